From an optimization exercise on the open Yosys and OpenROAD flow, aimed at small area; shortcuts taken in it are not production practice. In this exercise RTL edits were held to simulation tests only and were not proved equivalent to the original. Runs are listed by start time; runs that overlapped did not see each other's results, and the first one shown may already differ from the original design. Not every run is shown, and edits may drop behaviour that the tests do not exercise. Power figures rest on the tool's default switching activity, not on a simulated workload.

### design/flow/design.v
module MIPS(
	input clk,
	input rst_n,
	input cpu_en,
	input [7:0] data_read,
	input ram_send,
	input ram_receive,
	output reg cpu_send,
	output reg cpu_receive,
	output reg cpu_ready,
	output reg [15:0] data_addr,
	output reg [7:0] data_store,
	output reg [1:0] mem_ctrl, 
	output reg done
	);
	reg [15:0] R [7:0]; 
	reg [15:0] PC,IR;
	reg [3:0] OP;
	reg [2:0] funct; 
	reg [2:0] state,next_state;
	parameter IDLE = 3'b000,
				 IF = 3'b001,
				 ID = 3'b010,
				 EX = 3'b011,
				 MEM = 3'b100,
				 WB = 3'b101;
	always@(posedge clk)
	begin
		if(~(rst_n&cpu_en))
		begin
			state <= IDLE;
		end
		else
		begin
			case(next_state)
				IDLE:state <= IDLE;
				IF:state <= IF;
				ID:state <= ID;
				EX:state <= EX;
				MEM:state <= MEM;
				WB:state <= WB;
				default:state <= state;
			endcase
		end
	end
	reg [15:0] rs,rt;
	reg [5:0] im;
	reg [11:0] addr;
	reg [15:0] temp;
	reg [1:0] read_cnt;
	reg [1:0] write_cnt;
	reg delay_cnt;
	reg delay_en;
	always@(posedge clk) 
	begin
		if(~(rst_n&cpu_en))
		begin
			cpu_ready <= 1'b0;
			delay_cnt <= 1'b0;
		end
		else if(delay_en)
		begin
			if(delay_cnt)
				cpu_ready <= 1'b0; 
			else
			begin
				cpu_ready <= 1'b1;
				delay_cnt <= 1'b1;
			end
		end
		else
		begin
			cpu_ready <= 1'b0;
			delay_cnt <= 1'b0;
		end
	end
	wire [15:0]PC_1;
	assign PC_1 = PC + 16'd2;
	always@(posedge clk)
	begin
		if(~(rst_n&cpu_en))
		begin
			{R[0],R[1],R[2],R[3],R[4],R[5],R[6],R[7]} <= 128'd0;
			{PC,IR} <= 32'd0;
			{rs,rt} <= 32'd0;
			im <= 6'd0;
			addr <= 12'd0;
			temp <= 16'd0;
			{cpu_receive,cpu_send} <= 2'b00;
			next_state <= IDLE;
			data_addr <= 16'd0;
			data_store <= 8'd0;
			OP <= 4'd0;
			IR <= 16'd0;
			funct <= 3'd0;
			delay_en <= 1'b0;
			done <= 1'b0;
			mem_ctrl <= 2'd0; 
			read_cnt <= 2'd0;
			write_cnt <= 2'd0;
		end
		else
		begin
			case(state)
				IDLE:
				begin
					done <= 1'b0;
					next_state <= IF;
					read_cnt <= 2'd0;
					write_cnt <= 2'd0;
					{cpu_receive,cpu_send} <= 2'b00;
					mem_ctrl <= 2'b00; 
				end
				IF:
				begin
					mem_ctrl <= 2'b10; 
					{cpu_receive,cpu_send} <= 2'b00; 
					if(read_cnt == 2'd0)
					begin
						data_addr <= PC;
						delay_en <= 1'b1;
						if(cpu_receive && ram_send) 
						begin
							cpu_receive <= 1'b0;
							delay_en <= 1'b0;
							read_cnt <= 2'd1;
						end
						else if(ram_send) 
						begin
							IR[15:8] <= data_read;
							if(IR[15:8] == data_read)
								cpu_receive <= 1'b1;
							else
								cpu_receive <= 1'b0;
						end
						else
						begin
							IR[15:8] <= IR[15:8];
							read_cnt <= 2'd0;
						end
					end
					else if(read_cnt == 2'd1)
					begin
						data_addr <= PC + 16'd1;
						delay_en <= 1'b1;
						if(cpu_receive && ram_send) 
						begin
							cpu_receive <= 1'b0;
							delay_en <= 1'b0;
							read_cnt <= 2'd2;
						end
						else if(ram_send) 
						begin
							IR[7:0] <= data_read;
							if(IR[7:0] == data_read)
								cpu_receive <= 1'b1;
							else
								cpu_receive <= 1'b0;
						end
						else
						begin
							IR[7:0] <= IR[7:0];
							read_cnt <= 2'd1;
						end
					end
					else if(read_cnt == 2'd2)
					begin
						next_state <= ID;
						PC <= PC + 16'd2;
						read_cnt <= 2'd0;
						mem_ctrl <= 2'b00; 
						{cpu_receive,cpu_send} <= 2'b00;
					end
					else
					begin
						next_state <= IF;
						PC <= PC;
					end
				end
				ID:
				begin
					OP <= IR[15:12];
					case(IR[11:9])
						3'd0:rs <= R[0];
						3'd1:rs <= R[1];
						3'd2:rs <= R[2];
						3'd3:rs <= R[3];
						3'd4:rs <= R[4];
						3'd5:rs <= R[5];
						3'd6:rs <= R[6];
						3'd7:rs <= R[7];
						default:rs <= 16'd0;
					endcase
					case(IR[8:6])
						3'd0:rt <= R[0];
						3'd1:rt <= R[1];
						3'd2:rt <= R[2];
						3'd3:rt <= R[3];
						3'd4:rt <= R[4];
						3'd5:rt <= R[5];
						3'd6:rt <= R[6];
						3'd7:rt <= R[7];
						default:rt <= 16'd0;
					endcase
					funct <= IR[2:0];
					im <= IR[5:0];
					addr <= IR[11:0];
					next_state <= EX;
				end
				EX:
				begin
					if(OP == 4'b0000) 
					begin
						case(funct)
							3'b000,3'b001:temp <= rs + rt; 
							3'b010,3'b011:temp <= rs - rt; 
							3'b100:temp <= (rs < rt) ? 16'd1:16'd0; 
							3'b101:temp <= rs & rt; 
							3'b110:temp <= rs | rt; 
							3'b111:PC <= rs; 
							default:temp <= 16'd0;
						endcase
					end
					else if(OP[3]) 
					begin
						case(OP)
							4'b1000:temp <= rs + {10'd0,im}; 
							4'b1001:temp <= rs - {10'd0,im}; 
							4'b1010:temp <= rs & {10'd0,im}; 
							4'b1011:temp <= rs | {10'd0,im}; 
							4'b1110:PC <= (rs==rt) ? (PC+16'd2+im<<1):PC; 
							4'b1111:PC <= (rs!=rt) ? (PC+16'd2+im<<1):PC; 
							default:temp <= 16'd0;
						endcase
					end
					else if(OP[2]) 
					begin
						if(OP == 4'b0100) 
							PC <= {PC_1[15:12],addr};
						else if(OP == 4'b0101) 
						begin
							R[7] <= PC;
							PC <= {PC_1[15:12],addr};
						end
					end
					else
						next_state <= IDLE;
					next_state <= MEM;
					read_cnt <= 2'd0;
					write_cnt <= 2'd0;
					data_addr <= 16'd0;
				end
				MEM:
				begin
					case(OP)
						4'b1100: 
							begin
								mem_ctrl <= 2'b10; 
								{cpu_receive,cpu_send} <= 2'b00; 
								if(read_cnt == 2'd0)
								begin
									data_addr <= rs + {10'd0,im};
									delay_en <= 1'b1;
									if(cpu_receive && ram_send) 
									begin
										cpu_receive <= 1'b0;
										delay_en <= 1'b0;
										read_cnt <= 2'd1;
									end
									else if(ram_send) 
									begin
										temp[15:8] <= data_read;
										if(temp[15:8] == data_read)
											cpu_receive <= 1'b1;
										else
											cpu_receive <= 1'b0;
									end
									else
									begin
										temp[15:8] <= temp[15:8];
										read_cnt <= 2'd0;
									end
								end
								else if(read_cnt == 2'd1)
								begin
									data_addr <= rs + {10'd0,im} + 16'd1;
									delay_en <= 1'b1;
									if(cpu_receive && ram_send) 
									begin
										cpu_receive <= 1'b0;
										delay_en <= 1'b0;
										read_cnt <= 2'd2;
									end
									else if(ram_send) 
									begin
										temp[7:0] <= data_read;
										if(temp[7:0] == data_read)
											cpu_receive <= 1'b1;
										else
											cpu_receive <= 1'b0;
									end
									else
									begin
										temp[7:0] <= temp[7:0];
										read_cnt <= 2'd1;
									end
								end
								else if(read_cnt == 2'd2)
								begin
									next_state <= WB;
									read_cnt <= 2'd0;
									mem_ctrl <= 2'b00; 
									{cpu_receive,cpu_send} <= 2'b00;
								end
								else
								begin
									next_state <= MEM;
									temp <= temp;
								end
							end
						4'b1101: 
							begin
								mem_ctrl <= 2'b01; 
								{cpu_receive,cpu_send} <= 2'b00; 
								if(write_cnt == 2'd0)
								begin
									data_addr <= rs + {10'd0,im};
									data_store <= rt[15:8];
									if(cpu_send && ram_receive)
									begin
										cpu_send <= 1'b0;
										write_cnt <= 2'd1;
									end
									else if(data_store == rt[15:8])
										cpu_send <= 1'b1;
									else
									begin
										cpu_send <= 1'b0;
										write_cnt <= 2'd0;
									end
								end
								else if(write_cnt == 2'd1)
								begin
									data_addr <= rs + {10'd0,im} + 16'd1;
									data_store <= rt[7:0];
									if(cpu_send && ram_receive)
									begin
										cpu_send <= 1'b0;
										write_cnt <= 2'd2;
									end
									else if(data_store == rt[7:0])
										cpu_send <= 1'b1;
									else
									begin
										cpu_send <= 1'b0;
										write_cnt <= 2'd1;
									end
								end
								else if(write_cnt == 2'd2)
								begin
									next_state <= WB;
									write_cnt <= 2'd0;
									mem_ctrl <= 2'b00; 
									{cpu_receive,cpu_send} <= 2'b00;
								end
								else
								begin
									next_state <= MEM;
									write_cnt <= write_cnt;
								end
							end
						default:
							begin
								mem_ctrl <= 2'b00; 
								temp <= temp;
								data_store <= 8'd0;
								data_addr <= 8'd0;
								next_state <= WB;
							end
					endcase
				end
				WB:
				begin
					if(OP == 4'b0000) 
					begin
						case(IR[5:3])
							3'd0:R[0] <= temp;
							3'd1:R[1] <= temp;
							3'd2:R[2] <= temp;
							3'd3:R[3] <= temp;
							3'd4:R[4] <= temp;
							3'd5:R[5] <= temp;
							3'd6:R[6] <= temp;
							3'd7:R[7] <= temp;
						endcase
					end
					else if(OP[3]) 
					begin
						if((OP[3:2] == 2'b10) | (OP == 4'b1100)) 
						begin
							case(IR[8:6])
								3'd0:R[0] <= temp;
								3'd1:R[1] <= temp;
								3'd2:R[2] <= temp;
								3'd3:R[3] <= temp;
								3'd4:R[4] <= temp;
								3'd5:R[5] <= temp;
								3'd6:R[6] <= temp;
								3'd7:R[7] <= temp;
							endcase
						end
					end
					else 
						{R[0],R[1],R[2],R[3],R[4],R[5],R[6],R[7]} <= {R[0],R[1],R[2],R[3],R[4],R[5],R[6],R[7]};
					done <= 1'b1;
					next_state <= IDLE;
				end
			endcase
		end
	end
endmodule
### design/flow/run.sh
#!/bin/bash
# synth_recipe.tcl (not shown) runs the flow's synth.tcl, then flattens the netlist and writes it again
# the make line also repeats each setting of config.mk as NAME=value (left out here)
make -C /OpenROAD-flow-scripts/flow DESIGN_CONFIG=/design/flow/config.mk WORK_HOME=/design/flow/orfs CLKGATE_MAP_FILE= SYNTH_SCRIPT=/design/flow/synth_recipe.tcl finish
### design/flow/config.mk
export PLATFORM = sky130hd
export DESIGN_NAME = MIPS
export DESIGN_NICKNAME = MIPS
export VERILOG_FILES = /design/flow/design.v
export SDC_FILE = /design/flow/constraint.sdc
export NUM_CORES = 4
export LEC_CHECK = 0
export CAP_MARGIN = 20
export CORE_MARGIN = 2
export CORE_UTILIZATION = 40
export SLEW_MARGIN = 20
### design/flow/constraint.sdc
create_clock -name core_clock -period 10.0 [get_ports {clk}]
set_input_delay 2.0000 -clock core_clock [delete_from_list [all_inputs] [get_ports {clk}]]
set_output_delay 2.0000 -clock core_clock [all_outputs]
set_load 0.01 [all_outputs]
==> results by group, run 1 <==
Timing
  – Slew @ Worst Pin: about 1.1 ns
  – Unrepaired setup endpoints after global routing: no
  – Hold slack: 0.382 ns
  – Hold Vio Cnt, Final: 0
  – Period utilization: a little over two fifths
  – Final worst path period need: around 4.2 ns
  – Final number of setup-violating endpoints: 0
  – Final setup TNS: 0 ns
  – Fmax: about 0.24 GHz
  – Rel. slew slack: between 20% and 30%
  – Setup Skew: 0.0205 ns
  – Final Slew Violations: 0

Setup path
  – Worst Path Arrival: ~4.6 ns
  – Crit path max fanout: 27
  – CP Cell Sequence: clkinv_1 -> ha_1 -> nor4_1 -> nand4b_1 -> or4_1 -> a31oi_1 -> a21oi_1 -> a21oi_4 -> a21boi_0 -> o22ai_1
  – CP max-delay cell: a21oi_4
  – Crit path capture type: register
  – Critical path class: register to register
  – Reg-to-reg startpoint: rs[9]
  – Register-to-Register Path Depth: 10
  – Worst endpoint required time: around 10 ns
  – Startpoint types: register
  – Reg-to-reg endpoint: PC[6]
  – FF-to-FF setup slack: 5.81 ns
  – CP max stage delay: roughly 0.66 ns

Synthesis
  – Sequential fraction of the synthesis area: 28.6%
  – Post-synthesis simple-gate area fraction: 19.2%
  – Mux cell area share after synthesis: roughly an eighth
  – Ys flop type: dfxtp_1
  – Combinational family with the most area after synthesis: compound AO/OA/AOI/OAI gates
  – Post-Synthesis Cells: approximately 2400
  – Netlist Area Pre-Place: ~19000 µm²
  – Synth Area in Adders: under 10%
  – Async SR Flop Fraction: 0%
  – Synth Area in Compound Gates: 23.4%
  – Synth Register Bits: 266
  – Synth area leader: dfxtp_1
  – Syn_area_per_cell: roughly 7.8 µm²
  – Synth Area in XOR/XNOR: roughly 5.6%
  – Unique masters post-synth: 90
  – YS warnings: 2
  – Count leader, synth: nor2_1
  – Post-synth EDFFs: 0
  – Ranking of synthesized cells by area: dfxtp_1, mux2i_1, nor2_1
  – Syn nets: between 2000 and 2500
  – Top cells by count, synth: nor2_1, dfxtp_1, a21oi_1
  – Area share of the largest cell type after synthesis: 28.6%

CTS
  – CTS H-tree depth: 1
  – Clk slew on worst S/H paths: about 0.060 ns
  – Inserted Clock Buffers: 31
  – Clock Tree Buf Depth: 3
  – Root Driver: clkbuf_16
  – Clock latency on the worst-skew pair: 0.60 ns
  – Sink Count: approximately 270
  – CTS tree: done
  – Post-CTS Resized: 0
  – Setup Buffers After CTS: 0
  – Cts-stage hold buffer count: 0

Final layout
  – Storage element area: 5330 µm²
  – # diodes: 0
  – Layout area overhead: 9.57%
  – Fin nets: ~2400
  – Area of the multi-input gates: roughly 12000 µm²
  – Fillers: around 4700
  – Fraction of layout instances using a drive strength above 1: under 10%

Floorplanning
  – Core Footprint: around 46000 µm²
  – Initial Utilization: 40.2%
  – Die Area: roughly 48000 µm²
  – Die Height: roughly 220 µm
  – Die X: 220 µm
  – # IOs: 43
  – Core Rows: 79

Route
  – Per-cell routed wire length: 24.4 µm
  – Residual DRC: 0
  – Total wire length: 71700 µm
  – DR vias/cell: 6.28
  – Antenna-violating nets left: 0
  – Via count: around 18000
  – 1st-pass router iterations: 6
  – DR iter-0 viols: ~2300

Placed design
  – IO Port Bufs: 42
  – Routability Congestion: about 1.0
  – Post-DP HPWL: 50900 µm

Global route
  – Initial antenna violation count: 1
  – Number of global-route vias before repair: ~17000
  – First-pass GRT wire length: 107000 µm
  – Remaining global-route overflow: 0
  – Largest net degree at the start of global routing: 84
  – Total global-route track usage: just under 30%

Worst hold path
  – Worst hold path class: register to register
  – WHS Endpoint: cpu_ready
  – Worst Hold Path Cells: 1
  – Worst Hold Launch: delay_cnt

Outcome
  – Outcome: timing/DRC/antenna clean

Flow run
  – Max cap viols: 0
placed cells by master (no fill, tap or decap), types with 31 or more instances in the layout:
master,count
nand3_1,72
o21ai_0,119
nor2_1,298
clkbuf_16,31
ha_1,75
xor2_1,41
buf_4,42
nand2_1,197
a21oi_1,205
clkdlybuf4s50_1,42
nor3_1,65
mux2i_1,175
xnor2_1,77
inv_1,73
dfxtp_1,263
area by class of cell:
| cell class | count | share of cell area [%] |
|---|---|---|
| Sequential cell | 266 | 26.1 |
| Inverter | 79 | 1.45 |
| Clock buffer | 50 | 4.74 |
| Multi-Input combinational cell | 1847 | 59.9 |
| Timing Repair Buffer | 84 | 3.61 |
| Tap cell | 607 | 3.73 |
| Clock inverter | 7 | 0.460 |
per-layer routing:
layer	GRT usage, %	up-vias	routed length (µm)
met1	39.1	8898	30200
li1	-	8441	-
met2	46.5	946	32500
met3	4.51	173	6210
met4	11.7	0	2820
met5	0	-	0
per-stage QoR:
stage | instance area, µm² | util [%] | cells | setup slack [ns]
3_5_place_dp | 19300 | 41.8 | 2883 | 5.36
4_1_cts | 20400 | 44.1 | 2940 | 5.89
3_3_place_gp | 19300 | 41.8 | 2882 | 5.39
2_1_floorplan | 18600 | - | 2392 | 6.55
6_report | 20400 | 44.1 | 2940 | 5.81
5_1_grt | 20400 | 44.1 | 2940 | 5.53
worst max path at each step:
stage                      start     endpoint  slack, ns  cells after the start
global placement           rst_n     temp[14]       5.39                      5
CTS                        rs[9]        PC[6]       5.89                     10
finish                     rs[9]        PC[6]       5.81                     10
detailed placement         rst_n     temp[14]       5.36                      5
floorplan           data_read[5]  cpu_receive       6.55                      8
global route               rs[9]        PC[6]       5.53                     10
sequential cells by signal (all words and copies together), names as in the netlist, 2 cells and up:
register and flops:
IR 16, OP 4, PC 16, R 128, addr 7, data_addr 16
data_store 8, funct 2, im 3, mem_ctrl 2, next_state 3, read_cnt 2
rs 16, rt 16, state 3, temp 16, write_cnt 2
critical path: cells and delay by family, from the launching register on:
family	cells	cell delay, ns
AO/OA/AOI/OAI	5	1.40
adder cells (fa/ha/maj)	1	0.48
buffers and inverters	1	0.33
flip-flops	1	0.57
AND/OR/NAND/NOR	3	1.25
cell families after synthesis:
family	after synthesis
AO/OA/AOI/OAI	667
XOR/XNOR	118
buffers and inverters	279
AND/OR/NAND/NOR	783
adder cells (fa/ha/maj)	80
flip-flops	266
multiplexers	199
Power of run 1 is not shown: the default activity estimate is doubtful for this run.
==> inputs of run 2 (changes only) <==
==> design/flow/design.v (replaced) <==
module MIPS(
	input clk,
	input rst_n,
	input cpu_en,
	input [7:0] data_read,
	input ram_send,
	input ram_receive,
	output reg cpu_send,
	output reg cpu_receive,
	output reg cpu_ready,
	output reg [15:0] data_addr,
	output reg [7:0] data_store,
	output reg [1:0] mem_ctrl,
	output reg done
	);
	localparam IDLE = 3'b000, IF = 3'b001, ID = 3'b011, EX = 3'b111, MEM = 3'b110, WB = 3'b100;
	wire rst = ~(rst_n & cpu_en);
	reg [15:0] R [7:0];
	reg [15:0] PC, IR, temp;
	reg [2:0] state;
	reg lv;
	reg [1:0] cnt;
	reg delay_cnt, delay_en;
	wire [3:0] OP = IR[15:12];
	wire [2:0] funct = IR[2:0];
	wire [5:0] im = IR[5:0];
	reg [15:0] rt;
	wire [15:0] rs = R[(state == ID) ? IR[8:6] : IR[11:9]];
	wire s_idle = state == IDLE;
	wire s_if   = state == IF;
	wire s_id   = state == ID;
	wire s_ex   = state == EX;
	wire s_mem  = state == MEM;
	wire s_wb   = state == WB;
	wire is_lw = OP == 4'b1100;
	wire is_sw = OP == 4'b1101;
	wire is_br = OP[3:1] == 3'b111;
	wire is_j  = OP[3:1] == 3'b010;
	wire [6:0] pc_b = s_ex ? ({1'b0, is_br ? im : 6'd0} + 7'd2) : {5'd0, cnt == 2'd2, cnt == 2'd1};
	wire [15:0] pc_sum = PC + {9'd0, pc_b};
	wire rtype = OP == 4'b0000;
	wire sub = s_ex & (rtype ? (funct[2:1] == 2'b01 || funct == 3'b100) : (OP[1:0] == 2'b01 || OP[2:1] == 2'b11));
	wire [15:0] alu_b0 = (s_ex & (rtype | is_br)) ? rt : {10'd0, im};
	wire eq = alu_sum[15:0] == 16'd0;
	wire [15:0] alu_b = sub ? ~alu_b0 : alu_b0;
	wire [16:0] alu_sum = {1'b0, rs} + {1'b0, alu_b} + {16'd0, sub | (cnt == 2'd1)};
	wire [15:0] logic_and = rs & alu_b0;
	wire [15:0] logic_or = rs | alu_b0;
	wire [7:0] cap_byte = s_if ? (cnt[0] ? IR[7:0] : IR[15:8]) : (cnt[0] ? temp[7:0] : temp[15:8]);
	wire cap_eq = cap_byte == data_read;
	wire [7:0] st_byte = cnt[0] ? rt[7:0] : rt[15:8];
	always @(posedge clk) begin
		if (rst) begin
			cpu_ready <= 1'b0;
			delay_cnt <= 1'b0;
		end else begin
			cpu_ready <= delay_en & ~delay_cnt;
			delay_cnt <= delay_en;
		end
	end
	always @(posedge clk)
		if (s_id) rt <= rs;
	wire wb_we = s_wb & (rtype | OP[3:2] == 2'b10 | is_lw);
	wire [2:0] wb_a = rtype ? IR[5:3] : IR[8:6];
	wire jal_we = s_ex & OP == 4'b0101;
	wire [15:0] wd = (jal_we ? PC : temp) & {16{~rst}};
	integer i;
	always @(posedge clk)
		for (i = 0; i < 8; i = i + 1)
			if (rst | (wb_we & wb_a == i) | (jal_we & i == 7))
				R[i] <= wd;
	always @(posedge clk) begin
		if (rst) begin
			PC <= 16'd0;
			IR <= 16'd0;
			temp <= 16'd0;
			{cpu_receive, cpu_send} <= 2'b00;
			lv <= 1'b0;
			state <= IDLE;
			data_addr <= 16'd0;
			data_store <= 8'd0;
			delay_en <= 1'b0;
			done <= 1'b0;
			mem_ctrl <= 2'd0;
			cnt <= 2'd0;
		end else begin
			if (lv) state <= {state[1:0], ~state[2]};
			lv <= ~lv & (cnt == 2'd2 | ~(s_if | (s_mem & (is_lw | is_sw))));
			case (state)
			IDLE: begin
				done <= 1'b0;
				cnt <= 2'd0;
				{cpu_receive, cpu_send} <= 2'b00;
				mem_ctrl <= 2'b00;
			end
			IF, MEM: begin
				if (s_if | is_lw) begin
					mem_ctrl <= 2'b10;
					{cpu_receive, cpu_send} <= 2'b00;
					if (cnt != 2'd2) begin
						data_addr <= s_if ? pc_sum : alu_sum[15:0];
						delay_en <= 1'b1;
						if (cpu_receive && ram_send) begin
							delay_en <= 1'b0;
							cnt <= cnt + 2'd1;
						end else if (ram_send) begin
							case ({s_if, cnt[0]})
							2'b11: IR[7:0] <= data_read;
							2'b10: IR[15:8] <= data_read;
							2'b01: temp[7:0] <= data_read;
							2'b00: temp[15:8] <= data_read;
							endcase
							cpu_receive <= cap_eq;
						end
					end else begin
						if (s_if) PC <= pc_sum;
						cnt <= 2'd0;
						mem_ctrl <= 2'b00;
					end
				end else if (is_sw) begin
					mem_ctrl <= 2'b01;
					{cpu_receive, cpu_send} <= 2'b00;
					if (cnt != 2'd2) begin
						data_addr <= alu_sum[15:0];
						data_store <= st_byte;
						if (cpu_send && ram_receive)
							cnt <= cnt + 2'd1;
						else if (data_store == st_byte)
							cpu_send <= 1'b1;
					end else begin
						cnt <= 2'd0;
						mem_ctrl <= 2'b00;
					end
				end else begin
					mem_ctrl <= 2'b00;
					data_store <= 8'd0;
					data_addr <= 16'd0;
				end
			end
			ID: begin
			end
			EX: begin
				if (rtype) begin
					case (funct)
					3'b000, 3'b001, 3'b010, 3'b011: temp <= alu_sum[15:0];
					3'b100: temp <= {15'd0, ~alu_sum[16]};
					3'b101: temp <= logic_and;
					3'b110: temp <= logic_or;
					3'b111: PC <= rs;
					endcase
				end else if (OP[3]) begin
					case (OP[2:0])
					3'b000, 3'b001: temp <= alu_sum[15:0];
					3'b010: temp <= logic_and;
					3'b011: temp <= logic_or;
					3'b110: if (eq) PC <= {pc_sum[14:0], 1'b0};
					3'b111: if (!eq) PC <= {pc_sum[14:0], 1'b0};
					default: temp <= 16'd0;
					endcase
				end else if (is_j) begin
					PC <= {pc_sum[15:12], IR[11:0]};
				end
				cnt <= 2'd0;
				data_addr <= 16'd0;
			end
			WB: begin
				done <= 1'b1;
			end
			default: ;
			endcase
		end
	end
endmodule
==> run 2 against run 1 <==
  * First-iteration DRC count down 41%
  * Highest routed layer unchanged
  * Worst setup slack worse by 3.2 ns
  * Via count down 36%
  * Maximum frequency down 44%
  * Register-to-register slack worse by 3.2 ns
  * Non-clock buffer count down 6
  * Synthesized cell count down 40%
  * Worst hold slack worse by 0.0024 ns
==> results by group, run 2 <==
Synthesis
  – Count leader, synth: nor2_1
  – Synth Area in Compound Gates: roughly 20%
  – Synth area leader: edfxtp_1
  – Post-synth EDFFs: 144
  – Ranking of synthesized cells by area: edfxtp_1, dfxtp_1, nor2_1
  – Async SR Flop Fraction: 0%
  – Synth Area in Adders: 2.52%
  – Netlist Area Pre-Place: between 10000 and 15000 µm²
  – Sequential fraction of the synthesis area: a little under half
  – Synth Area in XOR/XNOR: roughly 3.7%
  – Syn nets: 1475
  – Post-Synthesis Cells: 1438
  – Area share of the largest cell type after synthesis: roughly a third
  – Synth Register Bits: 230
  – Syn_area_per_cell: 9.29 µm²
  – Mux cell area share after synthesis: approximately 7%
  – Post-synthesis simple-gate area fraction: 17.2%
  – Combinational family with the most area after synthesis: compound AO/OA/AOI/OAI gates
  – Top cells by count, synth: nor2_1, edfxtp_1, nand2_1
  – Unique masters post-synth: between 80 and 90
  – Ys flop type: edfxtp_1
  – YS warnings: 2

Final layout
  – Fin nets: between 1000 and 1500
  – Layout area overhead: 13.4%
  – Most frequent cells in the layout: nor2_1, edfxtp_1, nand2_1, a21oi_1, dfxtp_1
  – Most common cell after layout, fill and taps aside: nor2_1
  – # diodes: 0
  – Fillers: ~3200
  – Max reg flops: between 100 and 150
  – Most flops, register: R
  – Fraction of layout instances using a drive strength above 1: 8.82%

Power and ir drop
  – Pwr Density: approximately 140 nW/µm²
  – Peak supply drop: approximately 0.18 mV
  – P_leak: ~5.6 nW

Flow run
  – Max cap viols: 0

CTS
  – Clock Tree Buf Depth: 3
  – Clk slew on worst S/H paths: about 0.060 ns
  – Clock latency on the worst-skew pair: 0.56 ns
  – Sink Count: 230
  – Cts-stage hold buffer count: 0
  – CTS tree: done
  – CTS H-tree depth: 1
  – Inserted Clock Buffers: 27
  – Root Driver: clkbuf_16
  – Post-CTS Resized: 0
  – Setup Buffers After CTS: 0

Placed design
  – Post-DP HPWL: 32800 µm
  – Routability Congestion: about 0.96
  – IO Port Bufs: 42
  – Post-Place Setup Slack: ~2.7 ns

Setup path
  – Crit path max fanout: 29
  – CP max stage delay: between 0.6 and 0.7 ns
  – Register-to-Register Path Depth: 23
  – End of the critical path: PC[1]
  – Worst Path Arrival: approximately 7.9 ns
  – Critical path class: register to register
  – Startpoint types: register
  – Crit path capture type: register
  – Reg-to-reg startpoint: state[0]
  – FF-to-FF setup slack: around 2.6 ns
  – Reg-to-reg endpoint: PC[1]
  – Worst setup startpoint: state[0]
  – CP max-delay cell: inv_2
  – CP Cell Sequence: nand3b_4 -> inv_2 -> mux2i_2 -> buf_4 -> nor2_1 -> nand2_1 -> a21oi_1 -> o22ai_1 -> inv_1 -> ha_1 -> a21o_1 -> a21o_1 -> a21o_1 -> a21oi_1 -> o31ai_1 -> o31a_1 -> a311o_1 -> a21oi_1 -> nand3_1 -> or4_4 -> nand3_2 -> nor2_1 -> a211oi_2
  – Worst endpoint required time: 10.47 ns

Floorplanning
  – Die X: 187 µm
  – Die Area: about 35000 µm²
  – Core Rows: 66
  – Core Footprint: about 33000 µm²
  – # IOs: 43
  – Die Height: approximately 190 µm
  – Initial Utilization: around two fifths

Timing
  – Final setup TNS: 0 ns
  – Slew @ Worst Pin: roughly 1.1 ns
  – Final Slew Violations: 0
  – Fmax: about 0.13 GHz
  – Setup WS post-layout: 2.56 ns
  – Final number of setup-violating endpoints: 0
  – Unrepaired setup endpoints after global routing: no
  – Period utilization: 74.4%
  – Setup Skew: 0.0141 ns
  – Final worst path period need: roughly 7.4 ns
  – Hold Vio Cnt, Final: 0
  – Rel. slew slack: a little over a quarter

Route
  – Total wire length: approximately 47000 µm
  – Antenna-violating nets left: 0
  – Residual DRC: 0
  – Via count: ~12000
  – 1st-pass router iterations: 6
  – Per-cell routed wire length: 24.6 µm
  – DR vias/cell: just over 6
  – DR iter-0 viols: approximately 1400

Outcome
  – Outcome: timing/DRC/antenna clean

Global route
  – Initial antenna violation count: 0
  – First-pass GRT wire length: between 70000 and 80000 µm
  – Total global-route track usage: a little over a quarter
  – Remaining global-route overflow: 0
  – Largest net degree at the start of global routing: 52
  – Number of global-route vias before repair: 11000

Worst hold path
  – Worst hold path class: register to register
-- run 2: cell count changes after synthesis, sizes merged, moves of 71 or more --
| cell | before | now |
|---|---|---|
| clkbuf | 155 | 84 |
| edfxtp | 0 | 144 |
| mux2i | 175 | 61 |
| dfxtp | 266 | 86 |
| a21oi | 210 | 119 |
| nor2 | 299 | 178 |
-- run 2: routing by layer --
metal | vias to the layer above | global-route usage [%] | wire length [µm]
met1 | 5760 | 36.5 | 19600
li1 | 5333 | - | -
met5 | - | 0 | 0
met4 | 0 | 10.9 | 2170
met3 | 128 | 4.89 | 4370
met2 | 627 | 40.4 | 20800
-- run 2: worst min-delay path by stage --
stage                          from        end  slack, ns  depth (start not counted)
final                     delay_cnt  cpu_ready       0.38                          1
after global routing      delay_cnt  cpu_ready       0.39                          1
after CTS                 delay_cnt  cpu_ready       0.38                          1
after detailed placement  delay_cnt  cpu_ready       0.37                          1
after global placement    delay_cnt  cpu_ready       0.37                          1
after floorplan           delay_cnt  cpu_ready       0.37                          1
-- run 2: per-stage QoR --
stage	util, %	instances	total power (W)	instance area [µm²]	hold WS [ns]
floorplan	-	1438	0.00112	13400	0.367
global placement	43.5	1855	0.00118	14200	0.375
detailed placement	43.5	1856	0.00118	14200	0.375
CTS	46.3	1904	0.00217	15100	0.382
global route	46.3	1904	0.00223	15200	0.389
finish	46.3	1904	0.00216	15200	0.379
-- run 2: worst max-delay path: cells and delay by family, from the launching register on --
kind            cells  cell delay (ns)
buf+inv             3             1.18
fa+ha+maj           1             0.37
compound gates     11             2.73
mux                 1             0.44
flops               1             0.59
simple gates        7             2.00
-- run 2: kinds of logic after synthesis --
family | after synthesis
XOR/XNOR | 57
multiplexers | 84
flip-flops | 230
buffers and inverters | 128
AO/OA/AOI/OAI | 419
AND/OR/NAND/NOR | 494
adder cells (fa/ha/maj) | 26
-- run 2: layout make-up --
| cell class | count | area [µm²] | share of cell area [%] |
|---|---|---|---|
| inverters | 26 | 100 | 0.661 |
| repair buffers | 78 | 691 | 4.56 |
| well taps | 442 | 553 | 3.65 |
| multi-input cells | 1080 | 6870 | 45.3 |
| clock inverters | 15 | 174 | 1.15 |
| flip-flops and latches | 230 | 6050 | 39.9 |
| clock buffers | 33 | 719 | 4.75 |
-- run 2: power by group --
group / internal (W) / switching, W / leakage (nW)
clock: 0.000592 / 0.000413 / 0.428
sequential: 0.00103 / 0.00000817 / 2.26
combinational: 0.0000370 / 0.0000871 / 2.87
total: 0.00166 / 0.000508 / 5.56
==> inputs of run 3 (changes only) <==
==> design/flow/design.v (replaced) <==
module MIPS(
	input clk,
	input rst_n,
	input cpu_en,
	input [7:0] data_read,
	input ram_send,
	input ram_receive,
	output reg cpu_send,
	output reg cpu_receive,
	output reg cpu_ready,
	output reg [15:0] data_addr,
	output reg [7:0] data_store,
	output reg [1:0] mem_ctrl,
	output reg done
	);
	localparam IDLE = 3'b000, IF = 3'b001, ID = 3'b011, EX = 3'b111, MEM = 3'b110, WB = 3'b100;
	wire rst = ~(rst_n & cpu_en);
	reg [15:0] R [7:0];
	reg [15:0] PC, IR, temp, rt;
	reg [2:0] state;
	reg lv;
	reg [1:0] cnt;
	reg delay_cnt, delay_en;
	wire s_idle = state == IDLE;
	wire s_if   = state == IF;
	wire s_id   = state == ID;
	wire s_ex   = state == EX;
	wire s_mem  = state == MEM;
	wire s_wb   = state == WB;
	wire [3:0] OP = IR[15:12];
	wire [2:0] funct = IR[2:0];
	wire [5:0] im = IR[5:0];
	wire rtype = OP == 4'b0000;
	wire is_lw = OP == 4'b1100;
	wire is_sw = OP == 4'b1101;
	wire is_br = OP[3:1] == 3'b111;
	wire is_j  = OP[3:1] == 3'b010;
	wire c0 = cnt == 2'd0;
	wire c1 = cnt == 2'd1;
	wire c2 = cnt == 2'd2;
	wire bus_rd = s_if | (s_mem & is_lw);
	wire bus_wr = s_mem & is_sw;
	wire rd_hs = cpu_receive & ram_send;
	wire rd_cap = bus_rd & ~c2 & ram_send & ~cpu_receive;
	wire wr_hs = cpu_send & ram_receive;
	wire [15:0] rs = R[s_id ? IR[8:6] : IR[11:9]];
	wire is_jr = rtype & funct == 3'b111;
	wire ex1 = s_ex & ~lv;
	reg taken;
	wire br_step = is_br & taken & ((s_ex & lv) | s_mem | (s_wb & ~lv));
	wire a_pc = s_if | (s_ex & is_j) | br_step;
	wire b_rt = ex1 & ((rtype & ~is_jr) | is_br);
	wire b_im = (ex1 & OP[3:2] == 2'b10) | (s_mem & (is_lw | is_sw)) | (br_step & lv);
	wire b_two = (s_if & c2) | (s_ex & is_j);
	wire sub = ex1 & (rtype ? (funct[2:1] == 2'b01 || funct == 3'b100) : (OP[3] & (OP[1:0] == 2'b01 || OP[2:1] == 2'b11)));
	wire [15:0] alu_b0 = b_rt ? rt : {10'd0, im & {6{b_im}}};
	wire [15:0] alu_b = (sub ? ~alu_b0 : alu_b0) | {14'd0, b_two, 1'b0};
	wire [15:0] alu_a = a_pc ? PC : rs;
	wire [16:0] alu_sum = {1'b0, alu_a} + {1'b0, alu_b} + {16'd0, sub | (c1 & (s_if | s_mem)) | br_step};
	wire eq = alu_sum[15:0] == 16'd0;
	wire op_and = rtype ? funct == 3'b101 : OP[2:0] == 3'b010;
	wire op_or  = rtype ? funct == 3'b110 : OP[2:0] == 3'b011;
	wire op_slt = rtype & funct == 3'b100;
	wire op_zero = ~rtype & OP[2];
	wire [15:0] alu_res = op_zero ? 16'd0 :
	                      op_and ? (rs & alu_b0) :
	                      op_or  ? (rs | alu_b0) :
	                      op_slt ? {15'd0, ~alu_sum[16]} : alu_sum[15:0];
	wire ex_temp = ex1 & (rtype ? ~is_jr : (OP[3] & ~is_br));
	wire [7:0] cap_byte = s_if ? (cnt[0] ? IR[7:0] : IR[15:8]) : (cnt[0] ? temp[7:0] : temp[15:8]);
	wire cap_eq = cap_byte == data_read;
	wire [7:0] st_byte = cnt[0] ? rt[7:0] : rt[15:8];
	wire [7:0] dr = data_read & {8{~rst}};
	always @(posedge clk) begin
		cpu_ready <= ~rst & delay_en & ~delay_cnt;
		delay_cnt <= ~rst & delay_en;
	end
	always @(posedge clk)
		if (s_id) rt <= rs;
	wire wb_we = s_wb & (rtype | OP[3:2] == 2'b10 | is_lw);
	wire [2:0] wb_a = rtype ? IR[5:3] : IR[8:6];
	wire jal_we = s_ex & OP == 4'b0101;
	wire [15:0] wd = (jal_we ? PC : temp) & {16{~rst}};
	integer i;
	always @(posedge clk)
		for (i = 0; i < 8; i = i + 1)
			if (rst | (wb_we & wb_a == i) | (jal_we & i == 7))
				R[i] <= wd;
	always @(posedge clk) begin
		if (rst | (rd_cap & s_if & ~cnt[0])) IR[15:8] <= dr;
		if (rst | (rd_cap & s_if & cnt[0])) IR[7:0] <= dr;
		if (rst | ex_temp | (rd_cap & ~s_if & ~cnt[0])) temp[15:8] <= ex_temp ? alu_res[15:8] & {8{~rst}} : dr;
		if (rst | ex_temp | (rd_cap & ~s_if & cnt[0])) temp[7:0] <= ex_temp ? alu_res[7:0] & {8{~rst}} : dr;
	end
	always @(posedge clk)
		if (ex1) taken <= eq ^ OP[0];
	wire pc_j = s_ex & is_j;
	wire pc_sh = br_step & ~lv;
	wire pc_en = (s_if & c2) | (s_ex & is_jr) | pc_j | br_step;
	wire [15:0] pc_d = pc_j ? {alu_sum[15:12], IR[11:0]} : pc_sh ? {alu_sum[14:0], 1'b0} : alu_sum[15:0];
	always @(posedge clk)
		if (rst | pc_en) PC <= pc_d & {16{~rst}};
	wire da_zero = rst | s_ex | (s_mem & ~is_lw & ~is_sw);
	always @(posedge clk)
		if (da_zero | ((bus_rd | bus_wr) & ~c2)) data_addr <= alu_sum[15:0] & {16{~da_zero}};
	always @(posedge clk) begin
		if (rst | (s_mem & ~is_lw & ~c2)) data_store <= st_byte & {8{is_sw & ~rst}};
	end
	always @(posedge clk) begin
		if (rst) begin
			{cpu_receive, cpu_send} <= 2'b00;
			lv <= 1'b0;
			state <= IDLE;
			delay_en <= 1'b0;
			done <= 1'b0;
			mem_ctrl <= 2'd0;
			cnt <= 2'd0;
		end else begin
			if (lv) state <= {state[1:0], ~state[2]};
			lv <= ~lv & (c2 | ~(bus_rd | bus_wr));
			if (~s_wb) cpu_send <= bus_wr & ~c2 & ~wr_hs & (data_store == st_byte);
			if (s_idle | bus_rd | bus_wr) cpu_receive <= rd_cap & cap_eq;
			if (bus_rd & ~c2) delay_en <= ~rd_hs;
			if (s_idle | bus_rd | s_mem) mem_ctrl <= {bus_rd & ~c2, bus_wr & ~c2};
			if (bus_rd | bus_wr) cnt <= c2 ? 2'd0 : cnt + {1'b0, bus_rd ? rd_hs : wr_hs};
			if (s_wb | s_idle) done <= s_wb;
		end
	end
endmodule
==> run 3 against run 2 <==
  * Flip-flop and latch count increased by 1
  * Wire length decreased by 20%
  * Worst setup slack improved by 1.4 ns
  * Maximum frequency increased by 23%
  * Non-clock buffer count decreased by 14
  * Sequential share of layout area increased by 11 points
  * Cell area decreased by 12%
  * Via count decreased by 25%
  * Global-route usage decreased by 2.0 points
  * Clock power decreased by 11%
  * Largest cell class is now flip-flops and latches
  * Highest routed layer unchanged
==> results by group, run 3 <==
Outcome
  – Outcome: timing/DRC/antenna clean

Placed design
  – Post-DP HPWL: roughly 26000 µm
  – Dpl cell area: roughly 13000 µm²
  – Inst Count DP: 1398
  – Routability Congestion: slightly below 1
  – Post-Place Setup Slack: ~4 ns
  – IO Port Bufs: 42

Setup path
  – Reg-to-reg endpoint: taken
  – Startpoint types: register
  – End of the critical path: taken
  – Worst setup startpoint: state[0]
  – Worst endpoint required time: approximately 10 ns
  – Crit path max fanout: 20
  – Critical path class: register to register
  – Crit path capture type: register
  – FF-to-FF setup slack: 3.96 ns
  – Reg-to-reg startpoint: state[0]
  – Register-to-Register Path Depth: 18
  – Worst Path Arrival: ~6.4 ns

Timing
  – Hold Vio Cnt, Final: 0
  – Slew @ Worst Pin: about 1.2 ns
  – Setup Skew: between 0.015 and 0.02 ns
  – Fmax: 0.165 GHz
  – Final number of setup-violating endpoints: 0
  – Final Slew Violations: 0
  – Final worst path period need: between 6 and 7 ns
  – Period utilization: about 60%
  – Rel. slew slack: around a fifth
  – Setup WS post-layout: between 3 and 4 ns
  – Unrepaired setup endpoints after global routing: no
  – Final setup TNS: 0 ns

Power and ir drop
  – Seq pwr share: 49.2%
  – Internal power: between 0.0015 and 0.002 W
  – P_leak: about 4.9 nW
  – Clock Power Share: around 37%
  – Pwr Density: roughly 180 nW/µm²
  – Peak supply drop: roughly 0.13 mV
  – Comb power frac: a little over an eighth
  – Power, Total: 0.00237 W
  – Net Switching: roughly 0.00065 W
  – Sw Share: 27.3%

Global route
  – GR met3 Demand/Resource: 4.33%
  – Total global-route track usage: 24.4%
  – First-pass GRT wire length: approximately 56000 µm
  – Met1 usage in global routing: a little over a third
  – Largest net degree at the start of global routing: 42
  – Gr busiest metal: met2
  – Number of global-route vias before repair: about 8400
  – Initial antenna violation count: 0
  – Grt met2 use: between 30% and 40%
  – Remaining global-route overflow: 0

Synthesis
  – Ranking of synthesized cells by area: edfxtp_1, nand2_1, a21oi_1
  – Post-Synthesis Cells: 1003
  – Post-synth EDFFs: between 200 and 250
  – Syn_area_per_cell: 11.6 µm²
  – Synth Register Bits: roughly 230
  – Unique masters post-synth: 83
  – Synth area leader: edfxtp_1
  – Count leader, synth: edfxtp_1
  – Sequential fraction of the synthesis area: between 50 and 60%
  – Syn nets: slightly above 1000
  – Netlist Area Pre-Place: 11700 µm²
  – Top cells by count, synth: edfxtp_1, nand2_1, nor2_1
  – YS warnings: 2
  – Ys flop type: edfxtp_1
  – Async SR Flop Fraction: 0%
  – Area share of the largest cell type after synthesis: between 50% and 60%

Flow run
  – Max cap viols: 0

CTS
  – Clock Tree Buf Depth: 3
  – CTS tree: done
  – Clk slew on worst S/H paths: around 0.06 ns
  – Cts-stage hold buffer count: 0
  – Clock latency on the worst-skew pair: about 0.56 ns
  – Sink Count: about 230
  – Root Driver: clkbuf_16
  – Setup Buffers After CTS: 0
  – Post-CTS Resized: 0
  – Inserted Clock Buffers: 25
  – CTS H-tree depth: 1

Final layout
  – Area of the multi-input gates: 4620 µm²
  – Fraction of layout instances using a drive strength above 1: approximately a tenth
  – Fillers: 2616
  – Most common cell after layout, fill and taps aside: edfxtp_1
  – Layout area overhead: 14.2%
  – Most frequent cells in the layout: edfxtp_1, nand2_1, nor2_1, a21oi_1, o21ai_0
  – Final instance count without filler cells: about 1400
  – Fin nets: ~1100
  – Most flops, register: R
  – Storage element area: between 6000 and 7000 µm²
  – Post-route design area: 13300 µm²
  – # diodes: 0
  – Max reg flops: around 130

Route
  – Per-cell routed wire length: roughly 26 µm
  – Via count: between 8000 and 9000
  – Residual DRC: 0
  – Total wire length: between 30000 and 40000 µm
  – DR vias/cell: just over 6
  – 1st-pass router iterations: 5
  – Antenna-violating nets left: 0
  – DR iter-0 viols: roughly 1200

Floorplanning
  – Core Rows: between 60 and 70
  – Initial Utilization: 40.6%
  – Core Footprint: 28700 µm²
  – Die X: ~170 µm
  – Die Height: roughly 170 µm
  – # IOs: 43
  – Die Area: between 30000 and 40000 µm²

Worst hold path
  – Worst hold path class: register to register
==> run 3: how the worst min path moves through the flow <==
stage	from	endpoint	slack, ns	cells past startpoint
after detailed placement	delay_cnt	cpu_ready	0.38	1
after floorplan	delay_cnt	cpu_ready	0.37	1
after global routing	delay_cnt	cpu_ready	0.41	1
final	delay_cnt	cpu_ready	0.39	1
after global placement	delay_cnt	cpu_ready	0.38	1
after CTS	delay_cnt	cpu_ready	0.39	1
==> run 3: power by group through the flow <==
stage	Sequential [W]	Combinational, W	Clock, W
final	0.00116	0.000317	0.000886
after global routing	0.00117	0.000337	0.000933
after CTS	0.00116	0.000311	0.000893
after detailed placement	0.00118	0.000310	0
after global placement	0.00118	0.000308	0
after floorplan	0.00116	0.000193	0
==> run 3: final cells by class <==
type | instances | share of cell area, %
clock buffer | 33 | 4.92
clock inverter | 13 | 0.799
inverter | 17 | 0.479
multi-input combinational | 702 | 34.7
sequential | 231 | 51.1
tap | 384 | 3.61
timing repair buffer | 64 | 4.45
==> run 3: cell families (layout without fill, tap and decap cells) <==
family / after synthesis / count (layout) / share of synthesized area, %
adders and majority gates: 18 / 18 / 2.06
AOI/OAI and AO/OA: 279 / 279 / 15.8
buffers and inverters: 70 / 127 / 2.49
xor gates and xnor gates: 47 / 47 / 3.53
DFF: 231 / 231 / 58.3
muxes: 45 / 45 / 4.88
and+or+nand+nor: 313 / 313 / 12.9
==> run 3: metal layers <==
metal | up-vias | routed length [µm]
met1 | 4356 | 15800
met5 | - | 0
met3 | 100 | 3550
met4 | 0 | 1620
li1 | 3913 | -
met2 | 542 | 16600
==> run 3: stage by stage <==
stage	utilization, %	hold WS [ns]
floorplan	-	0.367
global placement	43.6	0.377
detailed placement	43.7	0.382
CTS	46.4	0.391
global route	46.4	0.412
finish	46.4	0.387
==> run 3: worst max-delay path, cell delays in order, from the launching register on <==
cell	delay [ns]
dfxtp_1	0.59
nand3b_4	0.29
mux2i_2	0.23
buf_4	0.29
mux2_2	0.37
a222oi_1	0.30
o221ai_1	0.17
o21a_1	0.19
mux2_2	0.30
fa_1	0.45
fa_1	0.51
a211oi_2	0.29
o21ai_1	0.16
a21oi_1	0.22
xor2_1	0.69
nand4_1	0.23
nor4_1	0.20
and4bb_1	0.24
xnor2_1	0.06
==> inputs of run 4 (changes only) <==
--- a/design/flow/design.v
+++ b/design/flow/design.v
@@ -16,6 +16,5 @@
 	localparam IDLE = 3'b000, IF = 3'b001, ID = 3'b011, EX = 3'b111, MEM = 3'b110, WB = 3'b100;
 	wire rst = ~(rst_n & cpu_en);
-	reg [15:0] R [7:0];
-	reg [15:0] PC, IR, temp, rt;
+	reg [15:0] PC, IR, temp, rt, rsr;
 	reg [2:0] state;
 	reg lv;
@@ -44,14 +43,23 @@
 	wire rd_cap = bus_rd & ~c2 & ram_send & ~cpu_receive;
 	wire wr_hs = cpu_send & ram_receive;
-	wire [15:0] rs = R[s_id ? IR[8:6] : IR[11:9]];
+	reg [15:0] S0, S1, S2, S3, S4, S5, S6, S7;
+	reg [2:0] rot;
+	reg [1:0] clr;
+	wire [2:0] rs_pos = IR[11:9] + rot;
+	wire [2:0] rt_pos = IR[8:6] + rot;
+	wire rw_win = s_id | s_ex;
+	wire [15:0] rs = rsr;
 	wire is_jr = rtype & funct == 3'b111;
 	wire ex1 = s_ex & ~lv;
 	reg taken;
-	wire br_step = is_br & taken & ((s_ex & lv) | s_mem | (s_wb & ~lv));
-	wire a_pc = s_if | (s_ex & is_j) | br_step;
-	wire b_rt = ex1 & ((rtype & ~is_jr) | is_br);
-	wire b_im = (ex1 & OP[3:2] == 2'b10) | (s_mem & (is_lw | is_sw)) | (br_step & lv);
-	wire b_two = (s_if & c2) | (s_ex & is_j);
-	wire sub = ex1 & (rtype ? (funct[2:1] == 2'b01 || funct == 3'b100) : (OP[3] & (OP[1:0] == 2'b01 || OP[2:1] == 2'b11)));
+	wire mem1 = s_mem & ~lv;
+	wire br_step = is_br & taken & ((s_mem & lv) | s_wb | (s_idle & ~lv));
+	wire j_step1 = ex1 & is_j;
+	wire j_step2 = is_j & ((s_ex & lv) | s_mem | (s_wb & ~lv)) & (rot[1:0] == 2'd0);
+	wire a_pc = s_if | j_step1 | j_step2 | br_step;
+	wire b_rt = mem1 & ((rtype & ~is_jr) | is_br);
+	wire b_im = (mem1 & OP[3:2] == 2'b10) | (s_mem & (is_lw | is_sw)) | (br_step & lv);
+	wire b_two = (s_if & c2) | j_step1 | j_step2;
+	wire sub = mem1 & (rtype ? (funct[2:1] == 2'b01 || funct == 3'b100) : (OP[3] & (OP[2:0] == 3'b001 || OP[2:1] == 2'b11)));
 	wire [15:0] alu_b0 = b_rt ? rt : {10'd0, im & {6{b_im}}};
 	wire [15:0] alu_b = (sub ? ~alu_b0 : alu_b0) | {14'd0, b_two, 1'b0};
@@ -63,9 +71,10 @@
 	wire op_slt = rtype & funct == 3'b100;
 	wire op_zero = ~rtype & OP[2];
-	wire [15:0] alu_res = op_zero ? 16'd0 :
-	                      op_and ? (rs & alu_b0) :
-	                      op_or  ? (rs | alu_b0) :
-	                      op_slt ? {15'd0, ~alu_sum[16]} : alu_sum[15:0];
-	wire ex_temp = ex1 & (rtype ? ~is_jr : (OP[3] & ~is_br));
+	wire s_and = op_and & ~op_zero;
+	wire s_or = op_or & ~op_zero;
+	wire s_slt = op_slt;
+	wire s_sum = ~op_and & ~op_or & ~op_slt & ~op_zero;
+	wire [15:0] alu_res = ({16{s_sum}} & alu_sum[15:0]) | ({16{s_and}} & rs & alu_b0) | ({16{s_or}} & (rs | alu_b0)) | {15'd0, s_slt & ~alu_sum[16]};
+	wire ex_temp = (mem1 & (rtype ? ~is_jr : OP[3:2] == 2'b10)) | (ex1 & OP[3:1] == 3'b110);
 	wire [7:0] cap_byte = s_if ? (cnt[0] ? IR[7:0] : IR[15:8]) : (cnt[0] ? temp[7:0] : temp[15:8]);
 	wire cap_eq = cap_byte == data_read;
@@ -76,15 +85,29 @@
 		delay_cnt <= ~rst & delay_en;
 	end
-	always @(posedge clk)
-		if (s_id) rt <= rs;
-	wire wb_we = s_wb & (rtype | OP[3:2] == 2'b10 | is_lw);
-	wire [2:0] wb_a = rtype ? IR[5:3] : IR[8:6];
-	wire jal_we = s_ex & OP == 4'b0101;
-	wire [15:0] wd = (jal_we ? PC : temp) & {16{~rst}};
-	integer i;
-	always @(posedge clk)
-		for (i = 0; i < 8; i = i + 1)
-			if (rst | (wb_we & wb_a == i) | (jal_we & i == 7))
-				R[i] <= wd;
+	always @(posedge clk) begin
+		if (rw_win & rs_pos[1:0] == 2'd0) rsr <= rs_pos[2] ? S4 : S0;
+		if (rw_win & rt_pos[1:0] == 2'd0) rt <= rt_pos[2] ? S4 : S0;
+	end
+	wire wb_we = (s_wb | s_idle) & (rtype | OP[3:2] == 2'b10 | is_lw);
+	wire jal_we = j_step2 & OP[0];
+	wire [2:0] wa = jal_we ? 3'd7 : rtype ? IR[5:3] : IR[8:6];
+	wire [2:0] w_pos = wa + rot;
+	wire zap = rst | (clr != 2'd0);
+	wire w_any = (wb_we | jal_we) & w_pos[1:0] == 2'd3;
+	wire w0 = zap | (w_any & w_pos[2]);
+	wire w4 = zap | (w_any & ~w_pos[2]);
+	wire [15:0] wd = (jal_we ? PC : temp) & {16{~zap}};
+	always @(posedge clk) begin
+		S0 <= w0 ? wd : S7;
+		S1 <= S0;
+		S2 <= S1;
+		S3 <= S2;
+		S4 <= w4 ? wd : S3;
+		S5 <= S4;
+		S6 <= S5;
+		S7 <= S6;
+		rot <= rst ? 3'd0 : rot + 3'd1;
+		clr <= rst ? 2'd3 : clr - {1'b0, clr != 2'd0};
+	end
 	always @(posedge clk) begin
 		if (rst | (rd_cap & s_if & ~cnt[0])) IR[15:8] <= dr;
@@ -94,8 +117,8 @@
 	end
 	always @(posedge clk)
-		if (ex1) taken <= eq ^ OP[0];
-	wire pc_j = s_ex & is_j;
+		if (mem1) taken <= eq ^ OP[0];
+	wire pc_j = j_step1 | j_step2;
 	wire pc_sh = br_step & ~lv;
-	wire pc_en = (s_if & c2) | (s_ex & is_jr) | pc_j | br_step;
+	wire pc_en = (s_if & c2) | (mem1 & is_jr) | pc_j | br_step;
 	wire [15:0] pc_d = pc_j ? {alu_sum[15:12], IR[11:0]} : pc_sh ? {alu_sum[14:0], 1'b0} : alu_sum[15:0];
 	always @(posedge clk)
==> run 4 against run 3 <==
  * Still clean on timing, DRC and antenna
  * Clock power up 11%
  * Sequential power decreased by 3%
  * Synthesized cell count fell by 4.2%
  * Worst hold slack lost 0.066 ns
  * Register-to-register slack improved by 0.20 ns
  * Wire length shrank 22%
  * Critical path type unchanged
  * Critical endpoint is now temp[12]
==> results by group, run 4 <==
Synthesis
  – Post-Synthesis Cells: a little under 1000
  – Netlist Area Pre-Place: 10900 µm²
  – Sequential fraction of the synthesis area: 55.9%
  – Post-synth EDFFs: 105
  – Area share of the largest cell type after synthesis: around 29%
  – Synth Area in XOR/XNOR: under 10%
  – Syn_area_per_cell: around 11 µm²
  – Post-synthesis simple-gate area fraction: between 10% and 20%
  – Mux cell area share after synthesis: 8.90%
  – Async SR Flop Fraction: 0%
  – YS warnings: 1
  – Synth Register Bits: 252
  – Top cells by count, synth: dfxtp_1, nor2_1, edfxtp_1
  – Synth Area in Adders: 3.32%
  – Combinational family with the most area after synthesis: compound AO/OA/AOI/OAI gates
  – Ys flop type: dfxtp_1
  – Unique masters post-synth: 75
  – Syn nets: 1000
  – Count leader, synth: dfxtp_1
  – Synth Area in Compound Gates: a little over an eighth
  – Synth area leader: edfxtp_1
  – Ranking of synthesized cells by area: edfxtp_1, dfxtp_1, mux2_2

Power and ir drop
  – Power, Total: roughly 0.0023 W
  – Peak supply drop: about 0.11 mV
  – P_leak: about 4.6 nW
  – Pwr Density: 179 nW/µm²

Timing
  – Final Slew Violations: 0
  – Final number of setup-violating endpoints: 0
  – Setup Skew: 0.00945 ns
  – Slew @ Worst Pin: about 1.1 ns
  – Final worst path period need: ~5.8 ns
  – Hold Vio Cnt, Final: 0
  – Final setup TNS: 0 ns
  – Rel. slew slack: 24.5%
  – Fmax: about 0.17 GHz
  – Period utilization: about three fifths
  – Unrepaired setup endpoints after global routing: no

Route
  – 1st-pass router iterations: 5
  – Per-cell routed wire length: between 20 and 25 µm
  – Total wire length: slightly below 30000 µm
  – Residual DRC: 0
  – Antenna-violating nets left: 0
  – DR iter-0 viols: roughly 870
  – Via count: 7685
  – DR vias/cell: around 5.7

CTS
  – CTS H-tree depth: 1
  – Inserted Clock Buffers: 27
  – CTS tree: done
  – Sink Count: between 200 and 300
  – Clock latency on the worst-skew pair: ~0.54 ns
  – Root Driver: clkbuf_16
  – Clk slew on worst S/H paths: about 0.060 ns
  – Setup Buffers After CTS: 0
  – Post-CTS Resized: 0
  – Clock Tree Buf Depth: 3
  – Cts-stage hold buffer count: 0

Setup path
  – Worst Path Arrival: between 6 and 7 ns
  – Crit path capture type: register
  – CP Cell Sequence: nand3_1 -> or4b_1 -> o211ai_1 -> a22oi_1 -> xnor2_1 -> fa_1 -> inv_1 -> fa_1 -> nor2b_4 -> o31a_1 -> o2111a_1 -> o41ai_2 -> xnor2_1 -> nor2_1 -> a2111oi_0 -> nor2_1
  – Startpoint types: register
  – Register-to-Register Path Depth: 16
  – Reg-to-reg startpoint: IR[14]
  – CP max stage delay: roughly 0.73 ns
  – Worst endpoint required time: roughly 10 ns
  – FF-to-FF setup slack: 4.16 ns
  – Reg-to-reg endpoint: temp[12]
  – CP max-delay cell: edfxtp_1
  – Crit path max fanout: 16
  – Critical path class: register to register

Global route
  – Initial antenna violation count: 0
  – Remaining global-route overflow: 0
  – Largest net degree at the start of global routing: 33
  – Total global-route track usage: about a fifth
  – Number of global-route vias before repair: approximately 7200
  – First-pass GRT wire length: about 44000 µm

Final layout
  – # diodes: 0
  – Most common cell after layout, fill and taps aside: dfxtp_1
  – Most frequent cells in the layout: dfxtp_1, nor2_1, edfxtp_1, nand2_1, a21oi_1
  – Fin nets: slightly above 1000
  – Fillers: roughly 2400
  – Layout area overhead: 15.3%
  – Final instance count without filler cells: between 1000 and 1500
  – Fraction of layout instances using a drive strength above 1: 13.9%
  – Fin util: roughly 47%

Worst hold path
  – Worst Hold Launch: S6[11]
  – Worst hold path class: register to register
  – Worst Hold Path Cells: 0
  – WHS Endpoint: S7[11]

Floorplanning
  – Initial Utilization: a little over 40%
  – Die Area: ~29000 µm²
  – # IOs: 43
  – Die Height: 169 µm
  – Core Footprint: ~27000 µm²
  – Die X: 169 µm
  – Core Rows: 60

Flow run
  – Max cap viols: 0

Placed design
  – Post-DP HPWL: about 21000 µm
  – Routability Congestion: approximately 0.96
  – IO Port Bufs: 42
  – Inst Count DP: approximately 1300

Outcome
  – Outcome: timing/DRC/antenna clean
run 4: cell count changes in the layout (fill, tap and decap cells not counted), sizes merged, moves of 12 or more:
cell and change:
nand2 -62, a211oi +34, edfxtp -112, dfxtp +133, mux2 +33, a21oi -19, a31oi -12, o21ai -23
nor2 +29
run 4: layout make-up:
| type | instances | area, µm² | area share [%] |
|---|---|---|---|
| clock buffer | 37 | 817 | 6.49 |
| sequential | 252 | 6100 | 48.4 |
| inverter | 20 | 75.1 | 0.596 |
| timing repair buffer | 55 | 518 | 4.12 |
| multi-input combinational | 635 | 4570 | 36.3 |
| clock inverter | 12 | 80.1 | 0.636 |
| tap | 341 | 427 | 3.39 |
run 4: how the worst max path moves through the flow:
stage | startpoint | to | depth (start not counted)
floorplan | state[1] | temp[12] | 19
global placement | rot[0] | temp[12] | 19
detailed placement | state[0] | temp[12] | 17
CTS | state[0] | temp[12] | 17
global route | state[0] | temp[12] | 17
finish | IR[14] | temp[12] | 16
run 4: layer usage:
layer	GRT usage [%]	part of all wire, %	vias up	routed length [µm]
met5	0	0	-	0
met4	6.91	3.3	0	954
met3	3.92	8.3	65	2420
met2	30.5	43	325	12600
met1	29.1	45	3707	13300
li1	-	-	3588	-
run 4: power by group:
part           internal [W]  switching [W]  total [W]
clock network      0.000575       0.000412   0.000987
registers           0.00109      0.0000260    0.00112
logic             0.0000592      0.0000858   0.000145
total               0.00173       0.000524    0.00225
run 4: cells by family after synthesis:
| kind of cell | count (synthesis) |
|---|---|
| simple gates | 268 |
| mux | 81 |
| xor+xnor | 47 |
| buf+inv | 74 |
| fa+ha+maj | 26 |
| flops | 252 |
| compound gates | 213 |
run 4: metrics by stage:
| stage | setup slack (ns) | instance area [µm²] | hold slack, ns |
|---|---|---|---|
| 2_1_floorplan | 5.16 | 10900 | 0.310 |
| 5_1_grt | 3.98 | 12600 | 0.331 |
| 3_3_place_gp | 4.47 | 11700 | 0.310 |
| 6_report | 4.16 | 12600 | 0.321 |
| 4_1_cts | 4.35 | 12600 | 0.315 |
| 3_5_place_dp | 4.35 | 11700 | 0.312 |
run 4: worst max-delay path, delay by kind of cell (launching register included):
family,cells,cell delay (ns)
buffers and inverters,1,0.11
and+or+nand+nor,5,1.14
DFF,1,0.73
AOI/OAI and AO/OA,6,2.34
adders and majority gates,2,0.72
xor gates and xnor gates,2,0.53
==> inputs of run 5 (changes only) <==
--- a/design/flow/design.v
+++ b/design/flow/design.v
@@ -57,4 +57,8 @@
 	wire j_step1 = ex1 & is_j;
 	wire j_step2 = is_j & ((s_ex & lv) | s_mem | (s_wb & ~lv)) & (rot[1:0] == 2'd0);
+	wire op_and = rtype ? funct == 3'b101 : OP[2:0] == 3'b010;
+	wire op_or  = rtype ? funct == 3'b110 : OP[2:0] == 3'b011;
+	wire op_slt = rtype & funct == 3'b100;
+	wire op_zero = ~rtype & OP[2];
 	wire a_pc = s_if | j_step1 | j_step2 | br_step;
 	wire b_rt = mem1 & ((rtype & ~is_jr) | is_br);
@@ -65,15 +69,26 @@
 	wire [15:0] alu_b = (sub ? ~alu_b0 : alu_b0) | {14'd0, b_two, 1'b0};
 	wire [15:0] alu_a = a_pc ? PC : rs;
-	wire [16:0] alu_sum = {1'b0, alu_a} + {1'b0, alu_b} + {16'd0, sub | (c1 & (s_if | s_mem)) | br_step};
+	wire [16:0] alu_sum;
+	wire [16:0] alu_c;
+	wire [15:0] alu_co;
+	wire lop = mem1 & (op_and | op_or) & ~op_zero;
+	wire lval = op_or;
+	assign alu_c[0] = lop ? lval : (sub | (c1 & (s_if | s_mem)) | br_step);
+	genvar gi;
+	generate for (gi = 0; gi < 16; gi = gi + 1) begin : g_add
+		assign alu_sum[gi] = alu_a[gi] ^ alu_b[gi] ^ alu_c[gi];
+		assign alu_co[gi] = (alu_a[gi] & alu_b[gi]) | (alu_c[gi] & (alu_a[gi] ^ alu_b[gi]));
+		if (gi < 15) begin : g_c
+			assign alu_c[gi+1] = lop ? lval : alu_co[gi];
+		end
+	end endgenerate
+	assign alu_c[16] = alu_co[15];
+	assign alu_sum[16] = alu_c[16];
 	wire eq = alu_sum[15:0] == 16'd0;
-	wire op_and = rtype ? funct == 3'b101 : OP[2:0] == 3'b010;
-	wire op_or  = rtype ? funct == 3'b110 : OP[2:0] == 3'b011;
-	wire op_slt = rtype & funct == 3'b100;
-	wire op_zero = ~rtype & OP[2];
 	wire s_and = op_and & ~op_zero;
 	wire s_or = op_or & ~op_zero;
 	wire s_slt = op_slt;
 	wire s_sum = ~op_and & ~op_or & ~op_slt & ~op_zero;
-	wire [15:0] alu_res = ({16{s_sum}} & alu_sum[15:0]) | ({16{s_and}} & rs & alu_b0) | ({16{s_or}} & (rs | alu_b0)) | {15'd0, s_slt & ~alu_sum[16]};
+	wire [15:0] alu_res = ({16{s_sum}} & alu_sum[15:0]) | ({16{s_and | s_or}} & alu_co) | {15'd0, s_slt & ~alu_sum[16]};
 	wire ex_temp = (mem1 & (rtype ? ~is_jr : OP[3:2] == 2'b10)) | (ex1 & OP[3:1] == 3'b110);
 	wire [7:0] cap_byte = s_if ? (cnt[0] ? IR[7:0] : IR[15:8]) : (cnt[0] ? temp[7:0] : temp[15:8]);
--- a/design/flow/config.mk
+++ b/design/flow/config.mk
@@ -9,3 +9,6 @@
 export CORE_MARGIN = 2
 export CORE_UTILIZATION = 40
+export CTS_BUF_LIST = sky130_fd_sc_hd__clkbuf_8
+export CTS_CLUSTER_DIAMETER = 60
+export CTS_CLUSTER_SIZE = 16
 export SLEW_MARGIN = 20
==> run 5 against run 4 <==
  * The layout now fails its checks (setup timing)
  * Register-to-register slack got worse by 4.5 ns
  * Worst hold slack about the same
  * Non-clock buffer count increased by 73
  * Clock skew increased by 0.0094 ns
  * Final cell count decreased by 4.4%
  * Combinational power increased by 15%
  * Critical path type unchanged
==> results by group, run 5 <==
Flow run
  – Max cap viols: 0

Synthesis
  – Syn nets: slightly below 900
  – Unique masters post-synth: 60
  – Top cells by count, synth: dfxtp_1, edfxtp_1, nor2_1
  – Async SR Flop Fraction: 0%
  – Syn_area_per_cell: 12.4 µm²
  – Synth Register Bits: around 250
  – Post-Synthesis Cells: ~850
  – YS warnings: 1
  – Count leader, synth: dfxtp_1
  – Post-synth EDFFs: approximately 110
  – Area share of the largest cell type after synthesis: 30.0%
  – Netlist Area Pre-Place: roughly 11000 µm²
  – Sequential fraction of the synthesis area: between 50 and 60%
  – Synth area leader: edfxtp_1
  – Ys flop type: dfxtp_1
  – Ranking of synthesized cells by area: edfxtp_1, dfxtp_1, mux2_2

Final layout
  – Most frequent cells in the layout: dfxtp_1, edfxtp_1, nor2_1, buf_4, mux2_2
  – Layout area overhead: 17.5%
  – Most common cell after layout, fill and taps aside: dfxtp_1
  – Fin nets: 983
  – Fin util: around 48%
  – # diodes: 0
  – Fraction of layout instances using a drive strength above 1: 25.8%
  – Fillers: ~2300
  – Post-route design area: between 10000 and 15000 µm²

CTS
  – Root Driver: clkbuf_8
  – CTS tree: done
  – Cts-stage hold buffer count: 0
  – Clock Tree Buf Depth: 3
  – Sink Count: 252
  – Clk slew on worst S/H paths: about 0.1 ns
  – Clock latency on the worst-skew pair: 0.56 ns
  – Inserted Clock Buffers: 21
  – CTS H-tree depth: 1

Setup path
  – Critical Path Most Common Cell: fa_2
  – Reg-to-reg startpoint: rot[1]
  – FF-to-FF setup slack: -0.37 ns
  – Crit path max fanout: 2
  – Crit path capture type: register
  – Startpoint types: register
  – Reg-to-reg endpoint: taken
  – Critical path class: register to register
  – Worst Path Arrival: 10.68 ns
  – Register-to-Register Path Depth: 43
  – CP max stage delay: between 0.4 and 0.5 ns
  – CP max-delay cell: fa_2
  – Worst endpoint required time: 10.32 ns

Timing
  – Final number of setup-violating endpoints: 5
  – Period utilization: 104%
  – Rel. slew slack: 32.8%
  – Setup WS post-layout: -0.366 ns
  – Setup Skew: approximately 0.019 ns
  – Final Slew Violations: 0
  – Unrepaired setup endpoints after global routing: yes
  – Final worst path period need: a little over 10 ns
  – Slew @ Worst Pin: between 1 and 1.5 ns
  – Hold Vio Cnt, Final: 0
  – Fmax: 0.0965 GHz

Worst hold path
  – WHS Endpoint: S7[11]
  – Worst hold path class: register to register
  – Worst Hold Path Cells: 0
  – Worst Hold Launch: S6[11]

Global route
  – Total global-route track usage: 19.1%
  – Number of global-route vias before repair: about 6900
  – Initial antenna violation count: 0
  – Largest net degree at the start of global routing: 34
  – First-pass GRT wire length: roughly 41000 µm
  – Remaining global-route overflow: 0

Floorplanning
  – Die Height: approximately 170 µm
  – Die X: 166 µm
  – Initial Utilization: approximately two fifths
  – Core Rows: about 60
  – Core Footprint: 25900 µm²
  – Die Area: between 20000 and 30000 µm²
  – # IOs: 43

Route
  – DR iter-0 viols: between 500 and 600
  – Met2 Routed Length: between 10000 and 15000 µm
  – Met3 WL: 1760 µm
  – Highest routed layer: met4
  – Via count: approximately 6900
  – Total wire length: 26400 µm
  – M1 wire length: between 10000 and 15000 µm
  – DR vias/cell: about 5.4
  – Per-cell routed wire length: 20.4 µm
  – Residual DRC: 0
  – 1st-pass router iterations: 5
  – Antenna-violating nets left: 0

Power and ir drop
  – P_leak: approximately 4.7 nW
  – Pwr Density: ~150 nW/µm²
  – Peak supply drop: approximately 0.11 mV

Outcome
  – Outcome: complete, but fails checks
  – SO Viols: setup timing

Placed design
  – Post-DP HPWL: around 19000 µm
  – IO Port Bufs: 42
  – Routability Congestion: ~0.95
  – Dpl cell area: roughly 12000 µm²
## run 5: how the worst max path moves through the flow
stage,from,end,slack [ns]
2_1_floorplan,IR[12],taken,-0.49
3_3_place_gp,rot[0],taken,-0.44
3_5_place_dp,rot[1],taken,-0.59
4_1_cts,rot[1],taken,-0.53
5_1_grt,rot[1],taken,-0.69
6_report,rot[1],taken,-0.37
## run 5: through the flow
step | worst slack (ns) | std cells | power, W | hold WS (ns) | setup TNS [ns]
5_1_grt | -0.690 | 1293 | 0.00190 | 0.332 | -3.19
3_3_place_gp | -0.443 | 1246 | 0.00129 | 0.310 | -1.36
4_1_cts | -0.525 | 1286 | 0.00184 | 0.321 | -2.10
2_1_floorplan | -0.485 | 845 | 0.00122 | 0.310 | -1.13
3_5_place_dp | -0.594 | 1246 | 0.00129 | 0.312 | -2.13
6_report | -0.366 | 1293 | 0.00183 | 0.321 | -1.34
## run 5: power by group
part	leakage, nW	internal, W	total, W	switching [W]
sequential	2.24	0.00109	0.00111	0.0000167
combinational	2.20	0.0000719	0.000167	0.0000949
clock	0.221	0.000211	0.000553	0.000342
total	4.66	0.00137	0.00183	0.000454
## run 5: cell families after synthesis
group	synth area share, %
buf+inv	3.11
fa+ha+maj	4.43
flops	58.0
simple gates	10.4
compound gates	10.0
mux	11.4
xor+xnor	2.67
## run 5: cell type report
class | count | area (µm²) | area share [%]
clock buffer | 22 | 303 | 2.45
clock inverter | 14 | 76.3 | 0.618
sequential | 252 | 6100 | 49.4
timing repair buffer | 128 | 1080 | 8.72
inverter | 16 | 60.1 | 0.486
tap | 335 | 419 | 3.39
multi-input combinational | 526 | 4310 | 34.9
## run 5: worst max-delay path, delay by kind of cell, from the launching register on
kind | cells | cell delay (ns)
XOR/XNOR | 1 | 0.15
adder cells (fa/ha/maj) | 17 | 5.54
AND/OR/NAND/NOR | 5 | 0.75
AO/OA/AOI/OAI | 16 | 2.85
flip-flops | 1 | 0.35
multiplexers | 1 | 0.33
buffers and inverters | 3 | 0.14
## run 5: timing repair
item | in CTS | in global routing
buffers inserted | 4 | 8
gates resized for setup | 8 | 12
gates cloned | 0 | 0
endpoints found under the setup margin | 7 | 8
pin swaps | 26 | 8
## run 5: metal layers
metal	GRT usage, %	vias to the layer above
li1	-	3224
met1	28.1	3405
met2	29.5	250
met3	2.79	40
met4	5.48	0
met5	0	-
==> inputs of run 6 (changes only) <==
--- a/design/flow/design.v
+++ b/design/flow/design.v
@@ -44,8 +44,6 @@
 	wire wr_hs = cpu_send & ram_receive;
 	reg [15:0] S0, S1, S2, S3, S4, S5, S6, S7;
-	reg [2:0] rot;
+	reg [2:0] q;
 	reg [1:0] clr;
-	wire [2:0] rs_pos = IR[11:9] + rot;
-	wire [2:0] rt_pos = IR[8:6] + rot;
 	wire rw_win = s_id | s_ex;
 	wire [15:0] rs = rsr;
@@ -56,5 +54,5 @@
 	wire br_step = is_br & taken & ((s_mem & lv) | s_wb | (s_idle & ~lv));
 	wire j_step1 = ex1 & is_j;
-	wire j_step2 = is_j & ((s_ex & lv) | s_mem | (s_wb & ~lv)) & (rot[1:0] == 2'd0);
+	wire j_step2 = is_j & ((s_ex & lv) | s_mem | (s_wb & ~lv)) & (q[1:0] == 2'd3);
 	wire op_and = rtype ? funct == 3'b101 : OP[2:0] == 3'b010;
 	wire op_or  = rtype ? funct == 3'b110 : OP[2:0] == 3'b011;
@@ -62,8 +60,11 @@
 	wire op_zero = ~rtype & OP[2];
 	wire a_pc = s_if | j_step1 | j_step2 | br_step;
-	wire b_rt = mem1 & ((rtype & ~is_jr) | is_br);
+	reg b_rt, sub;
+	always @(posedge clk) begin
+		b_rt <= ~rst & s_ex & lv & ((rtype & ~is_jr) | is_br);
+		sub <= ~rst & s_ex & lv & (rtype ? (funct[2:1] == 2'b01 || funct == 3'b100) : (OP[3] & (OP[2:0] == 3'b001 || OP[2:1] == 2'b11)));
+	end
 	wire b_im = (mem1 & OP[3:2] == 2'b10) | (s_mem & (is_lw | is_sw)) | (br_step & lv);
 	wire b_two = (s_if & c2) | j_step1 | j_step2;
-	wire sub = mem1 & (rtype ? (funct[2:1] == 2'b01 || funct == 3'b100) : (OP[3] & (OP[2:0] == 3'b001 || OP[2:1] == 2'b11)));
 	wire [15:0] alu_b0 = b_rt ? rt : {10'd0, im & {6{b_im}}};
 	wire [15:0] alu_b = (sub ? ~alu_b0 : alu_b0) | {14'd0, b_two, 1'b0};
@@ -71,17 +72,10 @@
 	wire [16:0] alu_sum;
 	wire [16:0] alu_c;
-	wire [15:0] alu_co;
-	wire lop = mem1 & (op_and | op_or) & ~op_zero;
-	wire lval = op_or;
-	assign alu_c[0] = lop ? lval : (sub | (c1 & (s_if | s_mem)) | br_step);
+	assign alu_c[0] = sub | (c1 & (s_if | s_mem)) | br_step;
 	genvar gi;
 	generate for (gi = 0; gi < 16; gi = gi + 1) begin : g_add
 		assign alu_sum[gi] = alu_a[gi] ^ alu_b[gi] ^ alu_c[gi];
-		assign alu_co[gi] = (alu_a[gi] & alu_b[gi]) | (alu_c[gi] & (alu_a[gi] ^ alu_b[gi]));
-		if (gi < 15) begin : g_c
-			assign alu_c[gi+1] = lop ? lval : alu_co[gi];
-		end
+		assign alu_c[gi+1] = (alu_a[gi] & alu_b[gi]) | (alu_c[gi] & (alu_a[gi] ^ alu_b[gi]));
 	end endgenerate
-	assign alu_c[16] = alu_co[15];
 	assign alu_sum[16] = alu_c[16];
 	wire eq = alu_sum[15:0] == 16'd0;
@@ -90,5 +84,5 @@
 	wire s_slt = op_slt;
 	wire s_sum = ~op_and & ~op_or & ~op_slt & ~op_zero;
-	wire [15:0] alu_res = ({16{s_sum}} & alu_sum[15:0]) | ({16{s_and | s_or}} & alu_co) | {15'd0, s_slt & ~alu_sum[16]};
+	wire [15:0] alu_res = ({16{s_sum}} & alu_sum[15:0]) | ({16{s_and}} & rs & alu_b0) | ({16{s_or}} & (rs | alu_b0)) | {15'd0, s_slt & ~alu_sum[16]};
 	wire ex_temp = (mem1 & (rtype ? ~is_jr : OP[3:2] == 2'b10)) | (ex1 & OP[3:1] == 3'b110);
 	wire [7:0] cap_byte = s_if ? (cnt[0] ? IR[7:0] : IR[15:8]) : (cnt[0] ? temp[7:0] : temp[15:8]);
@@ -101,26 +95,25 @@
 	end
 	always @(posedge clk) begin
-		if (rw_win & rs_pos[1:0] == 2'd0) rsr <= rs_pos[2] ? S4 : S0;
-		if (rw_win & rt_pos[1:0] == 2'd0) rt <= rt_pos[2] ? S4 : S0;
+		if (rw_win & IR[10:9] == q[1:0]) rsr <= (IR[11] ^ q[2]) ? S4 : S0;
+		if (rw_win & IR[7:6] == q[1:0]) rt <= (IR[8] ^ q[2]) ? S4 : S0;
 	end
 	wire wb_we = (s_wb | s_idle) & (rtype | OP[3:2] == 2'b10 | is_lw);
 	wire jal_we = j_step2 & OP[0];
 	wire [2:0] wa = jal_we ? 3'd7 : rtype ? IR[5:3] : IR[8:6];
-	wire [2:0] w_pos = wa + rot;
 	wire zap = rst | (clr != 2'd0);
-	wire w_any = (wb_we | jal_we) & w_pos[1:0] == 2'd3;
-	wire w0 = zap | (w_any & w_pos[2]);
-	wire w4 = zap | (w_any & ~w_pos[2]);
+	wire w_any = (wb_we | jal_we) & wa[1:0] == q[1:0];
+	wire w1 = zap | (w_any & ~(wa[2] ^ q[2]));
+	wire w5 = zap | (w_any & (wa[2] ^ q[2]));
 	wire [15:0] wd = (jal_we ? PC : temp) & {16{~zap}};
 	always @(posedge clk) begin
-		S0 <= w0 ? wd : S7;
-		S1 <= S0;
+		S0 <= S7;
+		S1 <= w1 ? wd : S0;
 		S2 <= S1;
 		S3 <= S2;
-		S4 <= w4 ? wd : S3;
-		S5 <= S4;
+		S4 <= S3;
+		S5 <= w5 ? wd : S4;
 		S6 <= S5;
 		S7 <= S6;
-		rot <= rst ? 3'd0 : rot + 3'd1;
+		q <= rst ? 3'd0 : q - 3'd1;
 		clr <= rst ? 2'd3 : clr - {1'b0, clr != 2'd0};
 	end
==> run 6 against run 5 <==
  * The run now finishes clean
  * Power decreased by 1.0%
  * Maximum frequency up 8.3%
  * Critical path depth shrank 18
  * Critical path type unchanged
  * Largest cell class unchanged
==> results by group, run 6 <==
Route
  – Antenna-violating nets left: 0
  – Via count: approximately 6900
  – DR vias/cell: around 5.5
  – Per-cell routed wire length: around 21 µm
  – DR iter-0 viols: approximately 570
  – 1st-pass router iterations: 7
  – Residual DRC: 0
  – Total wire length: approximately 26000 µm

Setup path
  – FF-to-FF setup slack: around 0.43 ns
  – Startpoint types: register
  – Register-to-Register Path Depth: 25
  – Reg-to-reg startpoint: lv
  – Critical path class: register to register
  – Crit path capture type: register
  – Critical Path Most Common Cell: fa_1
  – Crit path max fanout: 4
  – CP max stage delay: approximately 0.50 ns
  – Reg-to-reg endpoint: taken
  – CP max-delay cell: fa_1
  – Worst Path Arrival: around 9.9 ns
  – Worst endpoint required time: a little over 10 ns

Global route
  – Number of global-route vias before repair: between 6000 and 7000
  – Total global-route track usage: 19.0%
  – Remaining global-route overflow: 0
  – Largest net degree at the start of global routing: just under 50
  – First-pass GRT wire length: 40700 µm
  – Initial antenna violation count: 0

Synthesis
  – Count leader, synth: dfxtp_1
  – Ranking of synthesized cells by area: edfxtp_1, dfxtp_1, mux2_2
  – Async SR Flop Fraction: 0%
  – Ys flop type: dfxtp_1
  – Area share of the largest cell type after synthesis: 29.8%
  – Synth area leader: edfxtp_1
  – Unique masters post-synth: 59
  – Post-synth EDFFs: about 110
  – Top cells by count, synth: dfxtp_1, edfxtp_1, nand2_1
  – Netlist Area Pre-Place: roughly 11000 µm²
  – Synth Register Bits: between 200 and 300
  – Sequential fraction of the synthesis area: about 58%
  – Syn nets: ~900
  – Post-Synthesis Cells: a little under 900
  – Syn_area_per_cell: 12.2 µm²
  – YS warnings: 1

Worst hold path
  – Worst hold path class: register to register
  – Worst Hold Launch: S5[6]
  – WHS Endpoint: S6[6]
  – Worst Hold Path Cells: 0

Placed design
  – Dpl cell area: roughly 11000 µm²
  – Post-Place Setup Slack: -0.0233 ns
  – Routability Congestion: roughly 0.9
  – Post-DP HPWL: 19000 µm
  – IO Port Bufs: 42

Floorplanning
  – Core Footprint: 26000 µm²
  – Initial Utilization: between 40% and 50%
  – Die X: approximately 170 µm
  – Core Rows: ~60
  – # IOs: 43
  – Die Height: ~170 µm
  – Die Area: between 20000 and 30000 µm²

Power and ir drop
  – Seq pwr share: around 62%
  – Net Switching: around 0.00045 W
  – Pwr Density: around 150 nW/µm²
  – P_leak: 4.59 nW
  – Internal power: roughly 0.0014 W
  – Peak supply drop: about 0.12 mV
  – Comb power frac: roughly 8.1%
  – Sw Share: between 20% and 30%
  – Clock Power Share: a little under a third

Outcome
  – Outcome: timing/DRC/antenna clean

CTS
  – Inserted Clock Buffers: 21
  – CTS H-tree depth: 1
  – Root Driver: clkbuf_8
  – CTS tree: done
  – Cts-stage hold buffer count: 0
  – Clk slew on worst S/H paths: 0.11 ns
  – Clock Tree Buf Depth: 3
  – Clock latency on the worst-skew pair: 0.56 ns
  – Sink Count: around 250

Final layout
  – # diodes: 0
  – Layout area overhead: 12.5%
  – Fraction of layout instances using a drive strength above 1: ~17%
  – Most frequent cells in the layout: dfxtp_1, edfxtp_1, nand2_1, mux2_2
  – Post-route design area: between 10000 and 15000 µm²
  – Fillers: around 2400
  – Most common cell after layout, fill and taps aside: dfxtp_1
  – Fin nets: about 950

Timing
  – Rel. slew slack: between 30% and 40%
  – Slew @ Worst Pin: a little over 1 ns
  – Period utilization: 95.7%
  – Setup WS post-layout: between 0.4 and 0.5 ns
  – Setup Skew: 0.0312 ns
  – Final Slew Violations: 0
  – Hold Vio Cnt, Final: 0
  – Final number of setup-violating endpoints: 0
  – Unrepaired setup endpoints after global routing: no
  – Fmax: approximately 0.10 GHz
  – Final worst path period need: between 9 and 10 ns

Flow run
  – Max cap viols: 0
[run 6: how the worst max path moves through the flow]
stage,cells after the start,to,slack (ns),from
final,25,taken,0.43,lv
after CTS,27,temp[0],0.05,state[1]
after detailed placement,27,temp[0],-0.02,state[1]
after global routing,27,temp[0],0.02,state[2]
after floorplan,30,temp[0],0.05,state[1]
after global placement,27,temp[0],0.12,state[1]
[run 6: cells by family (layout without fill, tap and decap cells)]
kind of cell | count (synthesis) | after routing | share of synthesized area (%)
buf+inv | 61 | 121 | 2.55
fa+ha+maj | 19 | 19 | 3.38
mux | 131 | 131 | 14.2
compound gates | 118 | 118 | 7.62
simple gates | 245 | 245 | 10.9
flops | 254 | 254 | 58.0
xor+xnor | 41 | 41 | 3.39
[run 6: layout make-up]
type | instances | area, µm² | share of cell area, %
inverter | 10 | 37.5 | 0.315
tap | 335 | 419 | 3.52
clock inverter | 14 | 78.8 | 0.662
multi-input combinational | 554 | 4270 | 35.8
clock buffer | 21 | 289 | 2.43
timing repair buffer | 76 | 676 | 5.68
sequential | 254 | 6140 | 51.6
[run 6: power by group through the flow]
stage | clock network, W | registers [W] | logic [W]
floorplan | 0 | 0.00113 | 0.0000943
global placement | 0 | 0.00114 | 0.000143
detailed placement | 0 | 0.00114 | 0.000144
CTS | 0.000569 | 0.00111 | 0.000145
global route | 0.000607 | 0.00112 | 0.000156
finish | 0.000549 | 0.00111 | 0.000147
[run 6: critical path, delay by kind of cell (launching register included)]
kind / cells / cell delay (ns)
fa+ha+maj: 16 / 7.08
flops: 1 / 0.40
compound gates: 2 / 0.24
simple gates: 5 / 1.18
mux: 1 / 0.28
xor+xnor: 1 / 0.16
[run 6: per-stage QoR]
step	total power, W	instances	hold slack (ns)	TNS (ns)	util (%)
global placement	0.00128	1228	0.310	0	44.1
detailed placement	0.00128	1228	0.312	-0.0233	44.1
finish	0.00181	1264	0.320	0	45.8
floorplan	0.00122	869	0.310	0	-
global route	0.00188	1264	0.324	0	45.8
CTS	0.00183	1263	0.322	0	45.6
[run 6: repair_timing]
| action | in CTS | in global routing |
|---|---|---|
| buffers inserted | 0 | 1 |
| endpoints found under the setup margin | 3 | 3 |
| pin swaps | 0 | 1 |
| resized for setup | 3 | 8 |
[run 6: routing by layer]
metal	GRT usage [%]	routed length, µm
met1	27.0	11900
met2	29.2	11800
met3	3.56	1940
met4	6.48	858
met5	0	0
==> inputs of run 7 (changes only) <==
==> design/flow/flow/run.sh (new file) <==
#!/bin/bash
# The standard layout (standard.sh: standard synthesis through finish),
# except that the port buffers are the platform's smallest buffer, buf_1.
# make's full output goes to standard.log; ORFS keeps each step's log under
# orfs/logs.
set -euo pipefail
export BUFFER_PORTS_ARGS="-buffer_cell sky130_fd_sc_hd__buf_1"
bash standard.sh > standard.log 2>&1
==> design/flow/standard.sh (new file) <==
#!/bin/bash
# synth_recipe.tcl (not shown) runs the flow's synth.tcl, then flattens the netlist and writes it again
# the make line also repeats each setting of config.mk as NAME=value (left out here)
make -C /OpenROAD-flow-scripts/flow DESIGN_CONFIG=/design/flow/config.mk WORK_HOME=/design/flow/orfs CLKGATE_MAP_FILE= SYNTH_SCRIPT=/design/flow/synth_recipe.tcl "${@:-finish}"
--- a/design/flow/config.mk
+++ b/design/flow/config.mk
@@ -8,5 +8,5 @@
 export CAP_MARGIN = 20
 export CORE_MARGIN = 2
-export CORE_UTILIZATION = 40
+export CORE_UTILIZATION = 65
 export CTS_BUF_LIST = sky130_fd_sc_hd__clkbuf_8
 export CTS_CLUSTER_DIAMETER = 60
removed: design/flow/run.sh
==> run 7 against run 6 <==
  * Still clean
  * Register-to-register slack got worse by 0.12 ns
  * Power rose by 2.1%
  * Clock-buffer cell count rose by 4
  * Worst setup slack got worse by 0.12 ns
  * Clock skew fell by 0.015 ns
  * Worst hold slack improved by 0.0054 ns
  * Synthesized area did not move
  * Cell area fell by 3.0%
  * Core utilization rose by 27 points
  * Via count rose by 7.3%
  * Synthesized cell count did not move
  * Critical path depth rose by 2
  * Critical endpoint is now temp[0]
==> results by group, run 7 <==
Route
  – Residual DRC: 0
  – Via count: 7395
  – Per-cell routed wire length: roughly 25 µm
  – 1st-pass router iterations: 5
  – Antenna-violating nets left: 0
  – DR iter-0 viols: approximately 840
  – Total wire length: 29100 µm
  – DR vias/cell: around 6.4

Floorplanning
  – # IOs: between 40 and 50
  – Core Rows: 46
  – Core Footprint: roughly 16000 µm²
  – Die X: 132 µm
  – Die Area: approximately 17000 µm²
  – Initial Utilization: between 60 and 70%
  – Die Height: between 100 and 150 µm

Setup path
  – Crit path capture type: register
  – Startpoint types: register
  – CP max-delay cell: fa_1
  – Worst endpoint required time: between 10 and 15 ns
  – Critical Path Most Common Cell: fa_1
  – FF-to-FF setup slack: ~0.30 ns
  – Reg-to-reg startpoint: state[2]
  – Reg-to-reg endpoint: temp[0]
  – Worst Path Arrival: approximately 10 ns
  – Crit path max fanout: 2
  – CP max stage delay: 0.48 ns
  – Worst setup startpoint: state[2]
  – Critical path class: register to register
  – End of the critical path: temp[0]
  – Register-to-Register Path Depth: 27

Timing
  – Final number of setup-violating endpoints: 0
  – Final Slew Violations: 0
  – Setup Skew: ~0.016 ns
  – Rel. slew slack: between 20% and 30%
  – Final setup TNS: 0 ns
  – Unrepaired setup endpoints after global routing: no
  – Period utilization: roughly 97%
  – Hold Vio Cnt, Final: 0
  – Final worst path period need: 9.70 ns
  – Fmax: ~0.10 GHz
  – Slew @ Worst Pin: 1.13 ns

Power and ir drop
  – Pwr Density: between 150 and 200 nW/µm²
  – Internal power: approximately 0.0014 W
  – Comb power frac: 7.9%
  – Clock Power Share: 31.7%
  – Seq pwr share: roughly 60%
  – Sw Share: 24.0%
  – P_leak: 4.54 nW
  – Peak supply drop: approximately 0.14 mV
  – Net Switching: 0.000443 W

Global route
  – Total global-route track usage: 33.7%
  – Remaining global-route overflow: 0
  – First-pass GRT wire length: around 44000 µm
  – Number of global-route vias before repair: roughly 7300
  – Initial antenna violation count: 1
  – Largest net degree at the start of global routing: between 40 and 50

Synthesis
  – Unique masters post-synth: 59
  – Async SR Flop Fraction: 0%
  – Sequential fraction of the synthesis area: roughly three fifths
  – Synth Register Bits: 254
  – Syn_area_per_cell: about 12 µm²
  – Post-Synthesis Cells: 869
  – Syn nets: 901
  – Synth area leader: edfxtp_1
  – Ys flop type: dfxtp_1
  – Netlist Area Pre-Place: 10600 µm²
  – YS warnings: 1
  – Ranking of synthesized cells by area: edfxtp_1, dfxtp_1, mux2_2
  – Post-synth EDFFs: 105
  – Area share of the largest cell type after synthesis: around 30%
  – Count leader, synth: dfxtp_1
  – Top cells by count, synth: dfxtp_1, edfxtp_1, nand2_1

CTS
  – CTS H-tree depth: 1
  – Sink Count: 254
  – Clock latency on the worst-skew pair: 0.53 ns
  – Cts-stage hold buffer count: 0
  – Inserted Clock Buffers: 20
  – Clock Tree Buf Depth: 3
  – CTS tree: done
  – Root Driver: clkbuf_8
  – Clk slew on worst S/H paths: around 0.10 ns

Final layout
  – Most common cell after layout, fill and taps aside: dfxtp_1
  – Fraction of layout instances using a drive strength above 1: roughly 17%
  – Fin util: slightly above 70%
  – Most frequent cells in the layout: dfxtp_1, edfxtp_1, nand2_1, mux2_2
  – # diodes: 0
  – Fin nets: around 960
  – Final instance count without filler cells: between 1000 and 1500
  – Layout area overhead: 9.19%

Outcome
  – Outcome: timing/DRC/antenna clean

Flow run
  – Max cap viols: 0

Worst hold path
  – Worst Hold Path Cells: 0
  – Worst hold path class: register to register

Placed design
  – Post-DP HPWL: a little over 20000 µm
  – Routability Congestion: 1.01
  – IO Port Bufs: 42
  – Inst Count DP: 1116
==> run 7: cell families after synthesis <==
kind of cell | synth area share [%]
AOI/OAI and AO/OA | 7.62
xor gates and xnor gates | 3.39
adders and majority gates | 3.38
buffers and inverters | 2.55
DFF | 58.0
muxes | 14.2
and+or+nand+nor | 10.9
==> run 7: how the worst min path moves through the flow <==
| stage | start | slack, ns | end |
|---|---|---|---|
| 6_report | S3[0] | 0.33 | S4[0] |
| 5_1_grt | S1[10] | 0.32 | S2[10] |
| 3_3_place_gp | S6[6] | 0.31 | S7[6] |
| 3_5_place_dp | S6[11] | 0.31 | S7[11] |
| 2_1_floorplan | S7[0] | 0.31 | S0[0] |
| 4_1_cts | S7[5] | 0.32 | S0[5] |
==> run 7: stage by stage <==
stage               worst slack, ns  area [µm²]  power, W  hold slack [ns]
finish                        0.302       11500   0.00185            0.325
detailed placement           0.0402       11100   0.00128            0.312
floorplan                    0.0478       10600   0.00122            0.310
CTS                          0.0118       11500   0.00185            0.322
global route                0.00115       11500   0.00189            0.322
global placement              0.132       11100   0.00128            0.309
==> run 7: power groups by stage <==
stage	Sequential, W	Combinational (W)	Clock [W]
floorplan	0.00113	0.0000943	0
global placement	0.00114	0.000137	0
detailed placement	0.00114	0.000140	0
finish	0.00112	0.000145	0.000585
CTS	0.00112	0.000140	0.000590
global route	0.00112	0.000151	0.000625
==> run 7: what timing repair did <==
action / 4_1_cts / 5_1_grt
gates resized for setup: 1 / 6
endpoints found under the setup margin: 1 / 4
buffers inserted: 0 / 1
pin swaps: 0 / 1
==> run 7: final cells by class <==
| class | instances | area [µm²] |
|---|---|---|
| Timing Repair Buffer | 83 | 465 |
| Inverter | 10 | 37.5 |
| Multi-Input combinational cell | 554 | 4220 |
| Tap cell | 216 | 270 |
| Clock buffer | 25 | 344 |
| Sequential cell | 254 | 6140 |
| Clock inverter | 11 | 72.6 |
| Fill cell | 1105 | 4340 |
==> run 7: critical path: cells and delay by family (launching register included) <==
| kind | cells | cell delay [ns] |
|---|---|---|
| flops | 1 | 0.34 |
| mux | 2 | 0.56 |
| fa+ha+maj | 16 | 7.11 |
| simple gates | 5 | 1.05 |
| compound gates | 4 | 0.49 |
==> run 7: routing by layer <==
layer | global-route usage [%] | routed length, µm
met1 | 47.4 | 11700
met2 | 53.0 | 13200
met3 | 4.67 | 2780
met4 | 14.3 | 1410
met5 | 0 | 13
==> inputs of run 8 (changes only) <==
==> design/flow/flow/run.sh (replaced) <==
#!/bin/bash
# The standard layout (standard.sh: standard synthesis through finish),
# with two changes:
#  - the port buffers are the platform's smallest buffer, buf_1;
#  - clock tree synthesis uses clkbuf_8 with clusters of up to 16 sinks
#    within 60 um, and inserts no dummy loads.
# make's full output goes to standard.log; ORFS keeps each step's log under
# orfs/logs.
set -euo pipefail
export BUFFER_PORTS_ARGS="-buffer_cell sky130_fd_sc_hd__buf_1"
export CTS_ARGS="-sink_clustering_enable -repair_clock_nets -buf_list sky130_fd_sc_hd__clkbuf_8 -sink_clustering_size 16 -sink_clustering_max_diameter 60 -dont_use_dummy_load"
bash standard.sh > standard.log 2>&1
--- a/design/flow/config.mk
+++ b/design/flow/config.mk
@@ -9,6 +9,3 @@
 export CORE_MARGIN = 2
 export CORE_UTILIZATION = 65
-export CTS_BUF_LIST = sky130_fd_sc_hd__clkbuf_8
-export CTS_CLUSTER_DIAMETER = 60
-export CTS_CLUSTER_SIZE = 16
 export SLEW_MARGIN = 20
==> run 8 against run 7 <==
  * Global-route usage down 0.27 points
  * Sequential share of layout area up 0.67 points
  * Non-clock buffer count unchanged
  * Power down 5.1%
  * Clock power down 16%
  * Maximum frequency down 0.25%
  * Register-to-register slack worse by 0.02 ns
  * Via count down 1.1%
  * Cell area down 1.2%
  * Final cell count down 1.4%
  * First-iteration DRC count up 10%
  * Highest routed layer is now met4
==> results by group, run 8 <==
Timing
  – Hold Vio Cnt, Final: 0
  – Rel. slew slack: approximately 24%
  – Final worst path period need: between 9 and 10 ns
  – Slew @ Worst Pin: around 1.1 ns
  – Final Slew Violations: 0
  – Final setup TNS: 0 ns
  – Final number of setup-violating endpoints: 0
  – Period utilization: between 90% and 100%
  – Unrepaired setup endpoints after global routing: no
  – Setup Skew: around 0.026 ns
  – Fmax: 0.103 GHz

Placed design
  – Post-DP HPWL: approximately 21000 µm
  – Inst Count DP: ~1100
  – Routability Congestion: 1.01
  – IO Port Bufs: 42

Final layout
  – # diodes: 0
  – Most frequent cells in the layout: dfxtp_1, edfxtp_1, nand2_1, mux2_2
  – Final instance count without filler cells: between 1000 and 1500
  – Fillers: 1120
  – Fin nets: 955
  – Storage element area: just over 6000 µm²
  – Layout area overhead: 7.83%
  – Most common cell after layout, fill and taps aside: dfxtp_1
  – Fin util: 71.8%
  – Area of the multi-input gates: 4220 µm²
  – Fraction of layout instances using a drive strength above 1: between 15 and 20%

Global route
  – Number of global-route vias before repair: between 7000 and 8000
  – First-pass GRT wire length: 43800 µm
  – Remaining global-route overflow: 0
  – Initial antenna violation count: 0
  – Largest net degree at the start of global routing: slightly below 50
  – Total global-route track usage: between 30% and 40%

Power and ir drop
  – Net Switching: about 0.00042 W
  – Seq pwr share: between 60% and 70%
  – P_leak: ~4.4 nW
  – Power, Total: ~0.0018 W
  – Clock Power Share: between 20% and 30%
  – Internal power: 0.00133 W
  – Pwr Density: approximately 150 nW/µm²
  – Comb power frac: 8.3%
  – Sw Share: 24.1%
  – Peak supply drop: ~0.16 mV

Route
  – DR iter-0 viols: roughly 900
  – 1st-pass router iterations: 5
  – Via count: 7310
  – Total wire length: ~29000 µm
  – DR vias/cell: approximately 6.4
  – Per-cell routed wire length: 25.4 µm
  – Antenna-violating nets left: 0
  – Residual DRC: 0

Synthesis
  – Ranking of synthesized cells by area: edfxtp_1, dfxtp_1, mux2_2
  – Area share of the largest cell type after synthesis: approximately 30%
  – Post-Synthesis Cells: approximately 870
  – Top cells by count, synth: dfxtp_1, edfxtp_1, nand2_1
  – Syn_area_per_cell: between 10 and 15 µm²
  – Unique masters post-synth: 59
  – Ys flop type: dfxtp_1
  – Async SR Flop Fraction: 0%
  – Syn nets: 901
  – Count leader, synth: dfxtp_1
  – Netlist Area Pre-Place: between 10000 and 15000 µm²
  – Synth area leader: edfxtp_1
  – Synth Register Bits: 254
  – Post-synth EDFFs: approximately 110
  – Sequential fraction of the synthesis area: between 50% and 60%
  – YS warnings: 1

Floorplanning
  – Core Footprint: approximately 16000 µm²
  – Die Area: roughly 17000 µm²
  – # IOs: 43
  – Die Height: 132 µm
  – Core Rows: 46
  – Initial Utilization: 66.6%
  – Die X: 132 µm

Setup path
  – WP buf/inv: 1
  – Critical path class: register to register
  – CP top delay family: adder cells
  – Worst endpoint required time: 10.39 ns
  – Crit path max fanout: 2
  – CP max stage delay: between 0.4 and 0.5 ns
  – Startpoint types: register
  – FF-to-FF setup slack: 0.28 ns
  – Critical Path Most Common Cell: fa_1
  – Crit path capture type: register
  – Reg-to-reg endpoint: temp[0]
  – Register-to-Register Path Depth: 28
  – Reg-to-reg startpoint: state[1]
  – Worst Path Arrival: between 10 and 15 ns
  – CP max-delay cell: fa_1

CTS
  – Inserted Clock Buffers: 20
  – Root Driver: clkbuf_8
  – Clk slew on worst S/H paths: approximately 0.10 ns
  – Clock latency on the worst-skew pair: roughly 0.54 ns
  – Sink Count: ~250
  – Clock Tree Buf Depth: 3
  – CTS tree: done
  – CTS H-tree depth: 1

Worst hold path
  – WHS Endpoint: S4[0]
  – Worst Hold Path Cells: 0
  – Worst Hold Launch: S3[0]
  – Worst hold path class: register to register

Outcome
  – Outcome: timing/DRC/antenna clean

Flow run
  – Max cap viols: 0
-- run 8: cell counts after synthesis --
Identical to the previous run, type by type.
-- run 8: timing repair --
item,4_1_cts,5_1_grt
pin swaps,0,1
setup endpoints to repair,1,3
gates resized for setup,1,5
buffers inserted,0,1
hold buffers,0,0
-- run 8: power groups by stage --
stage | combinational [W] | clock (W) | sequential, W
3_3_place_gp | 0.000137 | 0 | 0.00114
6_report | 0.000145 | 0.000492 | 0.00112
5_1_grt | 0.000151 | 0.000528 | 0.00112
4_1_cts | 0.000140 | 0.000495 | 0.00112
3_5_place_dp | 0.000140 | 0 | 0.00114
2_1_floorplan | 0.0000943 | 0 | 0.00113
-- run 8: area by class of cell --
class                   count  share of cell area, %
clock buffers              20                   2.41
inverters                  10                  0.329
multi-input cells         554                   37.0
flip-flops and latches    254                   53.8
well taps                 216                   2.37
repair buffers             83                   4.08
-- run 8: per-layer routing --
layer	GRT usage [%]	part of all wire [%]	vias up
met1	47.0	41	3552
met2	51.9	45	477
met3	5.71	9.9	85
li1	-	-	3196
met5	0	0	-
met4	13.8	4.5	0
-- run 8: how the worst max path moves through the flow --
stage,endpoint,slack (ns),cells past startpoint,from
after floorplan,temp[0],0.05,30,state[1]
after global placement,temp[0],0.13,27,state[2]
after detailed placement,temp[0],0.04,27,state[1]
after CTS,temp[0],0.03,27,lv
after global routing,temp[0],0.007,27,state[2]
final,temp[0],0.28,28,state[1]
-- run 8: cells by family (layout without fill, tap and decap cells) --
kind of cell,count (synthesis),count (layout),share of synthesized area [%]
AO/OA/AOI/OAI,118,118,7.62
XOR/XNOR,41,41,3.39
adder cells (fa/ha/maj),19,19,3.38
buffers and inverters,61,113,2.55
flip-flops,254,254,58.0
multiplexers,131,131,14.2
AND/OR/NAND/NOR,245,245,10.9
-- run 8: stage by stage --
stage	setup WS (ns)	hold WS [ns]	instance area [µm²]
floorplan	0.0478	0.310	10600
CTS	0.0292	0.321	11400
global placement	0.132	0.309	11100
detailed placement	0.0402	0.312	11100
global route	0.00723	0.311	11400
finish	0.278	0.325	11400
==> inputs of run 9 (changes only) <==
--- a/design/flow/design.v
+++ b/design/flow/design.v
@@ -59,12 +59,28 @@
 	wire op_slt = rtype & funct == 3'b100;
 	wire op_zero = ~rtype & OP[2];
-	wire a_pc = s_if | j_step1 | j_step2 | br_step;
-	reg b_rt, sub;
+	wire [2:0] n_st = rst ? IDLE : lv ? {state[1:0], ~state[2]} : state;
+	wire n_lv = ~rst & ~lv & (c2 | ~(bus_rd | bus_wr));
+	wire [1:0] n_cnt = rst ? 2'd0 : (bus_rd | bus_wr) ? (c2 ? 2'd0 : cnt + {1'b0, bus_rd ? rd_hs : wr_hs}) : cnt;
+	wire n_taken = mem1 ? eq ^ OP[0] : taken;
+	wire [2:0] n_q = rst ? 3'd0 : q - 3'd1;
+	wire n_idle = n_st == IDLE;
+	wire n_if = n_st == IF;
+	wire n_ex = n_st == EX;
+	wire n_mem = n_st == MEM;
+	wire n_wb = n_st == WB;
+	wire n_ex1 = n_ex & ~n_lv;
+	wire n_mem1 = n_mem & ~n_lv;
+	wire n_br_step = is_br & n_taken & ((n_mem & n_lv) | n_wb | (n_idle & ~n_lv));
+	wire n_j_step = is_j & (n_ex1 | (((n_ex & n_lv) | n_mem | (n_wb & ~n_lv)) & n_q[1:0] == 2'd3));
+	reg b_rt, sub, a_pc, b_im, b_two, cin;
+	wire n_sub = ~rst & s_ex & lv & (rtype ? (funct[2:1] == 2'b01 || funct == 3'b100) : (OP[3] & (OP[2:0] == 3'b001 || OP[2:1] == 2'b11)));
 	always @(posedge clk) begin
 		b_rt <= ~rst & s_ex & lv & ((rtype & ~is_jr) | is_br);
-		sub <= ~rst & s_ex & lv & (rtype ? (funct[2:1] == 2'b01 || funct == 3'b100) : (OP[3] & (OP[2:0] == 3'b001 || OP[2:1] == 2'b11)));
+		sub <= n_sub;
+		a_pc <= ~rst & (n_if | n_j_step | n_br_step);
+		b_im <= ~rst & ((n_mem1 & OP[3:2] == 2'b10) | (n_mem & (is_lw | is_sw)) | (n_br_step & n_lv));
+		b_two <= ~rst & ((n_if & n_cnt == 2'd2) | n_j_step);
+		cin <= ~rst & (n_sub | (n_cnt == 2'd1 & (n_if | n_mem)) | n_br_step);
 	end
-	wire b_im = (mem1 & OP[3:2] == 2'b10) | (s_mem & (is_lw | is_sw)) | (br_step & lv);
-	wire b_two = (s_if & c2) | j_step1 | j_step2;
 	wire [15:0] alu_b0 = b_rt ? rt : {10'd0, im & {6{b_im}}};
 	wire [15:0] alu_b = (sub ? ~alu_b0 : alu_b0) | {14'd0, b_two, 1'b0};
@@ -72,5 +88,5 @@
 	wire [16:0] alu_sum;
 	wire [16:0] alu_c;
-	assign alu_c[0] = sub | (c1 & (s_if | s_mem)) | br_step;
+	assign alu_c[0] = cin;
 	genvar gi;
 	generate for (gi = 0; gi < 16; gi = gi + 1) begin : g_add
==> run 9 against run 8 <==
  * Clock skew up 0.028 ns
  * Via count down 2.2%
  * Non-clock buffer count down 24
  * Final cell count down 1.1%
  * Clock power up 1%
  * Sequential share of layout area up 1.1 points
==> results by group, run 9 <==
CTS
  – CTS tree: done
  – Cts-stage hold buffer count: 0
  – Root Driver: clkbuf_8
  – Clock latency on the worst-skew pair: approximately 0.55 ns
  – Clock Tree Buf Depth: 3
  – Post-CTS Resized: 0
  – Clk slew on worst S/H paths: 0.10 ns
  – Sink Count: around 260
  – CTS H-tree depth: 1
  – Inserted Clock Buffers: 21
  – Setup Buffers After CTS: 0

Placed design
  – Post-Place Setup Slack: 0.802 ns
  – Routability Congestion: between 0.9 and 1
  – Inst Count DP: around 1100
  – IO Port Bufs: 42
  – Post-DP HPWL: 19500 µm

Setup path
  – Worst endpoint required time: between 10 and 15 ns
  – Startpoint types: register
  – Crit path capture type: register
  – Critical path class: register to register
  – Worst Path Arrival: between 9 and 10 ns
  – Critical Path Most Common Cell: fa_1
  – CP max-delay cell: fa_1
  – Crit path max fanout: 6
  – CP max stage delay: just under 0.5 ns

Synthesis
  – Synth Register Bits: approximately 260
  – Async SR Flop Fraction: 0%
  – Syn nets: ~920
  – Netlist Area Pre-Place: 10700 µm²
  – Area share of the largest cell type after synthesis: between 20% and 30%
  – Top cells by count, synth: dfxtp_1, edfxtp_1, nand2_1
  – Ys flop type: dfxtp_1
  – Count leader, synth: dfxtp_1
  – YS warnings: 1
  – Sequential fraction of the synthesis area: roughly three fifths
  – Synth area leader: edfxtp_1
  – Unique masters post-synth: 65
  – Post-synth EDFFs: 104
  – Ranking of synthesized cells by area: edfxtp_1, dfxtp_1, mux2_2
  – Syn_area_per_cell: around 12 µm²
  – Post-Synthesis Cells: between 800 and 900

Power and ir drop
  – Seq pwr share: between 60% and 70%
  – Sw Share: about a quarter
  – Clock Power Share: 28.2%
  – Peak supply drop: roughly 0.14 mV
  – Net Switching: roughly 0.00042 W
  – Pwr Density: about 160 nW/µm²
  – Internal power: approximately 0.0014 W
  – P_leak: around 4.2 nW
  – Comb power frac: 7.5%

Timing
  – Final Slew Violations: 0
  – Final worst path period need: about 9.3 ns
  – Unrepaired setup endpoints after global routing: no
  – Hold Vio Cnt, Final: 0
  – Setup WS post-layout: between 0.7 and 0.8 ns
  – Rel. slew slack: 26.2%
  – Fmax: ~0.11 GHz
  – Final number of setup-violating endpoints: 0
  – Period utilization: 92.8%
  – Setup Skew: 0.0531 ns
  – Slew @ Worst Pin: 1.11 ns
  – Final setup TNS: 0 ns

Global route
  – Largest net degree at the start of global routing: a little under 50
  – First-pass GRT wire length: 41400 µm
  – Remaining global-route overflow: 0
  – Total global-route track usage: a little under a third
  – Initial antenna violation count: 0
  – Number of global-route vias before repair: roughly 7000

Final layout
  – Layout area overhead: 5.69%
  – Final instance count without filler cells: around 1100
  – Most common cell after layout, fill and taps aside: dfxtp_1
  – Fin nets: between 900 and 1000
  – Fraction of layout instances using a drive strength above 1: between 10% and 20%
  – Storage element area: just over 6000 µm²
  – Area of the multi-input gates: between 4000 and 5000 µm²
  – Fillers: approximately 1200
  – # diodes: 0
  – Most frequent cells in the layout: dfxtp_1, edfxtp_1, nand2_1, mux2_2, nor2_1

Floorplanning
  – Core Footprint: 16000 µm²
  – Die Area: 17500 µm²
  – Die X: 132 µm
  – # IOs: between 40 and 50
  – Die Height: approximately 130 µm
  – Core Rows: 46
  – Initial Utilization: roughly two thirds

Route
  – DR iter-0 viols: between 700 and 800
  – Total wire length: between 20000 and 30000 µm
  – 1st-pass router iterations: 5
  – Per-cell routed wire length: approximately 24 µm
  – Residual DRC: 0
  – DR vias/cell: between 6 and 7
  – Via count: slightly above 7000
  – Antenna-violating nets left: 0

Outcome
  – Outcome: timing/DRC/antenna clean

Worst hold path
  – Worst hold path class: register to register

Flow run
  – Max cap viols: 0
-- run 9: worst paths after layout --
path | start | end | slack (ns) | depth (start not counted)
setup / recovery | b_im | cin | 0.72 | 26
hold / removal | S6[6] | S7[6] | 0.28 | 0
setup reg to reg | b_im | cin | 0.72 | 26
hold reg to reg | S6[6] | S7[6] | 0.28 | 0
-- run 9: per-stage QoR --
| step | hold slack [ns] | power (W) | cell area [µm²] | util (%) |
|---|---|---|---|---|
| 2_1_floorplan | 0.310 | 0.00124 | 10700 | - |
| 3_3_place_gp | 0.310 | 0.00129 | 11000 | 68.7 |
| 3_5_place_dp | 0.312 | 0.00129 | 11000 | 68.8 |
| 4_1_cts | 0.284 | 0.00177 | 11300 | 70.6 |
| 5_1_grt | 0.285 | 0.00182 | 11300 | 70.6 |
| 6_report | 0.280 | 0.00177 | 11300 | 70.6 |
-- run 9: routing by layer --
metal	track usage, %	share of wire (%)	vias up	routed length [µm]
li1	-	-	3191	-
met1	44.8	42	3531	11400
met2	48.1	46	377	12300
met3	6.07	9.3	53	2500
met4	7.83	2.5	0	680
met5	0	0	-	0
-- run 9: layout make-up --
type,instances,share of cell area [%]
flip-flops and latches,258,54.9
repair buffers,59,2.56
multi-input cells,559,37.2
clock buffers,21,2.56
well taps,216,2.39
inverters,11,0.366
-- run 9: cell families after synthesis --
kind of cell	share of synthesized area [%]
DFF	58.1
and+or+nand+nor	11.8
AOI/OAI and AO/OA	7.81
muxes	12.6
buffers and inverters	2.91
xor gates and xnor gates	3.52
adders and majority gates	3.35
-- run 9: power by group through the flow --
stage / clock, W / combinational, W / sequential [W]
global route: 0.000539 / 0.000139 / 0.00114
detailed placement: 0 / 0.000129 / 0.00116
floorplan: 0 / 0.0000989 / 0.00115
global placement: 0 / 0.000126 / 0.00116
CTS: 0.000506 / 0.000129 / 0.00114
finish: 0.000499 / 0.000132 / 0.00114
-- run 9: worst max-delay path: cells and delay by family (launching register included) --
family                   cells  cell delay [ns]
AO/OA/AOI/OAI                4             0.76
XOR/XNOR                     2             0.38
adder cells (fa/ha/maj)     16             6.75
buffers and inverters        1             0.10
flip-flops                   1             0.32
AND/OR/NAND/NOR              3             0.90
==> inputs of run 10 (changes only) <==
==> design/flow/run.sh (new file) <==
#!/bin/bash
# synth_recipe.tcl (not shown) runs the flow's synth.tcl, then flattens the netlist and writes it again
# the make line also repeats each setting of config.mk as NAME=value (left out here)
make -C /OpenROAD-flow-scripts/flow DESIGN_CONFIG=/design/flow/config.mk WORK_HOME=/design/flow/orfs CLKGATE_MAP_FILE= SYNTH_SCRIPT=/design/flow/synth_recipe.tcl finish
--- a/design/flow/config.mk
+++ b/design/flow/config.mk
@@ -9,3 +9,6 @@
 export CORE_MARGIN = 2
 export CORE_UTILIZATION = 65
+export CTS_BUF_LIST = sky130_fd_sc_hd__clkbuf_8
+export CTS_CLUSTER_DIAMETER = 60
+export CTS_CLUSTER_SIZE = 16
 export SLEW_MARGIN = 20
removed: design/flow/flow/run.sh
removed: design/flow/standard.sh
==> run 10 against run 9 <==
  * Largest cell class unchanged
  * Power up 6.9%
  * Synthesized area unchanged
  * Clock skew down 0.0070 ns
  * Clock-buffer cell count up 3
  * Maximum frequency up 0.15%
  * Register-to-register slack about the same
  * Flip-flop and latch count unchanged
  * Highest routed layer unchanged
  * Critical path depth unchanged
  * Sequential share of layout area down 2.0 points
  * Cell area up 3.7%
==> results by group, run 10 <==
Floorplanning
  – Die Area: approximately 17000 µm²
  – # IOs: 43
  – Core Footprint: roughly 16000 µm²
  – Die Height: about 130 µm
  – Initial Utilization: between 60 and 70%
  – Core Rows: 46
  – Die X: ~130 µm

Synthesis
  – Async SR Flop Fraction: 0%
  – Sequential fraction of the synthesis area: approximately three fifths
  – Synth Register Bits: about 260
  – Post-synth EDFFs: 104
  – Syn nets: 915
  – Synth area leader: edfxtp_1
  – Syn_area_per_cell: 12.1 µm²
  – Count leader, synth: dfxtp_1
  – Ranking of synthesized cells by area: edfxtp_1, dfxtp_1, mux2_2
  – Post-Synthesis Cells: around 880
  – Netlist Area Pre-Place: ~11000 µm²
  – Area share of the largest cell type after synthesis: 29.2%
  – Ys flop type: dfxtp_1
  – Top cells by count, synth: dfxtp_1, edfxtp_1, nand2_1
  – YS warnings: 1
  – Unique masters post-synth: 65

CTS
  – Cts-stage hold buffer count: 0
  – Setup Buffers After CTS: 0
  – Clock latency on the worst-skew pair: 0.57 ns
  – Clk slew on worst S/H paths: 0.10 ns
  – Clock Tree Buf Depth: 3
  – Inserted Clock Buffers: 22
  – CTS tree: done
  – Post-CTS Resized: 0
  – Root Driver: clkbuf_8
  – Sink Count: 258
  – CTS H-tree depth: 1

Final layout
  – Most common cell after layout, fill and taps aside: dfxtp_1
  – Most frequent cells in the layout: dfxtp_1, edfxtp_1, nand2_1, mux2_2, nor2_1
  – Layout area overhead: 9.65%
  – Fin util: 73.2%
  – Fraction of layout instances using a drive strength above 1: between 10% and 20%
  – # diodes: 0
  – Final instance count without filler cells: 1142
  – Fin nets: ~940

Global route
  – Number of global-route vias before repair: between 7000 and 8000
  – Total global-route track usage: a little under a third
  – First-pass GRT wire length: 42500 µm
  – Remaining global-route overflow: 0
  – Largest net degree at the start of global routing: approximately 50
  – Initial antenna violation count: 1

Setup path
  – Worst Path Arrival: 9.73 ns
  – Worst setup startpoint: b_im
  – CP top delay family: adder cells
  – Worst endpoint required time: 10.46 ns
  – Crit path max fanout: 6
  – Critical Path Most Common Cell: fa_1
  – WP buf/inv: 1
  – Reg-to-reg startpoint: b_im
  – Startpoint types: register
  – CP max stage delay: slightly below 0.5 ns
  – CP max-delay cell: fa_1
  – Crit path capture type: register
  – Critical path class: register to register

Timing
  – Final number of setup-violating endpoints: 0
  – Rel. slew slack: approximately 33%
  – Final setup TNS: 0 ns
  – Setup WS post-layout: 0.735 ns
  – Hold Vio Cnt, Final: 0
  – Slew @ Worst Pin: roughly 1 ns
  – Fmax: 0.108 GHz
  – Period utilization: 92.7%
  – Unrepaired setup endpoints after global routing: no
  – Final Slew Violations: 0
  – Setup Skew: approximately 0.046 ns
  – Final worst path period need: between 9 and 10 ns

Placed design
  – Routability Congestion: around 0.98
  – Inst Count DP: around 1100
  – IO Port Bufs: 42
  – Post-DP HPWL: slightly below 20000 µm
  – Post-Place Setup Slack: around 0.86 ns

Route
  – Met2 Routed Length: between 10000 and 15000 µm
  – Highest routed layer: met4
  – Per-cell routed wire length: 24.2 µm
  – M1 wire length: around 12000 µm
  – Total wire length: 27600 µm
  – DR vias/cell: approximately 6.4
  – Met3 WL: about 2500 µm
  – DR iter-0 viols: roughly 990
  – 1st-pass router iterations: 5
  – Antenna-violating nets left: 0
  – Via count: roughly 7300
  – Residual DRC: 0

Power and ir drop
  – P_leak: approximately 4.4 nW
  – Peak supply drop: between 0.15 and 0.2 mV
  – Pwr Density: between 150 and 200 nW/µm²

Worst hold path
  – Worst Hold Launch: S6[4]
  – Worst hold path class: register to register

Outcome
  – Outcome: timing/DRC/antenna clean

Flow run
  – Max cap viols: 0
-- run 10: cell counts after synthesis --
No cell type changed its count.
-- run 10: path summary, 6_finish.rpt --
path | end | slack, ns | cells past startpoint
max | cin | 0.73 | 26
min | S7[4] | 0.31 | 0
max reg2reg | cin | 0.73 | 26
min reg2reg | S7[4] | 0.31 | 0
-- run 10: cell families after synthesis --
group                    after synthesis  synth area share, %
buffers and inverters                 66                 2.91
adder cells (fa/ha/maj)               19                 3.35
multiplexers                         116                 12.6
flip-flops                           258                 58.1
AND/OR/NAND/NOR                      256                 11.8
AO/OA/AOI/OAI                        125                 7.81
XOR/XNOR                              43                 3.52
-- run 10: routing by layer --
layer,vias to the layer above,GRT usage (%)
met3,79,6.61
met4,0,11.5
li1,3211,-
met1,3576,45.7
met2,445,47.8
met5,-,0
-- run 10: final cells by class --
class / instances / area (µm²)
flip-flops and latches: 258 / 6210
fillers: 1133 / 4280
multi-input cells: 559 / 4210
repair buffers: 59 / 552
clock buffers: 24 / 330
well taps: 216 / 270
clock inverters: 15 / 111
inverters: 11 / 41.3
-- run 10: through the flow --
step / instance area (µm²) / hold WS [ns] / total power (W)
after detailed placement: 11300 / 0.312 / 0.00130
after floorplan: 10700 / 0.310 / 0.00124
after global routing: 11700 / 0.323 / 0.00194
final: 11700 / 0.306 / 0.00189
after global placement: 11200 / 0.310 / 0.00129
after CTS: 11700 / 0.309 / 0.00189
-- run 10: power breakdown --
| part | switching [W] | internal [W] |
|---|---|---|
| Clock | 0.000355 | 0.000256 |
| Combinational | 0.0000814 | 0.0000611 |
| Sequential | 0.0000271 | 0.00111 |

## static timing again, ports no longer ideal
The results above use ideal ports. As a check the final layouts listed here were re-extracted and re-timed, cells and wires unchanged.
Step 1, drivers: a clkbuf_16 drives clk and a buf_2 each remaining input, both assumed.
Step 2, shift: input delay + t, output delay - t, t = (earliest + latest rising clock arrival at the registers) / 2. This alone moves slack from input paths to output paths.
Slacks: ideal ports / drivers / drivers and shift; pairs: ideal ports / drivers.
run | t (ns) | slack for setup (ns) | worst setup path after step 2
run 1 | 0.639 | 5.807 / 5.807 / 5.264 | input to register
run 2 | 0.604 | 2.561 / 2.561 / 2.561 | register to register
run 3 | 0.603 | 3.957 / 3.957 / 3.957 | register to register
run 4 | 0.585 | 4.161 / 4.161 / 4.161 | register to register
run 5 | 0.591 | -0.366 / -0.366 / -0.366 | register to register
run 6 | 0.593 | 0.426 / 0.426 / 0.426 | register to register
run 7 | 0.564 | 0.302 / 0.302 / 0.302 | register to register
run 8 | 0.563 | 0.278 / 0.278 / 0.278 | register to register
run 9 | 0.558 | 0.720 / 0.720 / 0.720 | register to register
run 10 | 0.589 | 0.735 / 0.735 / 0.735 | register to register
The setup slack of run 1, which loses most, moves by 0.000 ns with the drivers and by -0.543 ns with both steps.
